Source: an optimization exercise on an open RTL-to-GDS flow (aim: small area and a short achievable clock period). Production flows keep margins and buffers that such runs may drop.
The RTL was checked by simulation tests, not by an equivalence proof against the original design.
Runs are listed by start time; runs that overlapped did not see each other's results, and the first one shown may already differ from the original design.
Not every run is shown, and edits may drop behaviour that the tests do not exercise.
Power is estimated from default activity; no workload was simulated.

<file path="config.mk">
export PLATFORM = sky130hd
export DESIGN_NAME = Bit_Manipulation_Unit
export DESIGN_NICKNAME = Bit_Manipulation_Unit
export VERILOG_FILES = /design/flow/design.v
export SDC_FILE = /design/flow/constraint.sdc
export NUM_CORES = 4
export LEC_CHECK = 0
export CAP_MARGIN = 20
export CORE_MARGIN = 2
export CORE_UTILIZATION = 40
export SLEW_MARGIN = 20
</file>
<file path="constraint.sdc">
create_clock -name core_clock -period 24.0 [get_ports {clk}]
set_input_delay 4.8000 -clock core_clock [delete_from_list [all_inputs] [get_ports {clk}]]
set_output_delay 4.8000 -clock core_clock [all_outputs]
set_load 0.01 [all_outputs]
</file>
<file path="design.v">
package rtl_pkg;
typedef struct packed {
                       logic misp;
                       logic ataken;
                       logic boffset;
                       logic pc4;
                       logic [1:0] hist;
                       logic [11:0] toffset;
                       logic valid;
                       logic br_error;
                       logic br_start_error;
                       logic pcall;
                       logic pja;
                       logic way;
                       logic pret;
                       logic [31:1] prett;
                       } rtl_predict_pkt_t;
typedef struct packed {
                       logic clz;   
                       logic ctz;   
                       logic cpop;
                       logic siext_b;
                       logic siext_h;
                       logic min;
                       logic max;
                       logic pack;
                       logic packu;
                       logic packh;
                       logic rol;  
                       logic ror;  
                       logic grev;
                       logic gorc;
                       logic zbb;
                       logic bset;
                       logic bclr;
                       logic binv;
                       logic bext;
                       logic sh1add;  
                       logic sh2add;  
                       logic sh3add;  
                       logic zba;  
                       logic land;  
                       logic lor;  
                       logic lxor;  
                       logic sll;  
                       logic srl;  
                       logic sra;  
                       logic beq;
                       logic bne;
                       logic blt;
                       logic bge;
                       logic add;     
                       logic sub;     
                       logic slt;     
                       logic unsign;  
                       logic jal;
                       logic predict_t;
                       logic predict_nt;
                       logic csr_write;
                       logic csr_imm;
                       } rtl_alu_pkt_t;
endpackage  
module rvdff #( parameter WIDTH=1, SHORT=0 )
   (
     input logic [WIDTH-1:0] din,
     input logic           clk,
     input logic                   rst_l,
     output logic [WIDTH-1:0] dout
     );
if (SHORT == 1) begin
   assign dout = din;
end
else begin
   always_ff @(posedge clk or negedge rst_l) begin
      if (rst_l == 0)
        dout[WIDTH-1:0] <= 0;
      else
        dout[WIDTH-1:0] <= din[WIDTH-1:0];
   end
end
endmodule
module rvdffs #( parameter WIDTH=1, SHORT=0 )
   (
     input logic [WIDTH-1:0] din,
     input logic             en,
     input logic           clk,
     input logic                   rst_l,
     output logic [WIDTH-1:0] dout
     );
if (SHORT == 1) begin : genblock
   assign dout = din;
end
else begin : genblock
   rvdff #(WIDTH) dffs (.din((en) ? din[WIDTH-1:0] : dout[WIDTH-1:0]), .*);
end
endmodule
module rvdffe #( parameter WIDTH=1, SHORT=0, OVERRIDE=0 )
   (
     input  logic [WIDTH-1:0] din,
     input  logic           en,
     input  logic           clk,
     input  logic           rst_l,
     input  logic             scan_mode,
     output logic [WIDTH-1:0] dout
     );
   logic                      l1clk;
if (SHORT == 1) begin : genblock
   if (1) begin : genblock
      assign dout = din;
   end
end
else begin : genblock
      rvdffs #(WIDTH) dff ( .* );
end  
endmodule  
module Bit_Manipulation_Unit
(
    input logic clk,        
    input logic rst_l,      
    input logic scan_mode,  
    input logic                valid_in,        
    input logic         [41:0] ap,              
    input logic                csr_ren_in,      
    input logic         [31:0] csr_rddata_in,   
    input logic signed  [31:0] a_in,            
    input logic         [31:0] b_in,            
    output logic [31:0] result_ff,   
    output logic error
);
  rtl_pkg::rtl_alu_pkt_t ap_pkt;
  assign ap_pkt = ap;
  localparam logic [4:0] BITMANIP_ZBA = 5'h01;
  localparam logic [4:0] BITMANIP_ZBB = 5'h01;
  localparam logic [4:0] BITMANIP_ZBE = 5'h00;
  localparam logic [4:0] BITMANIP_ZBF = 5'h00;
  localparam logic [4:0] BITMANIP_ZBP = 5'h00;
  localparam logic [4:0] BITMANIP_ZBS = 5'h01;
  logic             [31:0] zba_a_in;
  logic             [31:0] aout;
  logic cout, ov, neg;
  logic [31:0] lout;
  logic [31:0] sout;
  logic        sel_shift;
  logic        sel_adder;
  logic        slt_one;
  logic eq, ne, lt, ge;
  logic [31:0] csr_write_data;
  logic [31:0] result;
  logic        ap_clz;
  logic        ap_ctz;
  logic        ap_cpop;
  logic        ap_siext_b;
  logic        ap_siext_h;
  logic        ap_min;
  logic        ap_max;
  logic        ap_rol;
  logic        ap_ror;
  logic        ap_rev8;
  logic        ap_orc_b;
  logic        ap_zbb;
  logic        ap_bset;
  logic        ap_bclr;
  logic        ap_binv;
  logic        ap_bext;
  logic        ap_pack;
  logic        ap_packu;
  logic        ap_packh;
  logic        ap_sh1add;
  logic        ap_sh2add;
  logic        ap_sh3add;
  logic        ap_zba;
  if (BITMANIP_ZBB == 1) begin
    assign ap_clz    = ap_pkt.clz;
    assign ap_ctz    = ap_pkt.ctz;
    assign ap_cpop   = ap_pkt.cpop;
    assign ap_siext_b = ap_pkt.siext_b;
    assign ap_siext_h = ap_pkt.siext_h;
    assign ap_min    = ap_pkt.min;
    assign ap_max    = ap_pkt.max;
  end else begin
    assign ap_clz    = 1'b0;
    assign ap_ctz    = 1'b0;
    assign ap_cpop   = 1'b0;
    assign ap_siext_b = 1'b0;
    assign ap_siext_h = 1'b0;
    assign ap_min    = 1'b0;
    assign ap_max    = 1'b0;
  end
  if ((BITMANIP_ZBB == 1) | (BITMANIP_ZBP == 1)) begin
    assign ap_rol   = ap_pkt.rol;
    assign ap_ror   = ap_pkt.ror;
    assign ap_rev8  = ap_pkt.grev & (b_in[4:0] == 5'b11000);
    assign ap_orc_b = ap_pkt.gorc & (b_in[4:0] == 5'b00111);
    assign ap_zbb   = ap_pkt.zbb;
  end else begin
    assign ap_rol   = 1'b0;
    assign ap_ror   = 1'b0;
    assign ap_rev8  = 1'b0;
    assign ap_orc_b = 1'b0;
    assign ap_zbb   = 1'b0;
  end
  if (BITMANIP_ZBS == 1) begin
    assign ap_bset = ap_pkt.bset;
    assign ap_bclr = ap_pkt.bclr;
    assign ap_binv = ap_pkt.binv;
    assign ap_bext = ap_pkt.bext;
  end else begin
    assign ap_bset = 1'b0;
    assign ap_bclr = 1'b0;
    assign ap_binv = 1'b0;
    assign ap_bext = 1'b0;
  end
  if (BITMANIP_ZBP == 1) begin
    assign ap_packu = ap_pkt.packu;
  end else begin
    assign ap_packu = 1'b0;
  end
  if ( (BITMANIP_ZBB == 1) | (BITMANIP_ZBP == 1) | (BITMANIP_ZBE == 1) | (BITMANIP_ZBF == 1) )
     begin
    assign ap_pack  = ap_pkt.pack;
    assign ap_packh = ap_pkt.packh;
  end else begin
    assign ap_pack  = 1'b0;
    assign ap_packh = 1'b0;
  end
  if (BITMANIP_ZBA == 1) begin
    assign ap_sh1add = ap_pkt.sh1add;
    assign ap_sh2add = ap_pkt.sh2add;
    assign ap_sh3add = ap_pkt.sh3add;
    assign ap_zba    = ap_pkt.zba;
  end else begin
    assign ap_sh1add = 1'b0;
    assign ap_sh2add = 1'b0;
    assign ap_sh3add = 1'b0;
    assign ap_zba    = 1'b0;
  end
  rvdffe #(32) i_result_ff (
      .*,
      .clk (clk),
      .en  (valid_in),
      .din (result[31:0]),
      .dout(result_ff[31:0])
  );
  assign zba_a_in[31:0]      = ( {32{ ap_sh1add}} & {a_in[30:0],1'b0} ) |
                                ( {32{ ap_sh2add}} & {a_in[29:0],2'b0} ) |
                                ( {32{ ap_sh3add}} & {a_in[28:0],3'b0} ) |
                                ( {32{~ap_zba   }} &  a_in[31:0]       );
  logic [31:0] bm;
  assign bm[31:0] = (ap_pkt.sub) ? ~b_in[31:0] : b_in[31:0];
  assign {cout, aout[31:0]} = {1'b0, zba_a_in[31:0]} + {1'b0, bm[31:0]} + {32'b0, ap_pkt.sub};
  assign ov = (~a_in[31] & ~bm[31] & aout[31]) | (a_in[31] & bm[31] & ~aout[31]);
  assign lt = (~ap_pkt.unsign & (neg ^ ov)) | (ap_pkt.unsign & ~cout);
  assign eq = (a_in[31:0] == b_in[31:0]);
  assign ne = ~eq;
  assign neg = aout[31];
  assign ge = ~lt;
  assign lout[31:0]          =   ( {32{csr_ren_in       }} &  csr_rddata_in[31:0]       ) |
                                 ( {32{ap_pkt.land & ~ap_zbb}} &  a_in[31:0] &  b_in[31:0]  ) |
                                 ( {32{ap_pkt.lor  & ~ap_zbb}} & (a_in[31:0] |  b_in[31:0]) ) |
                                 ( {32{ap_pkt.lxor & ~ap_zbb}} & (a_in[31:0] ^  b_in[31:0]) ) |
                                 ( {32{ap_pkt.land &  ap_zbb}} &  a_in[31:0] & ~b_in[31:0]  ) |
                                 ( {32{ap_pkt.lor  &  ap_zbb}} & (a_in[31:0] | ~b_in[31:0]) ) |
                                 ( {32{ap_pkt.lxor &  ap_zbb}} & (a_in[31:0] ^ ~b_in[31:0]) );
  logic [ 5:0] shift_amount;
  logic [31:0] shift_mask;
  logic [62:0] shift_extend;
  logic [62:0] shift_long;
  assign shift_amount[5:0]            = ( { 6{ap_pkt.sll}}   & (6'd32 - {1'b0,b_in[4:0]}) ) |    
                                         ( { 6{ap_pkt.srl}}   &          {1'b0,b_in[4:0]}  ) |
                                         ( { 6{ap_pkt.sra}}   &          {1'b0,b_in[4:0]}  ) |
                                         ( { 6{ap_rol}}   & (6'd32 - {1'b0,b_in[4:0]}) ) |
                                         ( { 6{ap_ror}}   &          {1'b0,b_in[4:0]}  ) |
                                         ( { 6{ap_bext}}  &          {1'b0,b_in[4:0]}  );
  assign shift_mask[31:0] = (32'hffffffff << ({5{ap_pkt.sll}} & b_in[4:0]));
  assign shift_extend[31:0] = a_in[31:0];
  assign shift_extend[62:32]          = ( {31{ap_pkt.sra}} & {31{a_in[31]}} ) |
                                         ( {31{ap_pkt.sll}} &     a_in[30:0] ) |
                                         ( {31{ap_rol}} &     a_in[30:0] ) |
                                         ( {31{ap_ror}} &     a_in[30:0] );
  assign shift_long[62:0] = (shift_extend[62:0] >> shift_amount[4:0]);   
  assign sout[31:0] = shift_long[31:0] & shift_mask[31:0];
  logic        bitmanip_clz_ctz_sel;
  logic [31:0] bitmanip_a_reverse_ff;
  logic [31:0] bitmanip_lzd_in;
  logic [ 5:0] bitmanip_dw_lzd_enc;
  logic [ 5:0] bitmanip_clz_ctz_result;
  assign bitmanip_clz_ctz_sel = ap_clz | ap_ctz;
  assign bitmanip_a_reverse_ff[31:0] = {
    a_in[0],
    a_in[1],
    a_in[2],
    a_in[3],
    a_in[4],
    a_in[5],
    a_in[6],
    a_in[7],
    a_in[8],
    a_in[9],
    a_in[10],
    a_in[11],
    a_in[12],
    a_in[13],
    a_in[14],
    a_in[15],
    a_in[16],
    a_in[17],
    a_in[18],
    a_in[19],
    a_in[20],
    a_in[21],
    a_in[22],
    a_in[23],
    a_in[24],
    a_in[25],
    a_in[26],
    a_in[27],
    a_in[28],
    a_in[29],
    a_in[30],
    a_in[31]
  };
  assign bitmanip_lzd_in[31:0]        = ( {32{ap_clz}} & a_in[31:0]                 ) |
                                         ( {32{ap_ctz}} & bitmanip_a_reverse_ff[31:0]);
  logic   [31:0] bitmanip_lzd_os;
  integer        i;
  logic          found;
  always_comb begin
    bitmanip_lzd_os[31:0] = bitmanip_lzd_in[31:0];
    bitmanip_dw_lzd_enc[5:0] = 6'b0;
    found = 1'b0;
    for (int i = 0; i < 32; i++) begin
      if (found == 0) begin
        if (bitmanip_lzd_os[31] == 1'b0) begin
          bitmanip_dw_lzd_enc[5:0] = bitmanip_dw_lzd_enc[5:0] + 6'b00_0001;
          bitmanip_lzd_os[31:0] = bitmanip_lzd_os[31:0] << 1;
        end else found = 1'b1;
      end
    end
  end
  assign bitmanip_clz_ctz_result[5:0] = {6{bitmanip_clz_ctz_sel}} & {bitmanip_dw_lzd_enc[5],( {5{~bitmanip_dw_lzd_enc[5]}} & bitmanip_dw_lzd_enc[4:0] )};
  logic   [5:0] bitmanip_cpop;
  logic   [5:0] bitmanip_cpop_result;
  integer       bitmanip_cpop_i;
  always_comb begin
    bitmanip_cpop[5:0] = 6'b0;
    for (bitmanip_cpop_i = 0; bitmanip_cpop_i < 32; bitmanip_cpop_i++) begin
      bitmanip_cpop[5:0] = bitmanip_cpop[5:0] + {5'b0, a_in[bitmanip_cpop_i]};
    end   
  end   
  assign bitmanip_cpop_result[5:0] = {6{ap_cpop}} & bitmanip_cpop[5:0];
  logic [31:0] bitmanip_siext_result;
  assign bitmanip_siext_result[31:0]   = ( {32{ap_siext_b}} & { {24{a_in[7]}} ,a_in[7:0]  } ) |
                                         ( {32{ap_siext_h}} & { {16{a_in[15]}},a_in[15:0] } );
  logic        bitmanip_minmax_sel;
  logic [31:0] bitmanip_minmax_result;
  assign bitmanip_minmax_sel = ap_min | ap_max;
  logic bitmanip_minmax_sel_a;
  assign bitmanip_minmax_sel_a = ge ^ ap_min;
  assign bitmanip_minmax_result[31:0] = ({32{bitmanip_minmax_sel &  bitmanip_minmax_sel_a}}  &  a_in[31:0]) |
                                         ({32{bitmanip_minmax_sel & ~bitmanip_minmax_sel_a}}  &  b_in[31:0]);
  logic [31:0] bitmanip_pack_result;
  logic [31:0] bitmanip_packu_result;
  logic [31:0] bitmanip_packh_result;
  assign bitmanip_pack_result[31:0]  = {32{ap_pack}} & {b_in[15:0], a_in[15:0]};
  assign bitmanip_packu_result[31:0] = {32{ap_packu}} & {b_in[31:16], a_in[31:16]};
  assign bitmanip_packh_result[31:0] = {32{ap_packh}} & {16'b0, b_in[7:0], a_in[7:0]};
  logic [31:0] bitmanip_rev8_result;
  logic [31:0] bitmanip_orc_b_result;
  assign bitmanip_rev8_result[31:0]   = {32{ap_rev8}}  & {a_in[7:0],a_in[15:8],a_in[23:16],a_in[31:24]};
  assign bitmanip_orc_b_result[31:0]  = {32{ap_orc_b}} & { {8{| a_in[31:24]}}, {8{| a_in[23:16]}}, {8{| a_in[15:8]}}, {8{| a_in[7:0]}} };
  logic [31:0] bitmanip_sb_1hot;
  logic [31:0] bitmanip_sb_data;
  assign bitmanip_sb_1hot[31:0] = (32'h00000001 << b_in[4:0]);
  assign bitmanip_sb_data[31:0]       = ( {32{ap_bset}} & ( a_in[31:0] |  bitmanip_sb_1hot[31:0]) ) |
                                         ( {32{ap_bclr}} & ( a_in[31:0] & ~bitmanip_sb_1hot[31:0]) ) |
                                         ( {32{ap_binv}} & ( a_in[31:0] ^  bitmanip_sb_1hot[31:0]) );
  assign sel_shift = ap_pkt.sll | ap_pkt.srl | ap_pkt.sra | ap_rol | ap_ror;
  assign sel_adder = (ap_pkt.add | ap_pkt.sub | ap_zba) & ~ap_pkt.slt & ~ap_min & ~ap_max;
  assign csr_write_data[31:0] = (ap_pkt.csr_imm) ? b_in[31:0] : a_in[31:0];
  assign slt_one = ap_pkt.slt & lt;
  assign result[31:0]        = error == 0 ? (
                                lout[31:0]                                                  |
                                ({32{sel_shift}}    &  sout[31:0]           )               |
                                ({32{sel_adder}}    &  aout[31:0]           )               |
                                ({32{ap_pkt.csr_write}} &  csr_write_data[31:0] )               |
                                                      {31'b0, slt_one}                      |
                                ({32{ap_bext}}      & {31'b0, sout[0]}      )               |
                                                      {26'b0, bitmanip_clz_ctz_result[5:0]} |
                                                      {26'b0, bitmanip_cpop_result[5:0]}    |
                                                       bitmanip_siext_result[31:0]          |
                                                       bitmanip_minmax_result[31:0]         |
                                                       bitmanip_pack_result [31:0]          |
                                                       bitmanip_packu_result[31:0]          |
                                                       bitmanip_packh_result[31:0]          |
                                                       bitmanip_rev8_result [31:0]          |
                                                       bitmanip_orc_b_result[31:0]          |
                                                       bitmanip_sb_data[31:0] ) : 0;         
  assign error = rst_l == 0 ? 0 : 
                 ((csr_ren_in == 1 & ap_pkt != 0) ? 1 :
                (!ap_zba & (ap_sh1add | ap_sh2add | ap_sh3add ) ? 1:
                (ap_zba & ap_pkt.sub ? 1: 0)));
endmodule   
</file>
<file path="run.sh">
#!/bin/bash
# synth_recipe.tcl (not shown) runs the flow's synth.tcl, then flattens the netlist and writes it again
# the make line also repeats each setting of config.mk as NAME=value (left out here)
make -C /OpenROAD-flow-scripts/flow DESIGN_CONFIG=/design/flow/config.mk WORK_HOME=/design/flow/orfs CLKGATE_MAP_FILE= SYNTH_SCRIPT=/design/flow/synth_recipe.tcl finish
</file>
==> reports/summary.txt, run 1 <==
drt first-iter violations = 4069
EDFF count, synth = 0
Worst Setup SP = a_in[1]
Top FF cell, synth = dfrtp_1
Syn Nets = 3637
CTS tree = built
Yosys reg bits = 32
vias in the first global route = 26261
CP Capture Type = register
synthesized area = 0.02237 mm2
Slew headroom = 13.21%
part of the power in registers = 6.4%
layout cells sized above 1 = 7.165%
die footprint = 0.05782 mm2
Lkg Pwr = 0.01006 uW
sw frac = 58.19%
DR vias = 28031
most frequent cells in the layout = nand2_1, o21ai_0, a21oi_1
Detail Route Antenna Nets = 0
clk_skew = 0 ns
average size of a mapped cell = 6.846 um2
worst r2r src = i_result_ff.genblock.dff.genblock.dffs.dout[3]$_DFFE_PN0P_
Cell Count, Final, Fillers Out = 4032
largest area contributor in the netlist = ha_1
power per cell area = 40.02 mW/mm2
Placed Instances = 4017
initial antenna violation count = 4
Final setup viols = 0
required time of the critical path = 24.15 ns
Clock Pin Slew Worst Setup and Hold Paths = 0.05 ns
r2r worst-path depth = 9
WL final = 118900 um
DIE WIDTH = 240.5 um
crit-path most repeated cell = ha_1
CTS HTree Levels = 2
Initial DRT Pass Iterations = 9
CTS Sinks = 32
PortBufs = 174
total track usage = 39.71%
maximum clock path buffer count = 2
max FFs per register = 32
pin count of the biggest net entering global routing = 74
crit path to = i_result_ff.genblock.dff.genblock.dffs.dout[4]$_DFFE_PN0P_
CP Launch Type = input port
Setup TNS = 0 ns
Final Critical Period = 22.88 ns
slowest cell delay on critical path = 0.54 ns
Critical R2R Capture = i_result_ff.genblock.dff.genblock.dffs.dout[3]$_DFFE_PN0P_
gp weighted congestion = 1.065
hpwl dp = 87780 um
RSZ-0062 raised after global routing = false
combinational share of power = 86.4%
largest registers = i_result_ff.genblock.dff.genblock.dffs.dout x32
status = complete, no violations
Cells after Synth = 3267
first-pass GRT wire length = 172700 um
commonest non-fill, non-tap cell in the layout = nand2_1
DRC = 0
period utilization = 95.34%
slowest CP cell = clkdlybuf4s50_1
cts bufs inserted = 5
top cell type's share of synthesized area = 11.30%
max-cap viol count = 0
Synth area leaders = ha_1, mux2i_1, nand2_1, o21ai_0, a21oi_1
Ports = 176
Synth warnings = 2
Yosys cell types = 126
Final #Nets = 3649
Overflow after GRT = 0
Clock Latency Late Sink = 0.27 ns
Biggest register = i_result_ff.genblock.dff.genblock.dffs.dout
Pint = 414.8 uW
Crit Path Category = input port to register
clk root buf = clkbuf_16
Die Height = 240.5 um
register area share after synthesis = 3.580%
CP arrival = 23.03 ns
R2R Setup Slk = 21.60 ns
routed vias/inst = 6.952
# fillers = 5806
ys async rst share = 100.0%
Area growth syn-to-layout = 10.85%
P_sw = 577.3 uW
Final Hold Viols = 0
Critical Path Fanout Max = 15
Row Count = 86
wire per inst = 29.49 um
Hold Crit Class = register to register
CORE AREA = 0.05520 mm2
pin slew with the least headroom to its limit = 1.299 ns
Fmax achieved = 0.04370 GHz
clock share of power = 7.1%
worst ir drop on vdd = 0.06786 mV
Initial Utilization = 40.52%
final slew viol count = 0
Post-CTS Hold Buffers = 0
## power groups by stage
stage                     combinational (uW)  sequential (uW)  clock [uW]
after global routing                     919             64.5        75.4
after detailed placement                 827             64.9           0
after floorplan                          544             67.1           0
after global placement                   811             64.9           0
final                                    858             63.9        70.5
after CTS                                831             64.0        71.9
## layout make-up
class | instances | area, um2 | area share (%)
inverter | 156 | 585.6 | 2.362
sequential | 32 | 800.8 | 3.230
antenna | 4 | 10.01 | 0.04037
tap | 748 | 935.9 | 3.775
clock buffer | 6 | 128.9 | 0.5198
multi-input combinational | 2793 | 19710 | 79.49
clock inverter | 2 | 35.03 | 0.1413
timing repair buffer | 291 | 2590 | 10.45
## synth_stat cells (22+ instances only)
cell	count
o22ai_1	49
a31oi_1	23
clkbuf_1	197
a222oi_1	33
fa_1	25
xor2_1	122
buf_2	29
nand2_1	392
nor3_1	58
o221ai_1	24
xnor2_1	43
a21o_1	23
buf_1	22
nand4_1	27
o2111ai_1	31
a221oi_1	48
mux2i_1	169
a21oi_1	244
a221o_1	36
buf_6	24
and3_1	24
a211oi_1	65
ha_1	202
nand3_1	85
inv_1	155
nor2_1	239
a22oi_1	66
o211ai_1	93
o21ai_0	252
nor4_1	23
dfrtp_1	32
o21a_1	22
## per-layer routing
layer  global-route usage (%)  wire length [um]  share of wire [%]  vias up
li1                         -                 -                  -    12357
met1                    48.62             44890                 38    13318
met2                    62.06             51590                 43     1886
met3                    9.047             12820                 11      464
met4                    26.46              9564                8.0        6
met5                        0                32              0.027        -
## critical path: cells and delay by family
family          cells  cell delay (ns)
mux                12             2.14
buf+inv             9             1.45
simple gates       21             2.09
compound gates     26             4.03
fa+ha+maj          29             8.51
## how the worst min path moves through the flow
| stage | from | end | slack (ns) | depth (start not counted) |
|---|---|---|---|---|
| global route | i_result_ff.genblock.dff.genblock.dffs.dout[5]$_DFFE_PN0P_ | i_result_ff.genblock.dff.genblock.dffs.dout[5]$_DFFE_PN0P_ | 0.55 | 1 |
| finish | i_result_ff.genblock.dff.genblock.dffs.dout[5]$_DFFE_PN0P_ | i_result_ff.genblock.dff.genblock.dffs.dout[5]$_DFFE_PN0P_ | 0.53 | 1 |
| global placement | i_result_ff.genblock.dff.genblock.dffs.dout[5]$_DFFE_PN0P_ | i_result_ff.genblock.dff.genblock.dffs.dout[5]$_DFFE_PN0P_ | 0.51 | 1 |
| detailed placement | i_result_ff.genblock.dff.genblock.dffs.dout[5]$_DFFE_PN0P_ | i_result_ff.genblock.dff.genblock.dffs.dout[5]$_DFFE_PN0P_ | 0.52 | 1 |
| CTS | i_result_ff.genblock.dff.genblock.dffs.dout[5]$_DFFE_PN0P_ | i_result_ff.genblock.dff.genblock.dffs.dout[5]$_DFFE_PN0P_ | 0.53 | 1 |
| floorplan | i_result_ff.genblock.dff.genblock.dffs.dout[5]$_DFFE_PN0P_ | i_result_ff.genblock.dff.genblock.dffs.dout[5]$_DFFE_PN0P_ | 0.54 | 1 |
## cells by family (layout without fill, tap and decap cells)
| group | after synthesis | count (layout) | share of synthesized area (%) |
|---|---|---|---|
| adder cells (fa/ha/maj) | 228 | 228 | 13.58 |
| multiplexers | 183 | 183 | 8.386 |
| other | 0 | 4 | 0 |
| flip-flops | 32 | 32 | 3.580 |
| XOR/XNOR | 172 | 172 | 7.166 |
| buffers and inverters | 442 | 455 | 8.699 |
| AND/OR/NAND/NOR | 985 | 985 | 20.58 |
| AO/OA/AOI/OAI | 1225 | 1225 | 38.01 |
## through the flow
step	worst slack (ns)	utilization, %	total power [uW]	area, um2	hold WS (ns)
5_1_grt	0.01034	44.90	1059	24780	0.5457
3_5_place_dp	0.6868	44.52	891.9	24580	0.5198
3_3_place_gp	1.024	44.51	875.6	24570	0.5085
4_1_cts	0.9045	44.82	967.0	24740	0.5277
2_1_floorplan	2.172	-	611.3	22370	0.5408
6_report	1.117	44.92	992.1	24790	0.5264
## what timing repair did
action                     CTS  global route
setup endpoints to repair    0             6
resized for setup            0             4
buffers inserted             0             0
==> run 2, diff against run 1 <==
==> design.v (replaced) <==
package rtl_pkg;
typedef struct packed {
                       logic misp;
                       logic ataken;
                       logic boffset;
                       logic pc4;
                       logic [1:0] hist;
                       logic [11:0] toffset;
                       logic valid;
                       logic br_error;
                       logic br_start_error;
                       logic pcall;
                       logic pja;
                       logic way;
                       logic pret;
                       logic [31:1] prett;
                       } rtl_predict_pkt_t;
typedef struct packed {
                       logic clz;   
                       logic ctz;   
                       logic cpop;
                       logic siext_b;
                       logic siext_h;
                       logic min;
                       logic max;
                       logic pack;
                       logic packu;
                       logic packh;
                       logic rol;  
                       logic ror;  
                       logic grev;
                       logic gorc;
                       logic zbb;
                       logic bset;
                       logic bclr;
                       logic binv;
                       logic bext;
                       logic sh1add;  
                       logic sh2add;  
                       logic sh3add;  
                       logic zba;  
                       logic land;  
                       logic lor;  
                       logic lxor;  
                       logic sll;  
                       logic srl;  
                       logic sra;  
                       logic beq;
                       logic bne;
                       logic blt;
                       logic bge;
                       logic add;     
                       logic sub;     
                       logic slt;     
                       logic unsign;  
                       logic jal;
                       logic predict_t;
                       logic predict_nt;
                       logic csr_write;
                       logic csr_imm;
                       } rtl_alu_pkt_t;
endpackage  
module rvdff #( parameter WIDTH=1, SHORT=0 )
   (
     input logic [WIDTH-1:0] din,
     input logic           clk,
     input logic                   rst_l,
     output logic [WIDTH-1:0] dout
     );
if (SHORT == 1) begin
   assign dout = din;
end
else begin
   always_ff @(posedge clk or negedge rst_l) begin
      if (rst_l == 0)
        dout[WIDTH-1:0] <= 0;
      else
        dout[WIDTH-1:0] <= din[WIDTH-1:0];
   end
end
endmodule
module rvdffs #( parameter WIDTH=1, SHORT=0 )
   (
     input logic [WIDTH-1:0] din,
     input logic             en,
     input logic           clk,
     input logic                   rst_l,
     output logic [WIDTH-1:0] dout
     );
if (SHORT == 1) begin : genblock
   assign dout = din;
end
else begin : genblock
   rvdff #(WIDTH) dffs (.din((en) ? din[WIDTH-1:0] : dout[WIDTH-1:0]), .*);
end
endmodule
module rvdffe #( parameter WIDTH=1, SHORT=0, OVERRIDE=0 )
   (
     input  logic [WIDTH-1:0] din,
     input  logic           en,
     input  logic           clk,
     input  logic           rst_l,
     input  logic             scan_mode,
     output logic [WIDTH-1:0] dout
     );
   logic                      l1clk;
if (SHORT == 1) begin : genblock
   if (1) begin : genblock
      assign dout = din;
   end
end
else begin : genblock
      rvdffs #(WIDTH) dff ( .* );
end  
endmodule  
module Bit_Manipulation_Unit
(
    input logic clk,        
    input logic rst_l,      
    input logic scan_mode,  
    input logic                valid_in,        
    input logic         [41:0] ap,              
    input logic                csr_ren_in,      
    input logic         [31:0] csr_rddata_in,   
    input logic signed  [31:0] a_in,            
    input logic         [31:0] b_in,            
    output logic [31:0] result_ff,   
    output logic error
);
  rtl_pkg::rtl_alu_pkt_t p;
  assign p = ap;
  logic [31:0] a, b;
  assign a = a_in;
  assign b = b_in;
  logic err;
  assign err   = (csr_ren_in & (|ap)) |
                 (~p.zba & (p.sh1add | p.sh2add | p.sh3add)) |
                 (p.zba & p.sub);
  assign error = rst_l & err;
  logic [31:0] bz, lout;
  assign bz   = b ^ {32{p.zbb}};
  assign lout = ({32{csr_ren_in}} & csr_rddata_in) |
                ({32{p.land}} & a & bz) |
                ({32{p.lor}}  & (a | bz)) |
                ({32{p.lxor}} & (a ^ bz));
  logic [31:0] x, y, sum;
  logic        cout;
  assign x = ({32{~p.zba}}    & a) |
             ({32{p.sh1add}}  & {a[30:0], 1'b0}) |
             ({32{p.sh2add}}  & {a[29:0], 2'b0}) |
             ({32{p.sh3add}}  & {a[28:0], 3'b0});
  assign y = b ^ {32{p.sub}};
  assign {cout, sum} = {1'b0, x} + {1'b0, y} + {32'b0, p.sub};
  logic ov, lt;
  assign ov = (~a[31] & ~y[31] & sum[31]) | (a[31] & y[31] & ~sum[31]);
  assign lt = (~p.unsign & (sum[31] ^ ov)) | (p.unsign & ~cout);
  logic sel_adder;
  assign sel_adder = (p.add | p.sub | p.zba) & ~p.slt & ~p.min & ~p.max;
  logic       lsh, rsh, rot;
  logic [4:0] s;
  assign lsh = p.sll | p.rol;
  assign rsh = p.srl | p.sra | p.ror | p.bext;
  assign rot = p.sll | p.rol | p.ror;
  assign s   = ({5{lsh}} & (5'd0 - b[4:0])) | ({5{rsh}} & b[4:0]);
  logic [31:0] r0, r1, r2, r3, r4;
  assign r0 = s[0] ? {a[0],     a[31:1]}  : a;
  assign r1 = s[1] ? {r0[1:0],  r0[31:2]} : r0;
  assign r2 = s[2] ? {r1[3:0],  r1[31:4]} : r1;
  assign r3 = s[3] ? {r2[7:0],  r2[31:8]} : r2;
  assign r4 = s[4] ? {r3[15:0], r3[31:16]} : r3;
  logic [31:0] sout;
  always_comb
    for (int i = 0; i < 32; i++) begin
      logic wrap, keep;
      wrap = ({1'b0, s} + 6'(i)) > 6'd31;
      keep = ~p.sll | (5'(i) >= b[4:0]);
      sout[i] = keep & (wrap ? ((rot & r4[i]) | (p.sra & a[31])) : r4[i]);
    end
  logic sel_shift;
  assign sel_shift = p.sll | p.srl | p.sra | p.rol | p.ror;
  logic [31:0] lz_in;
  always_comb
    for (int i = 0; i < 32; i++) lz_in[i] = (p.clz & a[i]) | (p.ctz & a[31-i]);
  logic [15:0] v1; logic [15:0][0:0] c1;
  logic [7:0]  v2; logic [7:0][1:0]  c2;
  logic [3:0]  v3; logic [3:0][2:0]  c3;
  logic [1:0]  v4; logic [1:0][3:0]  c4;
  logic        v5; logic [4:0]       c5;
  always_comb begin
    for (int k = 0; k < 16; k++) begin
      v1[k] = lz_in[2*k+1] | lz_in[2*k];
      c1[k] = ~lz_in[2*k+1];
    end
    for (int k = 0; k < 8; k++) begin
      v2[k] = v1[2*k+1] | v1[2*k];
      c2[k] = v1[2*k+1] ? {1'b0, c1[2*k+1]} : {1'b1, c1[2*k]};
    end
    for (int k = 0; k < 4; k++) begin
      v3[k] = v2[2*k+1] | v2[2*k];
      c3[k] = v2[2*k+1] ? {1'b0, c2[2*k+1]} : {1'b1, c2[2*k]};
    end
    for (int k = 0; k < 2; k++) begin
      v4[k] = v3[2*k+1] | v3[2*k];
      c4[k] = v3[2*k+1] ? {1'b0, c3[2*k+1]} : {1'b1, c3[2*k]};
    end
    v5 = v4[1] | v4[0];
    c5 = v4[1] ? {1'b0, c4[1]} : {1'b1, c4[0]};
  end
  logic [5:0] lzc;
  assign lzc = {6{p.clz | p.ctz}} & {~v5, {5{v5}} & c5};
  logic [5:0] pc;
  wire pc_s0 = a[0] ^ a[1] ^ a[2];
  wire pc_c0 = (a[0] & a[1]) | (a[0] & a[2]) | (a[1] & a[2]);
  wire pc_s1 = a[3] ^ a[4] ^ a[5];
  wire pc_c1 = (a[3] & a[4]) | (a[3] & a[5]) | (a[4] & a[5]);
  wire pc_s2 = a[6] ^ a[7] ^ a[8];
  wire pc_c2 = (a[6] & a[7]) | (a[6] & a[8]) | (a[7] & a[8]);
  wire pc_s3 = a[9] ^ a[10] ^ a[11];
  wire pc_c3 = (a[9] & a[10]) | (a[9] & a[11]) | (a[10] & a[11]);
  wire pc_s4 = a[12] ^ a[13] ^ a[14];
  wire pc_c4 = (a[12] & a[13]) | (a[12] & a[14]) | (a[13] & a[14]);
  wire pc_s5 = a[15] ^ a[16] ^ a[17];
  wire pc_c5 = (a[15] & a[16]) | (a[15] & a[17]) | (a[16] & a[17]);
  wire pc_s6 = a[18] ^ a[19] ^ a[20];
  wire pc_c6 = (a[18] & a[19]) | (a[18] & a[20]) | (a[19] & a[20]);
  wire pc_s7 = a[21] ^ a[22] ^ a[23];
  wire pc_c7 = (a[21] & a[22]) | (a[21] & a[23]) | (a[22] & a[23]);
  wire pc_s8 = a[24] ^ a[25] ^ a[26];
  wire pc_c8 = (a[24] & a[25]) | (a[24] & a[26]) | (a[25] & a[26]);
  wire pc_s9 = a[27] ^ a[28] ^ a[29];
  wire pc_c9 = (a[27] & a[28]) | (a[27] & a[29]) | (a[28] & a[29]);
  wire pc_s10 = pc_s0 ^ pc_s1 ^ pc_s2;
  wire pc_c10 = (pc_s0 & pc_s1) | (pc_s0 & pc_s2) | (pc_s1 & pc_s2);
  wire pc_s11 = pc_s3 ^ pc_s4 ^ pc_s5;
  wire pc_c11 = (pc_s3 & pc_s4) | (pc_s3 & pc_s5) | (pc_s4 & pc_s5);
  wire pc_s12 = pc_s6 ^ pc_s7 ^ pc_s8;
  wire pc_c12 = (pc_s6 & pc_s7) | (pc_s6 & pc_s8) | (pc_s7 & pc_s8);
  wire pc_s13 = pc_s9 ^ a[30] ^ a[31];
  wire pc_c13 = (pc_s9 & a[30]) | (pc_s9 & a[31]) | (a[30] & a[31]);
  wire pc_s14 = pc_c0 ^ pc_c1 ^ pc_c2;
  wire pc_c14 = (pc_c0 & pc_c1) | (pc_c0 & pc_c2) | (pc_c1 & pc_c2);
  wire pc_s15 = pc_c3 ^ pc_c4 ^ pc_c5;
  wire pc_c15 = (pc_c3 & pc_c4) | (pc_c3 & pc_c5) | (pc_c4 & pc_c5);
  wire pc_s16 = pc_c6 ^ pc_c7 ^ pc_c8;
  wire pc_c16 = (pc_c6 & pc_c7) | (pc_c6 & pc_c8) | (pc_c7 & pc_c8);
  wire pc_s17 = pc_s10 ^ pc_s11 ^ pc_s12;
  wire pc_c17 = (pc_s10 & pc_s11) | (pc_s10 & pc_s12) | (pc_s11 & pc_s12);
  wire pc_s18 = pc_c10 ^ pc_c11 ^ pc_c12;
  wire pc_c18 = (pc_c10 & pc_c11) | (pc_c10 & pc_c12) | (pc_c11 & pc_c12);
  wire pc_s19 = pc_c13 ^ pc_s14 ^ pc_s15;
  wire pc_c19 = (pc_c13 & pc_s14) | (pc_c13 & pc_s15) | (pc_s14 & pc_s15);
  wire pc_s20 = pc_c14 ^ pc_c15 ^ pc_c16;
  wire pc_c20 = (pc_c14 & pc_c15) | (pc_c14 & pc_c16) | (pc_c15 & pc_c16);
  wire pc_s21 = pc_s17 ^ pc_s13;
  wire pc_c21 = pc_s17 & pc_s13;
  wire pc_s22 = pc_c17 ^ pc_s18 ^ pc_s19;
  wire pc_c22 = (pc_c17 & pc_s18) | (pc_c17 & pc_s19) | (pc_s18 & pc_s19);
  wire pc_s23 = pc_c18 ^ pc_c19 ^ pc_s20;
  wire pc_c23 = (pc_c18 & pc_c19) | (pc_c18 & pc_s20) | (pc_c19 & pc_s20);
  wire pc_s24 = pc_c21 ^ pc_s22 ^ pc_s16;
  wire pc_c24 = (pc_c21 & pc_s22) | (pc_c21 & pc_s16) | (pc_s22 & pc_s16);
  wire pc_s25 = pc_s24 ^ pc_c9;
  wire pc_c25 = pc_s24 & pc_c9;
  wire pc_s26 = pc_c24 ^ pc_c22 ^ pc_s23;
  wire pc_c26 = (pc_c24 & pc_c22) | (pc_c24 & pc_s23) | (pc_c22 & pc_s23);
  wire pc_s27 = pc_c25 ^ pc_s26;
  wire pc_c27 = pc_c25 & pc_s26;
  wire pc_s28 = pc_c26 ^ pc_c23 ^ pc_c20;
  wire pc_c28 = (pc_c26 & pc_c23) | (pc_c26 & pc_c20) | (pc_c23 & pc_c20);
  wire pc_s29 = pc_c27 ^ pc_s28;
  wire pc_c29 = pc_c27 & pc_s28;
  wire pc_s30 = pc_c29 ^ pc_c28;
  wire pc_c30 = pc_c29 & pc_c28;
  assign pc[0] = pc_s21;
  assign pc[1] = pc_s25;
  assign pc[2] = pc_s27;
  assign pc[3] = pc_s29;
  assign pc[4] = pc_s30;
  assign pc[5] = pc_c30;
  logic [31:0] misc;
  logic sel_a, mm, rev8, orcb;
  assign mm    = p.min | p.max;
  assign sel_a = ~lt ^ p.min;
  assign rev8  = p.grev & (b[4:0] == 5'b11000);
  assign orcb  = p.gorc & (b[4:0] == 5'b00111);
  logic [31:0] oh;
  always_comb
    for (int i = 0; i < 32; i++) oh[i] = (b[4:0] == 5'(i));
  assign misc = ({32{p.csr_write}} & (p.csr_imm ? b : a)) |
                ({32{p.siext_b}} & {{24{a[7]}}, a[7:0]}) |
                ({32{p.siext_h}} & {{16{a[15]}}, a[15:0]}) |
                ({32{mm & sel_a}} & a) | ({32{mm & ~sel_a}} & b) |
                ({32{p.pack}}  & {b[15:0], a[15:0]}) |
                ({32{p.packh}} & {16'b0, b[7:0], a[7:0]}) |
                ({32{rev8}} & {a[7:0], a[15:8], a[23:16], a[31:24]}) |
                ({32{orcb}} & {{8{|a[31:24]}}, {8{|a[23:16]}}, {8{|a[15:8]}}, {8{|a[7:0]}}}) |
                ({32{p.bset}} & (a | oh)) |
                ({32{p.bclr}} & (a & ~oh)) |
                ({32{p.binv}} & (a ^ oh));
  logic [31:0] res;
  assign res = err ? 32'b0 :
               (lout | misc |
                ({32{sel_shift}} & sout) |
                ({32{sel_adder}} & sum) |
                {31'b0, (p.slt & lt) | (p.bext & sout[0])} |
                {26'b0, lzc} |
                {26'b0, {6{p.cpop}} & pc});
  always_ff @(posedge clk or negedge rst_l)
    if (!rst_l)        result_ff <= '0;
    else if (valid_in) result_ff <= res;
endmodule
==> run 2 against run 1 <==
  * Total power shrank 34%
  * Largest power group unchanged
  * Final cell count fell by 38%
  * Sequential power shrank 2%
  * Clock skew stayed put
  * Fmax up 75%
  * Clock power is 9.9% lower
  * Die area is 39% lower
==> reports/summary.txt, run 2 <==
status = complete, no violations (unchanged)
wire per inst = 31.49 um (was 29.49 um)
Final Hold Viols = 0 (unchanged)
Initial Utilization = 40.48% (was 40.52%)
DRC = 0 (unchanged)
final slew viol count = 0 (unchanged)
max-cap viol count = 0 (unchanged)
EDFF count, synth = 0 (unchanged)
Critical R2R Capture = result_ff[30]$_DFFE_PN0P_ (was i_result_ff.genblock.dff.genblock.dffs.dout[3]$_DFFE_PN0P_)
crit path to = error (was i_result_ff.genblock.dff.genblock.dffs.dout[4]$_DFFE_PN0P_)
Top FF cell, synth = dfrtp_1 (unchanged)
Row Count = 67 (was 86)
Fmax achieved = 0.07655 GHz (was 0.04370 GHz)
Clock Latency Late Sink = 0.28 ns (was 0.27 ns)
Synth area leaders = ha_1, o21ai_0, nand2_1, mux2i_1, dfrtp_1 (was ha_1, mux2i_1, nand2_1, o21ai_0, a21oi_1)
Final Critical Period = 13.06 ns (was 22.88 ns)
first-pass GRT wire length = 113100 um (was 172700 um)
slowest CP cell = clkdlybuf4s50_1 (unchanged)
WL final = 78200 um (was 118900 um)
DIE WIDTH = 188.0 um (was 240.5 um)
PortBufs = 174 (unchanged)
worst r2r src = result_ff[30]$_DFFE_PN0P_ (was i_result_ff.genblock.dff.genblock.dffs.dout[3]$_DFFE_PN0P_)
Hold Crit Class = register to register (unchanged)
pre-CTS setup slack = 11.07 ns (was 0.6868 ns)
Crit Path Category = input port to output port (was input port to register)
Final #Nets = 2349 (was 3649)
RSZ-0062 raised after global routing = false (unchanged)
CP cell instances = clkdlybuf4s50_1 -> or2_2 -> nor2_1 -> nand4_1 -> or3_1 -> a221oi_1 -> buf_4 -> nor2b_1 -> clkdlybuf4s50_1
Die Height = 188.0 um (was 240.5 um)
Yosys reg bits = 32 (unchanged)
Post-Synth Adder-Cell Area = 17.74% (was 13.58%)
WHS = 0.4830 ns (was 0.5264 ns)
top-count cell post-synth = nand2_1 (unchanged)
register area share after synthesis = 5.914% (was 3.580%)
Critical Path Fanout Max = 16 (was 15)
synthesized area = 0.01354 mm2 (was 0.02237 mm2)
average size of a mapped cell = 6.922 um2 (was 6.846 um2)
Syn Nets = 2274 (was 3637)
Compound-Gate Fraction of Synth Area = 37.45% (was 38.01%)
total chip power = 656.7 uW (was 992.1 uW)
Cell Count, Final, Fillers Out = 2483 (was 4032)
clk_skew = 0 ns (unchanged)
Yosys cell types = 77 (was 126)
r2r worst-path depth = 6 (was 9)
DR vias = 17733 (was 28031)
pin slew with the least headroom to its limit = 1.288 ns (was 1.299 ns)
initial antenna violation count = 3 (was 4)
Post-CTS Hold Buffers = 0 (unchanged)
Worst Setup SP = ap[15] (was a_in[1])
CP Launch Type = input port (unchanged)
post-CTS setup buffer count = 0 (unchanged)
layout cells sized above 1 = 5.610% (was 7.165%)
drt first-iter violations = 2950 (was 4069)
total track usage = 42.72% (was 39.71%)
Slew headroom = 13.46% (was 13.21%)
Final WS setup = 10.94 ns (was 1.117 ns)
required time of the critical path = 19.20 ns (was 24.15 ns)
worst ir drop on vdd = 0.06642 mV (was 0.06786 mV)
Ports = 176 (unchanged)
Overflow after GRT = 0 (unchanged)
Lkg Pwr = 0.006492 uW (was 0.01006 uW)
largest registers = result_ff x32 (was i_result_ff.genblock.dff.genblock.dffs.dout x32)
pin count of the biggest net entering global routing = 46 (was 74)
most frequent cells after synthesis = nand2_1, o21ai_0, clkbuf_1, ha_1, a21oi_1 (was nand2_1, o21ai_0, a21oi_1, nor2_1, ha_1)
crit-path most repeated cell = clkdlybuf4s50_1 (was ha_1)
CTS Sinks = 32 (unchanged)
Placed Instances = 2471 (was 4017)
CTS tree = built (unchanged)
die footprint = 0.03534 mm2 (was 0.05782 mm2)
hpwl dp = 55490 um (was 87780 um)
Setup TNS = 0 ns (unchanged)
Detail Route Antenna Nets = 0 (unchanged)
Biggest register = result_ff (was i_result_ff.genblock.dff.genblock.dffs.dout)
ys async rst share = 100.0% (unchanged)
CP Capture Type = output port (was register)
Area growth syn-to-layout = 17.35% (was 10.85%)
CORE AREA = 0.03345 mm2 (was 0.05520 mm2)
maximum clock path buffer count = 2 (unchanged)
R2R Setup Slk = 22.46 ns (was 21.60 ns)
CTS HTree Levels = 2 (unchanged)
clk root buf = clkbuf_16 (unchanged)
most frequent cells in the layout = nand2_1, o21ai_0, clkdlybuf4s50_1 (was nand2_1, o21ai_0, a21oi_1)
period utilization = 54.43% (was 95.34%)
main combinational cell family by area after synthesis = compound AO/OA/AOI/OAI gates (unchanged)
max FFs per register = 32 (unchanged)
xor and xnor area share after synthesis = 5.822% (was 7.166%)
Synth warnings = 1 (was 2)
mux cell area share after synthesis = 7.347% (was 8.386%)
cts bufs inserted = 5 (unchanged)
largest area contributor in the netlist = ha_1 (unchanged)
power per cell area = 41.34 mW/mm2 (was 40.02 mW/mm2)
vias in the first global route = 16641 (was 26261)
Initial DRT Pass Iterations = 7 (was 9)
Simple-Gate Fraction of Synth Area = 18.01% (was 20.58%)
CP arrival = 8.26 ns (was 23.03 ns)
commonest non-fill, non-tap cell in the layout = nand2_1 (unchanged)
Clock Pin Slew Worst Setup and Hold Paths = 0.05 ns (about the same)
slowest cell delay on critical path = 0.82 ns (was 0.54 ns)
gp weighted congestion = 1.053 (was 1.065)
CTS resizes = 0 (unchanged)
Cells after Synth = 1956 (was 3267)
routed vias/inst = 7.142 (was 6.952)
Final setup viols = 0 (unchanged)
top cell type's share of synthesized area = 13.68% (was 11.30%)
run 2: layout make-up:
cell class	count	area, um2
fill	3452	17560
multi-input combinational	1653	11740
sequential	32	800.8
antenna	3	7.507
timing repair buffer	252	2310
tap	448	560.5
clock buffer	8	146.4
inverter	87	326.6
run 2: worst max-delay path: cells and delay by family:
family | cells | cell delay [ns]
AOI/OAI and AO/OA | 1 | 0.34
buffers and inverters | 3 | 1.53
and+or+nand+nor | 5 | 1.59
run 2: cells by family after synthesis:
family / Yosys count
xor gates and xnor gates: 90
buffers and inverters: 271
and+or+nand+nor: 542
adders and majority gates: 176
AOI/OAI and AO/OA: 747
DFF: 32
muxes: 98
run 2: per-layer routing:
layer	global-route usage [%]	wire length [um]	vias to the layer above
li1	-	-	7511
met2	60.16	30630	1532
met4	26.56	5890	2
met1	56.70	30080	8323
met3	12.61	11580	365
met5	0.1374	16	-
run 2: worst min-delay path by stage:
stage / start / cells past startpoint / endpoint
CTS: result_ff[25]$_DFFE_PN0P_ / 1 / result_ff[25]$_DFFE_PN0P_
global placement: result_ff[22]$_DFFE_PN0P_ / 1 / result_ff[22]$_DFFE_PN0P_
detailed placement: result_ff[25]$_DFFE_PN0P_ / 1 / result_ff[25]$_DFFE_PN0P_
floorplan: result_ff[0]$_DFFE_PN0P_ / 1 / result_ff[0]$_DFFE_PN0P_
finish: result_ff[25]$_DFFE_PN0P_ / 1 / result_ff[25]$_DFFE_PN0P_
global route: result_ff[25]$_DFFE_PN0P_ / 1 / result_ff[25]$_DFFE_PN0P_
run 2: report_power, final:
group / switching [uW] / leakage (uW) / internal [uW]
Combinational: 334 / 0.00600 / 196
Clock: 22.2 / 0.0000712 / 41.3
Sequential: 3.69 / 0.000417 / 59.3
run 2: through the flow:
step / util (%) / cell area, um2
floorplan: - / 13540
global placement: 46.99 / 15720
detailed placement: 47.01 / 15720
CTS: 47.45 / 15870
global route: 47.48 / 15880
finish: 47.50 / 15890
==> run 3, diff against run 2 <==
--- a/design.v
+++ b/design.v
@@ -138,10 +138,4 @@
                  (p.zba & p.sub);
   assign error = rst_l & err;
-  logic [31:0] bz, lout;
-  assign bz   = b ^ {32{p.zbb}};
-  assign lout = ({32{csr_ren_in}} & csr_rddata_in) |
-                ({32{p.land}} & a & bz) |
-                ({32{p.lor}}  & (a | bz)) |
-                ({32{p.lxor}} & (a ^ bz));
   logic [31:0] x, y, sum;
   logic        cout;
@@ -151,5 +145,5 @@
              ({32{p.sh3add}}  & {a[28:0], 3'b0});
   assign y = b ^ {32{p.sub}};
-  assign {cout, sum} = {1'b0, x} + {1'b0, y} + {32'b0, p.sub};
+  bmu_adder u_add (.x(x), .y(y), .cin(p.sub), .sum(sum), .cout(cout));
   logic ov, lt;
   assign ov = (~a[31] & ~y[31] & sum[31]) | (a[31] & y[31] & ~sum[31]);
@@ -157,10 +151,239 @@
   logic sel_adder;
   assign sel_adder = (p.add | p.sub | p.zba) & ~p.slt & ~p.min & ~p.max;
+  logic [31:0] sout;
+  bmu_shift u_sh (.a(a), .b(b[4:0]), .sll(p.sll), .srl(p.srl), .sra(p.sra),
+                  .rol(p.rol), .ror(p.ror), .bext(p.bext), .sout(sout));
+  logic sel_shift;
+  assign sel_shift = p.sll | p.srl | p.sra | p.rol | p.ror;
+  logic [31:0] lz_in;
+  always_comb
+    for (int i = 0; i < 32; i++) lz_in[i] = (p.clz & a[i]) | (p.ctz & a[31-i]);
+  logic [5:0] lzn, lzc;
+  bmu_lzc u_lzc (.d(lz_in), .n(lzn));
+  assign lzc = {6{p.clz | p.ctz}} & lzn;
+  logic [5:0] pc;
+  bmu_pop u_pop (.a(a), .pc(pc));
+  logic sel_a, mm, rev8, orcb;
+  assign mm    = p.min | p.max;
+  assign sel_a = ~lt ^ p.min;
+  assign rev8  = p.grev & (b[4:0] == 5'b11000);
+  assign orcb  = p.gorc & (b[4:0] == 5'b00111);
+  logic [31:0] oh;
+  always_comb
+    for (int i = 0; i < 32; i++) oh[i] = (b[4:0] == 5'(i));
+  logic zbb, cw, imm;
+  assign zbb = p.zbb;
+  assign cw  = p.csr_write;
+  assign imm = p.csr_imm;
+  logic t11, t10, t01, t00, lo8, lo16;
+  assign t11 = (p.land & ~zbb) | p.lor | (p.lxor & zbb) | cw | mm;
+  assign t10 = (p.land & zbb) | p.lor | (p.lxor & ~zbb) | (cw & ~imm) | (mm & sel_a);
+  assign t01 = (p.lor & ~zbb) | (p.lxor & ~zbb) | (cw & imm) | (mm & ~sel_a);
+  assign t00 = (p.lor | p.lxor) & zbb;
+  assign lo8  = p.siext_b | p.siext_h | p.pack | p.packh;
+  assign lo16 = p.siext_h | p.pack;
+  logic k1, k0, kc;
+  assign k1 = p.bset | p.bclr | p.binv;
+  assign kc = ~p.bset & (p.bclr | p.binv);
+  assign k0 = p.bset | p.binv;
+  logic [31:0] res;
+  always_comb
+    for (int i = 0; i < 32; i++) begin
+      logic lo, f1, f0, o;
+      lo = (i < 8) ? lo8 : (i < 16) ? lo16 : 1'b0;
+      f1 = (b[i] ? t11 : t10) | lo | (k1 & ~(kc & oh[i]));
+      f0 = (b[i] ? t01 : t00) | (k0 & oh[i]);
+      o  = a[i] ? f1 : f0;
+      o  = o | (csr_ren_in & csr_rddata_in[i]) | (sel_shift & sout[i]) | (sel_adder & sum[i]) |
+           (rev8 & a[(3 - i/8)*8 + i%8]) | (orcb & (|a[(i/8)*8 +: 8]));
+      if (i >= 8)  o = o | (p.siext_b & a[7]);
+      if (i >= 16) o = o | (p.siext_h & a[15]) | (p.pack & b[i-16]);
+      if (i >= 8 && i < 16) o = o | (p.packh & b[i-8]);
+      if (i == 0)  o = o | (p.slt & lt) | (p.bext & sout[0]);
+      if (i < 6)   o = o | lzc[i] | (p.cpop & pc[i]);
+      res[i] = ~err & o;
+    end
+  always_ff @(posedge clk or negedge rst_l)
+    if (!rst_l)        result_ff <= '0;
+    else if (valid_in) result_ff <= res;
+endmodule
+module bmu_adder (input logic [31:0] x, input logic [31:0] y, input logic cin,
+                  output logic [31:0] sum, output logic cout);
+  logic [31:0] p, g;
+  assign p = x ^ y;
+  assign g = x & y;
+  wire g0c = g[0] | (p[0] & cin);
+  wire G0 = g[1] | (p[1] & g0c);
+  wire G1 = g[3] | (p[3] & g[2]);
+  wire P1 = p[3] & p[2];
+  wire G2 = g[5] | (p[5] & g[4]);
+  wire P2 = p[5] & p[4];
+  wire G3 = g[7] | (p[7] & g[6]);
+  wire P3 = p[7] & p[6];
+  wire G4 = g[9] | (p[9] & g[8]);
+  wire P4 = p[9] & p[8];
+  wire G5 = g[11] | (p[11] & g[10]);
+  wire P5 = p[11] & p[10];
+  wire G6 = g[13] | (p[13] & g[12]);
+  wire P6 = p[13] & p[12];
+  wire G7 = g[15] | (p[15] & g[14]);
+  wire P7 = p[15] & p[14];
+  wire G8 = g[17] | (p[17] & g[16]);
+  wire P8 = p[17] & p[16];
+  wire G9 = g[19] | (p[19] & g[18]);
+  wire P9 = p[19] & p[18];
+  wire G10 = g[21] | (p[21] & g[20]);
+  wire P10 = p[21] & p[20];
+  wire G11 = g[23] | (p[23] & g[22]);
+  wire P11 = p[23] & p[22];
+  wire G12 = g[25] | (p[25] & g[24]);
+  wire P12 = p[25] & p[24];
+  wire G13 = g[27] | (p[27] & g[26]);
+  wire P13 = p[27] & p[26];
+  wire G14 = g[29] | (p[29] & g[28]);
+  wire P14 = p[29] & p[28];
+  wire G15 = g[31] | (p[31] & g[30]);
+  wire P15 = p[31] & p[30];
+  wire G16 = g[2] | (p[2] & G0);
+  wire G17 = G1 | (P1 & G0);
+  wire G18 = g[6] | (p[6] & G2);
+  wire P18 = p[6] & P2;
+  wire G19 = G3 | (P3 & G2);
+  wire P19 = P3 & P2;
+  wire G20 = g[10] | (p[10] & G4);
+  wire P20 = p[10] & P4;
+  wire G21 = G5 | (P5 & G4);
+  wire P21 = P5 & P4;
+  wire G22 = g[14] | (p[14] & G6);
+  wire P22 = p[14] & P6;
+  wire G23 = G7 | (P7 & G6);
+  wire P23 = P7 & P6;
+  wire G24 = g[18] | (p[18] & G8);
+  wire P24 = p[18] & P8;
+  wire G25 = G9 | (P9 & G8);
+  wire P25 = P9 & P8;
+  wire G26 = g[22] | (p[22] & G10);
+  wire P26 = p[22] & P10;
+  wire G27 = G11 | (P11 & G10);
+  wire P27 = P11 & P10;
+  wire G28 = g[26] | (p[26] & G12);
+  wire P28 = p[26] & P12;
+  wire G29 = G13 | (P13 & G12);
+  wire P29 = P13 & P12;
+  wire G30 = g[30] | (p[30] & G14);
+  wire P30 = p[30] & P14;
+  wire G31 = G15 | (P15 & G14);
+  wire P31 = P15 & P14;
+  wire G32 = g[4] | (p[4] & G17);
+  wire G33 = G2 | (P2 & G17);
+  wire G34 = G18 | (P18 & G17);
+  wire G35 = G19 | (P19 & G17);
+  wire G36 = g[12] | (p[12] & G21);
+  wire P36 = p[12] & P21;
+  wire G37 = G6 | (P6 & G21);
+  wire P37 = P6 & P21;
+  wire G38 = G22 | (P22 & G21);
+  wire P38 = P22 & P21;
+  wire G39 = G23 | (P23 & G21);
+  wire P39 = P23 & P21;
+  wire G40 = g[20] | (p[20] & G25);
+  wire P40 = p[20] & P25;
+  wire G41 = G10 | (P10 & G25);
+  wire P41 = P10 & P25;
+  wire G42 = G26 | (P26 & G25);
+  wire P42 = P26 & P25;
+  wire G43 = G27 | (P27 & G25);
+  wire P43 = P27 & P25;
+  wire G44 = g[28] | (p[28] & G29);
+  wire P44 = p[28] & P29;
+  wire G45 = G14 | (P14 & G29);
+  wire P45 = P14 & P29;
+  wire G46 = G30 | (P30 & G29);
+  wire P46 = P30 & P29;
+  wire G47 = G31 | (P31 & G29);
+  wire P47 = P31 & P29;
+  wire G48 = g[8] | (p[8] & G35);
+  wire G49 = G4 | (P4 & G35);
+  wire G50 = G20 | (P20 & G35);
+  wire G51 = G21 | (P21 & G35);
+  wire G52 = G36 | (P36 & G35);
+  wire G53 = G37 | (P37 & G35);
+  wire G54 = G38 | (P38 & G35);
+  wire G55 = G39 | (P39 & G35);
+  wire G56 = g[24] | (p[24] & G43);
+  wire P56 = p[24] & P43;
+  wire G57 = G12 | (P12 & G43);
+  wire P57 = P12 & P43;
+  wire G58 = G28 | (P28 & G43);
+  wire P58 = P28 & P43;
+  wire G59 = G29 | (P29 & G43);
+  wire P59 = P29 & P43;
+  wire G60 = G44 | (P44 & G43);
+  wire P60 = P44 & P43;
+  wire G61 = G45 | (P45 & G43);
+  wire P61 = P45 & P43;
+  wire G62 = G46 | (P46 & G43);
+  wire P62 = P46 & P43;
+  wire G63 = G47 | (P47 & G43);
+  wire P63 = P47 & P43;
+  wire G64 = g[16] | (p[16] & G55);
+  wire G65 = G8 | (P8 & G55);
+  wire G66 = G24 | (P24 & G55);
+  wire G67 = G25 | (P25 & G55);
+  wire G68 = G40 | (P40 & G55);
+  wire G69 = G41 | (P41 & G55);
+  wire G70 = G42 | (P42 & G55);
+  wire G71 = G43 | (P43 & G55);
+  wire G72 = G56 | (P56 & G55);
+  wire G73 = G57 | (P57 & G55);
+  wire G74 = G58 | (P58 & G55);
+  wire G75 = G59 | (P59 & G55);
+  wire G76 = G60 | (P60 & G55);
+  wire G77 = G61 | (P61 & G55);
+  wire G78 = G62 | (P62 & G55);
+  wire G79 = G63 | (P63 & G55);
+  assign sum[0] = p[0] ^ cin;
+  assign sum[1] = p[1] ^ g0c;
+  assign sum[2] = p[2] ^ G0;
+  assign sum[3] = p[3] ^ G16;
+  assign sum[4] = p[4] ^ G17;
+  assign sum[5] = p[5] ^ G32;
+  assign sum[6] = p[6] ^ G33;
+  assign sum[7] = p[7] ^ G34;
+  assign sum[8] = p[8] ^ G35;
+  assign sum[9] = p[9] ^ G48;
+  assign sum[10] = p[10] ^ G49;
+  assign sum[11] = p[11] ^ G50;
+  assign sum[12] = p[12] ^ G51;
+  assign sum[13] = p[13] ^ G52;
+  assign sum[14] = p[14] ^ G53;
+  assign sum[15] = p[15] ^ G54;
+  assign sum[16] = p[16] ^ G55;
+  assign sum[17] = p[17] ^ G64;
+  assign sum[18] = p[18] ^ G65;
+  assign sum[19] = p[19] ^ G66;
+  assign sum[20] = p[20] ^ G67;
+  assign sum[21] = p[21] ^ G68;
+  assign sum[22] = p[22] ^ G69;
+  assign sum[23] = p[23] ^ G70;
+  assign sum[24] = p[24] ^ G71;
+  assign sum[25] = p[25] ^ G72;
+  assign sum[26] = p[26] ^ G73;
+  assign sum[27] = p[27] ^ G74;
+  assign sum[28] = p[28] ^ G75;
+  assign sum[29] = p[29] ^ G76;
+  assign sum[30] = p[30] ^ G77;
+  assign sum[31] = p[31] ^ G78;
+  assign cout = G79;
+endmodule
+module bmu_shift (input logic [31:0] a, input logic [4:0] b,
+                  input logic sll, srl, sra, rol, ror, bext,
+                  output logic [31:0] sout);
   logic       lsh, rsh, rot;
   logic [4:0] s;
-  assign lsh = p.sll | p.rol;
-  assign rsh = p.srl | p.sra | p.ror | p.bext;
-  assign rot = p.sll | p.rol | p.ror;
-  assign s   = ({5{lsh}} & (5'd0 - b[4:0])) | ({5{rsh}} & b[4:0]);
+  assign lsh = sll | rol;
+  assign rsh = srl | sra | ror | bext;
+  assign rot = sll | rol | ror;
+  assign s   = ({5{lsh}} & (5'd0 - b)) | ({5{rsh}} & b);
   logic [31:0] r0, r1, r2, r3, r4;
   assign r0 = s[0] ? {a[0],     a[31:1]}  : a;
@@ -169,17 +392,24 @@
   assign r3 = s[3] ? {r2[7:0],  r2[31:8]} : r2;
   assign r4 = s[4] ? {r3[15:0], r3[31:16]} : r3;
-  logic [31:0] sout;
+  function automatic logic [31:0] therm(input logic [4:0] v);
+    logic [31:0] t;
+    t = 32'b1;
+    for (int n = 0; n < 5; n++)
+      for (int k = (2 << n) - 1; k >= 0; k--)
+        t[k] = (k >= (1 << n)) ? (v[n] & t[k - (1 << n)]) : (v[n] | t[k]);
+    therm = t;
+  endfunction
+  logic [31:0] ts, tb;
+  assign ts = therm(s);
+  assign tb = therm(b);
   always_comb
     for (int i = 0; i < 32; i++) begin
       logic wrap, keep;
-      wrap = ({1'b0, s} + 6'(i)) > 6'd31;
-      keep = ~p.sll | (5'(i) >= b[4:0]);
-      sout[i] = keep & (wrap ? ((rot & r4[i]) | (p.sra & a[31])) : r4[i]);
+      wrap = (i == 0) ? 1'b0 : ts[(32 - i) % 32];
+      keep = ~sll | ~tb[(i + 1) % 32] | (i == 31);
+      sout[i] = keep & (wrap ? ((rot & r4[i]) | (sra & a[31])) : r4[i]);
     end
-  logic sel_shift;
-  assign sel_shift = p.sll | p.srl | p.sra | p.rol | p.ror;
-  logic [31:0] lz_in;
-  always_comb
-    for (int i = 0; i < 32; i++) lz_in[i] = (p.clz & a[i]) | (p.ctz & a[31-i]);
+endmodule
+module bmu_lzc (input logic [31:0] d, output logic [5:0] n);
   logic [15:0] v1; logic [15:0][0:0] c1;
   logic [7:0]  v2; logic [7:0][1:0]  c2;
@@ -189,6 +419,6 @@
   always_comb begin
     for (int k = 0; k < 16; k++) begin
-      v1[k] = lz_in[2*k+1] | lz_in[2*k];
-      c1[k] = ~lz_in[2*k+1];
+      v1[k] = d[2*k+1] | d[2*k];
+      c1[k] = ~d[2*k+1];
     end
     for (int k = 0; k < 8; k++) begin
@@ -207,7 +437,7 @@
     c5 = v4[1] ? {1'b0, c4[1]} : {1'b1, c4[0]};
   end
-  logic [5:0] lzc;
-  assign lzc = {6{p.clz | p.ctz}} & {~v5, {5{v5}} & c5};
-  logic [5:0] pc;
+  assign n = {~v5, {5{v5}} & c5};
+endmodule
+module bmu_pop (input logic [31:0] a, output logic [5:0] pc);
   wire pc_s0 = a[0] ^ a[1] ^ a[2];
   wire pc_c0 = (a[0] & a[1]) | (a[0] & a[2]) | (a[1] & a[2]);
@@ -278,34 +508,3 @@
   assign pc[4] = pc_s30;
   assign pc[5] = pc_c30;
-  logic [31:0] misc;
-  logic sel_a, mm, rev8, orcb;
-  assign mm    = p.min | p.max;
-  assign sel_a = ~lt ^ p.min;
-  assign rev8  = p.grev & (b[4:0] == 5'b11000);
-  assign orcb  = p.gorc & (b[4:0] == 5'b00111);
-  logic [31:0] oh;
-  always_comb
-    for (int i = 0; i < 32; i++) oh[i] = (b[4:0] == 5'(i));
-  assign misc = ({32{p.csr_write}} & (p.csr_imm ? b : a)) |
-                ({32{p.siext_b}} & {{24{a[7]}}, a[7:0]}) |
-                ({32{p.siext_h}} & {{16{a[15]}}, a[15:0]}) |
-                ({32{mm & sel_a}} & a) | ({32{mm & ~sel_a}} & b) |
-                ({32{p.pack}}  & {b[15:0], a[15:0]}) |
-                ({32{p.packh}} & {16'b0, b[7:0], a[7:0]}) |
-                ({32{rev8}} & {a[7:0], a[15:8], a[23:16], a[31:24]}) |
-                ({32{orcb}} & {{8{|a[31:24]}}, {8{|a[23:16]}}, {8{|a[15:8]}}, {8{|a[7:0]}}}) |
-                ({32{p.bset}} & (a | oh)) |
-                ({32{p.bclr}} & (a & ~oh)) |
-                ({32{p.binv}} & (a ^ oh));
-  logic [31:0] res;
-  assign res = err ? 32'b0 :
-               (lout | misc |
-                ({32{sel_shift}} & sout) |
-                ({32{sel_adder}} & sum) |
-                {31'b0, (p.slt & lt) | (p.bext & sout[0])} |
-                {26'b0, lzc} |
-                {26'b0, {6{p.cpop}} & pc});
-  always_ff @(posedge clk or negedge rst_l)
-    if (!rst_l)        result_ff <= '0;
-    else if (valid_in) result_ff <= res;
 endmodule
==> run 3 against run 2 <==
  * Global-route usage is 2.6 points lower
  * Sequential power is 1% lower
  * Sequential share of layout area increased by 1.2 points
  * Synthesized area fell by 22%
  * Final cell count down 23%
  * Count of clock-buffer cells in the layout shrank 1
  * Synthesized cell count fell by 24%
  * Register-to-register slack got worse by 0.53 ns
  * Total power decreased by 9.6%
  * Flip-flop and latch count is the same
  * Via count down 23%
  * Die area decreased by 22%
  * Largest cell class unchanged
  * Largest power group unchanged
==> reports/summary.txt, run 3 <==
EDFF count, synth = 0 (unchanged)
clock share of power = 13.1% (was 9.7%)
Biggest register = result_ff (unchanged)
most frequent cells in the layout = clkdlybuf4s50_1, nand2_1, o21ai_0 (was nand2_1, o21ai_0, clkdlybuf4s50_1)
WL final = 58140 um (was 78200 um)
CORE AREA = 0.02598 mm2 (was 0.03345 mm2)
# fillers = 2631 (was 3452)
DR top layer = met5 (unchanged)
Row Count = 59 (was 67)
vias in the first global route = 12623 (was 16641)
top cell type's share of synthesized area = 8.052% (was 13.68%)
CP Capture Type = output port (unchanged)
pin count of the biggest net entering global routing = 45 (was 46)
cts bufs inserted = 5 (unchanged)
required time of the critical path = 19.20 ns (about the same)
CTS HTree Levels = 2 (unchanged)
Clock Pin Slew Worst Setup and Hold Paths = 0.05 ns (about the same)
Setup TNS = 0 ns (unchanged)
Final #Nets = 1798 (was 2349)
Detail Route Antenna Nets = 0 (unchanged)
Overflow after GRT = 0 (unchanged)
worst ir drop on vdd = 0.06896 mV (was 0.06642 mV)
CP Launch Type = input port (unchanged)
Lkg Pwr = 0.005152 uW (was 0.006492 uW)
Final setup viols = 0 (unchanged)
post-CTS setup buffer count = 0 (unchanged)
DR vias = 13727 (was 17733)
status = complete, no violations (unchanged)
Syn Nets = 1705 (was 2274)
WL met3 = 8801 um (was 11580 um)
Clock Latency Late Sink = 0.28 ns (about the same)
largest area contributor in the netlist = mux2i_1 (was ha_1)
largest registers = result_ff x32 (unchanged)
DIE WIDTH = 166.5 um (was 188.0 um)
drt first-iter violations = 2666 (was 2950)
CTS resizes = 0 (unchanged)
RSZ-0062 raised after global routing = false (unchanged)
CTS tree = built (unchanged)
Critical Path Fanout Max = 23 (was 16)
first-pass GRT wire length = 84500 um (was 113100 um)
Yosys cell types = 79 (was 77)
commonest non-fill, non-tap cell in the layout = clkdlybuf4s50_1 (was nand2_1)
period utilization = 53.06% (was 54.43%)
PortBufs = 174 (unchanged)
metal2 WL = 23510 um (was 30630 um)
Initial Utilization = 40.66% (was 40.48%)
CP arrival = 7.93 ns (was 8.26 ns)
Die Height = 166.5 um (was 188.0 um)
Final Hold Viols = 0 (unchanged)
maximum clock path buffer count = 2 (unchanged)
Pint = 286.1 uW (was 296.5 uW)
Ports = 176 (unchanged)
register area share after synthesis = 7.578% (was 5.914%)
pin slew with the least headroom to its limit = 1.189 ns (was 1.288 ns)
DRC = 0 (unchanged)
die footprint = 0.02773 mm2 (was 0.03534 mm2)
max FFs per register = 32 (unchanged)
top-count cell post-synth = nand2_1 (unchanged)
Initial DRT Pass Iterations = 10 (was 7)
hpwl dp = 42520 um (was 55490 um)
P_sw = 307.2 uW (was 360.2 uW)
Hold Crit Class = register to register (unchanged)
routed vias/inst = 7.172 (was 7.142)
Post-CTS Hold Buffers = 0 (unchanged)
wire per inst = 30.37 um (was 31.49 um)
ys async rst share = 100.0% (unchanged)
most frequent cells after synthesis = nand2_1, o21ai_0, a21oi_1, clkbuf_1, mux2i_1 (was nand2_1, o21ai_0, clkbuf_1, ha_1, a21oi_1)
sw frac = 51.78% (was 54.85%)
CTS Sinks = 32 (unchanged)
average size of a mapped cell = 7.125 um2 (was 6.922 um2)
Area growth syn-to-layout = 21.00% (was 17.35%)
Fmax achieved = 0.07853 GHz (was 0.07655 GHz)
layout cells sized above 1 = 7.039% (was 5.610%)
Synth area leaders = mux2i_1, dfrtp_1, o21ai_0, a21oi_1, fa_1 (was ha_1, o21ai_0, nand2_1, mux2i_1, dfrtp_1)
Final Critical Period = 12.73 ns (was 13.06 ns)
final core utilization = 49.20% (was 47.50%)
gp weighted congestion = 1.042 (was 1.053)
Synth warnings = 3 (was 1)
Yosys reg bits = 32 (unchanged)
clk_skew = 0 ns (unchanged)
initial antenna violation count = 2 (was 3)
combinational share of power = 76.4% (was 80.8%)
Top FF cell, synth = dfrtp_1 (unchanged)
Cells after Synth = 1483 (was 1956)
max-cap viol count = 0 (unchanged)
DRT met1 WL = 22370 um (was 30080 um)
power per cell area = 46.41 mW/mm2 (was 41.34 mW/mm2)
part of the power in registers = 10.5% (was 9.6%)
total track usage = 40.10% (was 42.72%)
final slew viol count = 0 (unchanged)
synthesized area = 0.01057 mm2 (was 0.01354 mm2)
Slew headroom = 20.51% (was 13.46%)
clk root buf = clkbuf_16 (unchanged)
Crit Path Category = input port to output port (unchanged)
==> run 3: changes by cell type after synthesis, moves of 13 or more <==
cell,previous run,this run
nand3_1,49,36
clkbuf_1,152,117
a221oi_1,51,15
a22oi_1,44,17
mux4_2,0,15
ha_1,148,48
nand2_1,268,143
o21ai_0,211,141
xnor2_1,50,13
nand4_1,29,10
==> run 3: worst max-delay path: stages <==
cell and delay (ns):
clkdlybuf4s50_1 0.89, nor3_1 0.55, nand4_1 0.14, o41ai_1 0.37, o211ai_1 0.39, and2_1 0.32
clkdlybuf4s50_1 0.47
==> run 3: stage by stage <==
| stage | power, uW | cells | hold slack (ns) | worst slack [ns] | cell area [um2] |
|---|---|---|---|---|---|
| 4_1_cts | 577.1 | 1912 | 0.4896 | 11.36 | 12780 |
| 5_1_grt | 626.8 | 1912 | 0.5184 | 11.09 | 12780 |
| 3_3_place_gp | 495.4 | 1904 | 0.4771 | 11.36 | 12600 |
| 3_5_place_dp | 497.3 | 1904 | 0.4776 | 11.36 | 12600 |
| 2_1_floorplan | 330.0 | 1483 | 0.5213 | 12.94 | 10570 |
| 6_report | 593.4 | 1914 | 0.4926 | 11.27 | 12780 |
==> run 3: power by group through the flow <==
| stage | Sequential (uW) | Clock (uW) | Combinational, uW |
|---|---|---|---|
| after floorplan | 64.8 | 0 | 265 |
| after global placement | 62.7 | 0 | 433 |
| after detailed placement | 62.9 | 0 | 434 |
| after CTS | 62.1 | 78.1 | 437 |
| after global routing | 62.7 | 80.1 | 484 |
| final | 62.1 | 77.8 | 453 |
==> run 3: logic make-up (layout without fill, tap and decap cells) <==
family,count (synthesis),in the layout,synth area share (%)
compound gates,611,611,39.63
simple gates,382,382,16.93
buf+inv,222,316,8.277
mux,102,102,11.46
fa+ha+maj,79,79,11.56
xor+xnor,55,55,4.559
flops,32,32,7.578
other cells,0,2,0
==> run 3: path summary, 6_finish.rpt <==
| kind | start | endpoint | slack, ns | depth (start not counted) |
|---|---|---|---|---|
| min in group asynchronous | rst_l | result_ff[22]$_DFFE_PN0P_ | 4.93 | 2 |
| min | result_ff[4]$_DFFE_PN0P_ | result_ff[4]$_DFFE_PN0P_ | 0.49 | 1 |
| max in group asynchronous | rst_l | result_ff[9]$_DFFE_PN0P_ | 18.75 | 2 |
| max | ap[19] | error | 11.27 | 7 |
| max reg2reg | result_ff[28]$_DFFE_PN0P_ | result_ff[28]$_DFFE_PN0P_ | 21.93 | 4 |
| min reg2reg | result_ff[4]$_DFFE_PN0P_ | result_ff[4]$_DFFE_PN0P_ | 0.49 | 1 |
==> run 3: per-layer routing <==
metal	GRT usage [%]	up-vias
li1	-	5888
met1	54.33	6435
met2	58.17	1187
met3	12.76	215
met4	17.88	2
met5	0	-
==> run 3: final cells by class <==
class                      count  area (um2)  area share (%)
clock buffer                   7       152.6           1.194
multi-input combinational   1229        8931           69.86
clock inverter                 1       30.03          0.2349
antenna                        2       5.005         0.03915
timing repair buffer         229        2150           16.81
tap                          335       419.2           3.279
inverter                      79       296.5           2.319
sequential                    32       800.8           6.263
==> run 4, diff against run 3 <==
==> flow/run.sh (new file) <==
#!/bin/bash
# Standard ORFS layout, with the port buffers made from the smallest buffer
# cell instead of the one buffer_ports picks by default.
set -e
cp standard.sh standard.sh.txt
echo 'export BUFFER_PORTS_ARGS = -buffer_cell sky130_fd_sc_hd__buf_1' >> config.mk
bash standard.sh > standard.log 2>&1
==> standard.sh (new file) <==
#!/bin/bash
# synth_recipe.tcl (not shown) runs the flow's synth.tcl, then flattens the netlist and writes it again
# the make line also repeats each setting of config.mk as NAME=value (left out here)
make -C /OpenROAD-flow-scripts/flow DESIGN_CONFIG=/design/flow/config.mk WORK_HOME=/design/flow/orfs CLKGATE_MAP_FILE= SYNTH_SCRIPT=/design/flow/synth_recipe.tcl "${@:-finish}"
--- a/config.mk
+++ b/config.mk
@@ -10,2 +10,3 @@
 export CORE_UTILIZATION = 40
 export SLEW_MARGIN = 20
+export BUFFER_PORTS_ARGS = -buffer_cell sky130_fd_sc_hd__buf_1
removed: run.sh
==> run 4 against run 3 <==
  * Critical path depth stayed put
  * Largest power group unchanged
  * Flip-flop and latch count stayed put
  * Final area is 7.8% lower
  * Clock skew stayed put
  * Highest routed layer unchanged
  * Sequential power hardly changed
  * Total power is 2.3% lower
  * Combinational power is 3% lower
  * Fmax is 6.3% higher
  * Global-route usage is 0.52 points higher
==> reports/summary.txt, run 4 <==
CP Launch Type = input port (unchanged)
synthesized area = 0.01057 mm2 (unchanged)
hpwl dp = 43470 um (was 42520 um)
drt first-iter violations = 2694 (was 2666)
pin slew with the least headroom to its limit = 1.380 ns (was 1.189 ns)
final slew viol count = 0 (unchanged)
average size of a mapped cell = 7.125 um2 (unchanged)
CORE AREA = 0.02598 mm2 (unchanged)
DR vias = 13784 (was 13727)
EDFF count, synth = 0 (unchanged)
CP cell instances = buf_1 -> nor4_1 -> nand2_1 -> o41ai_1 -> o211ai_1 -> and2_1 -> buf_1 (was clkdlybuf4s50_1 -> nor3_1 -> nand4_1 -> o41ai_1 -> o211ai_1 -> and2_1 -> clkdlybuf4s50_1)
first-pass GRT wire length = 84640 um (was 84500 um)
CP arrival = 7.18 ns (was 7.93 ns)
Hold Startpoint = result_ff[4]$_DFFE_PN0P_ (unchanged)
maximum clock path buffer count = 2 (unchanged)
Final Hold Viols = 0 (unchanged)
slowest CP cell = nor4_1 (was clkdlybuf4s50_1)
Final Critical Period = 11.98 ns (was 12.73 ns)
power per cell area = 49.21 mW/mm2 (was 46.41 mW/mm2)
Synth area leaders = mux2i_1, dfrtp_1, o21ai_0, a21oi_1, fa_1 (unchanged)
P_sw = 312.7 uW (was 307.2 uW)
Biggest register = result_ff (unchanged)
DIE WIDTH = 166.5 um (unchanged)
most frequent cells after synthesis = nand2_1, o21ai_0, a21oi_1, clkbuf_1, mux2i_1 (unchanged)
required time of the critical path = 19.20 ns (about the same)
CTS tree = built (unchanged)
Top FF cell, synth = dfrtp_1 (unchanged)
Fmax achieved = 0.08349 GHz (was 0.07853 GHz)
commonest non-fill, non-tap cell in the layout = buf_1 (was clkdlybuf4s50_1)
clk root buf = clkbuf_16 (unchanged)
period utilization = 49.91% (was 53.06%)
Clock Pin Slew Worst Setup and Hold Paths = 0.05 ns (about the same)
CP Capture Type = output port (unchanged)
initial antenna violation count = 1 (was 2)
slowest cell delay on critical path = 0.65 ns (was 0.89 ns)
Critical Path Fanout Max = 6 (was 23)
Clock Latency Late Sink = 0.28 ns (about the same)
Hold Crit Class = register to register (unchanged)
Initial DRT Pass Iterations = 10 (unchanged)
Yosys reg bits = 32 (unchanged)
Final setup viols = 0 (unchanged)
Syn Nets = 1705 (unchanged)
combinational share of power = 75.9% (was 76.4%)
CTS Sinks = 32 (unchanged)
Ports = 176 (unchanged)
cts bufs inserted = 5 (unchanged)
clk_skew = 0 ns (unchanged)
Overflow after GRT = 0 (unchanged)
Pint = 267.2 uW (was 286.1 uW)
die footprint = 0.02773 mm2 (unchanged)
R2R Setup Slk = 22.18 ns (was 21.93 ns)
sw frac = 53.92% (was 51.78%)
Detail Route Antenna Nets = 0 (unchanged)
crit-path most repeated cell = buf_1 (was clkdlybuf4s50_1)
Initial Utilization = 40.66% (unchanged)
status = complete, no violations (unchanged)
ys async rst share = 100.0% (unchanged)
CTS resizes = 0 (unchanged)
PortBufs = 174 (unchanged)
Final #Nets = 1808 (was 1798)
layout cells sized above 1 = 7.876% (was 7.039%)
max FFs per register = 32 (unchanged)
Yosys cell types = 79 (unchanged)
largest area contributor in the netlist = mux2i_1 (unchanged)
Row Count = 59 (unchanged)
hold endpoint = result_ff[4]$_DFFE_PN0P_ (unchanged)
worst hold stages = 1 (unchanged)
DRC = 0 (unchanged)
vias in the first global route = 12514 (was 12623)
Slew headroom = 7.780% (was 20.51%)
Lkg Pwr = 0.004742 uW (was 0.005152 uW)
routed vias/inst = 7.172 (about the same)
largest registers = result_ff x32 (unchanged)
worst ir drop on vdd = 0.05675 mV (was 0.06896 mV)
post-CTS setup buffer count = 0 (unchanged)
Cells after Synth = 1483 (unchanged)
top-count cell post-synth = nand2_1 (unchanged)
max-cap viol count = 0 (unchanged)
gp weighted congestion = 1.067 (was 1.042)
total chip power = 579.9 uW (was 593.4 uW)
Post-CTS Hold Buffers = 0 (unchanged)
RSZ-0062 raised after global routing = false (unchanged)
pin count of the biggest net entering global routing = 45 (unchanged)
Synth warnings = 3 (unchanged)
CTS HTree Levels = 2 (unchanged)
most frequent cells in the layout = buf_1, nand2_1, o21ai_0 (was clkdlybuf4s50_1, nand2_1, o21ai_0)
Setup TNS = 0 ns (unchanged)
wire per inst = 30.77 um (was 30.37 um)
Crit Path Category = input port to output port (unchanged)
Area growth syn-to-layout = 11.51% (was 21.00%)
clock share of power = 13.5% (was 13.1%)
antenna fix cells = 0 (was 2)
part of the power in registers = 10.7% (was 10.5%)
WL final = 59150 um (was 58140 um)
total track usage = 40.63% (was 40.10%)
register area share after synthesis = 7.578% (unchanged)
worst r2r src = result_ff[28]$_DFFE_PN0P_ (unchanged)
top cell type's share of synthesized area = 8.052% (unchanged)
# fillers = 2727 (was 2631)
Die Height = 166.5 um (unchanged)
r2r worst-path depth = 4 (unchanged)
Critical R2R Capture = result_ff[28]$_DFFE_PN0P_ (unchanged)
-- run 4: cell counts after synthesis --
Identical to the previous run, type by type.
-- run 4: worst max path at each step --
stage,end,from,depth (start not counted)
4_1_cts,error,ap[13],7
5_1_grt,error,ap[13],7
3_3_place_gp,error,ap[13],7
2_1_floorplan,error,ap[41],8
3_5_place_dp,error,ap[13],7
6_report,error,ap[13],7
-- run 4: critical path, delay by kind of cell --
family	cells	cell delay, ns
AOI/OAI and AO/OA	2	0.84
buffers and inverters	2	0.25
and+or+nand+nor	3	1.29
-- run 4: cell type report --
cell class / instances / area, um2 / area share, %
multi-input cells: 1229 / 8939 / 75.86
repair buffers: 239 / 1145 / 9.716
flip-flops and latches: 32 / 800.8 / 6.796
well taps: 335 / 419.2 / 3.557
inverters: 79 / 296.5 / 2.517
clock buffers: 7 / 152.6 / 1.296
clock inverters: 1 / 30.03 / 0.2549
-- run 4: kinds of logic after synthesis --
| group | share of synthesized area (%) |
|---|---|
| buffers and inverters | 8.277 |
| xor gates and xnor gates | 4.559 |
| and+or+nand+nor | 16.93 |
| muxes | 11.46 |
| DFF | 7.578 |
| adders and majority gates | 11.56 |
| AOI/OAI and AO/OA | 39.63 |
-- run 4: per-layer routing --
metal | track usage, % | vias to the layer above | routed length [um]
li1 | - | 5905 | -
met2 | 58.25 | 1171 | 23640
met5 | 0 | - | 9
met1 | 56.45 | 6487 | 23110
met3 | 11.95 | 219 | 8923
met4 | 17.43 | 2 | 3464
-- run 4: power by group through the flow --
| stage | clock network [uW] | logic, uW | registers (uW) |
|---|---|---|---|
| 3_3_place_gp | 0 | 416 | 62.6 |
| 2_1_floorplan | 0 | 265 | 64.8 |
| 6_report | 78.0 | 440 | 61.9 |
| 5_1_grt | 80.4 | 468 | 62.6 |
| 4_1_cts | 78.0 | 423 | 61.9 |
| 3_5_place_dp | 0 | 421 | 62.8 |
-- run 4: metrics by stage --
step | hold slack (ns) | util [%] | setup WS [ns] | std cells | area (um2)
3_5_place_dp | 0.4794 | 44.64 | 12.10 | 1914 | 11600
2_1_floorplan | 0.5213 | - | 12.94 | 1483 | 10570
5_1_grt | 0.5177 | 45.34 | 11.88 | 1922 | 11780
6_report | 0.4899 | 45.34 | 12.02 | 1922 | 11780
3_3_place_gp | 0.4666 | 44.64 | 12.09 | 1914 | 11600
4_1_cts | 0.4919 | 45.34 | 12.08 | 1922 | 11780

==> re-timing with driven ports <==
The results above use ideal ports. As a check the final layouts listed here were re-extracted and re-timed, cells and wires unchanged.
Step 1 sets driving cells, clkbuf_16 on the clock port and buf_2 on the other inputs (assumed; they add their load-dependent delay and slew).
Step 2 times the ports against the registers' clock, not the clock port: input delays grow and output delays shrink by t, the midpoint of the rising clock arrivals with the driver on.
a / b / c = ideal ports / drivers / drivers and shift; a / b = the first two.
| run | shift t [ns] | slack for setup (ns) | pins driven straight from the clock port |
|---|---|---|---|
| run 1 | 0.309 | 1.117 / 1.128 / 0.819 | 1 |
| run 2 | 0.307 | 10.937 / 10.913 / 10.913 | 1 |
| run 3 | 0.310 | 11.266 / 11.240 / 11.240 | 1 |
| run 4 | 0.304 | 12.022 / 12.002 / 12.002 | 1 |
After both steps setup and hold are still met in every run listed. The setup slack of run 1, which loses most, moves by +0.011 ns with the drivers and by -0.298 ns with both steps.
